What follows belongs to an exercise in optimizing a design on an open flow for small area and a short achievable clock period; a production flow would make more cautious choices.
In this exercise RTL edits were held to simulation tests only and were not proved equivalent to the original.
Order is by start time. A run may have started before the one above it ended, and the first run may already hold edits.
The series may have gaps, and a smaller design here may also do less where the tests do not look.
No activity file was given, so power comes from the tool's default toggle rates.

--- flow/design.v ---
module riscv_top(
    input           clk,
    input           rst,
    input   [31:0]  Instruction,
    input   [31:0]  mem_data_in,
    output  [31:0]  mem_data_out,
    output  [31:0]  mem_address_out,
    output  [31:0]  PC,
    output          mem_we,
    output  [1:0]   mem_Write_Strobe_out
    );
reg  [31:0] pc_q;
reg         id_v;            
reg  [31:0] id_ir;
reg  [31:0] id_pc;
reg  [31:0] ex_a, ex_b, ex_c;
reg         ex_arith, ex_sub, ex_xor, ex_or, ex_and, ex_sll, ex_srl, ex_slt;
reg  [4:0]  ex_rd;
reg         ex_regw, ex_memw, ex_load;
reg  [4:0]  ex_rs2;
reg  [1:0]  ex_ws;
reg         ex_uns, ex_link;
reg  [31:0] mem_fu;
reg  [31:0] mem_c;
reg  [4:0]  mem_rd;
reg         mem_regw, mem_memw, mem_load;
reg  [4:0]  mem_rs2;
reg  [1:0]  mem_ws;
reg         mem_uns, mem_link;
reg  [31:0] wb_din;
reg  [4:0]  wb_rd;
reg         wb_regw;
reg  [31:0] rf [1:31];
reg  [31:1] rf_v;
wire [31:0] ir = id_v ? id_ir : 32'd0;
wire [6:0]  opc = ir[6:0];
wire [2:0]  f3  = ir[14:12];
wire isR     = opc == 7'b0110011;
wire isI     = opc == 7'b0010011;
wire isS     = opc == 7'b0100011;
wire isL     = opc == 7'b0000011;
wire isB     = opc == 7'b1100011;
wire isJALR  = opc == 7'b1100111;
wire isJAL   = opc == 7'b1101111;
wire isAUIPC = opc == 7'b0010111;
wire isLUI   = opc == 7'b0110111;
wire [4:0] rs1 = isLUI ? 5'd0 : ir[19:15];
wire [4:0] rs2 = ir[24:20];
wire [4:0] rd  = ir[11:7];
wire jump   = isJAL | isJALR;
wire bj     = isB | jump;
wire regw   = ~(isS | isB);
wire mux_b  = isI | isS | isL | isJAL | isLUI;
reg [31:0] imm;
always @(*) begin
    if (isS)
        imm = {{21{ir[31]}}, ir[30:25], ir[11:7]};
    else if (isB)
        imm = {{20{ir[31]}}, ir[7], ir[30:25], ir[11:8], 1'b0};
    else if (isAUIPC | isLUI)
        imm = {ir[31:12], 12'd0};
    else if (isJAL)
        imm = {11'd0, ir[31], ir[19:12], ir[20], ir[30:21], 1'b0};
    else
        imm = {{21{ir[31]}}, ir[30:20]};
end
wire alu_op  = isR | isI;
wire op_slt  = alu_op & (f3 == 3'b010 | f3 == 3'b011);
wire op_xor  = alu_op & (f3 == 3'b100);
wire op_or   = alu_op & (f3 == 3'b110);
wire op_and  = alu_op & (f3 == 3'b111);
wire op_sll  = alu_op & (f3 == 3'b001);
wire op_srl  = alu_op & (f3 == 3'b101);
wire op_sub  = (isR & f3 == 3'b000 & ir[30]) | isB;
wire op_arith = ~(op_slt | op_xor | op_or | op_and | op_sll | op_srl);
reg [1:0] ws;
always @(*) begin
    if (isS)
        ws = (f3 == 3'b000) ? 2'b00 : (f3 == 3'b001) ? 2'b01 : 2'b10;
    else
        ws = (f3[1:0] == 2'b00) ? 2'b00 : (f3 == 3'b010) ? 2'b10 : 2'b01;
end
wire        wb_we  = wb_regw & (wb_rd != 5'd0);
function [31:0] rf_read;
    input [4:0] a;
    integer k;
    begin
        rf_read = 32'd0;
        for (k = 1; k < 32; k = k + 1)
            if (a == k && rf_v[k]) rf_read = rf_read | rf[k];
    end
endfunction
wire [31:0] r1 = (wb_we && wb_rd == rs1) ? wb_din : rf_read(rs1);
wire [31:0] r2 = (wb_we && wb_rd == rs2) ? wb_din : rf_read(rs2);
integer j;
always @(posedge clk) begin
    if (wb_we) rf[wb_rd] <= wb_din;
end
always @(posedge clk or negedge rst) begin
    if (!rst)
        rf_v <= 31'd0;
    else
        for (j = 1; j < 32; j = j + 1)
            if (wb_we && wb_rd == j) rf_v[j] <= 1'b1;
end
wire [7:0] lb = (mem_fu[1:0] == 2'd0) ? mem_data_in[7:0]  :
                (mem_fu[1:0] == 2'd1) ? mem_data_in[15:8] :
                (mem_fu[1:0] == 2'd2) ? mem_data_in[23:16] : mem_data_in[31:24];
wire [15:0] lh = (mem_fu[1:0] == 2'd0) ? mem_data_in[15:0]  :
                 (mem_fu[1:0] == 2'd1) ? mem_data_in[23:8]  : mem_data_in[31:16];
reg [31:0] ld;
always @(*) begin
    case (mem_ws)
        2'b00: ld = {{24{~mem_uns & lb[7]}}, lb};
        2'b01: ld = (mem_fu[1:0] == 2'd3) ? 32'd0 : {{16{~mem_uns & lh[15]}}, lh};
        2'b10: ld = (mem_fu[1:0] == 2'd0) ? mem_data_in : 32'd0;
        default: ld = 32'd0;
    endcase
end
wire [31:0] mem_busd = mem_load ? ld : mem_fu;
wire stall_ld = ex_load & (ex_rd == rs1 | ex_rd == rs2);
wire stall_br = ex_regw & bj & (ex_rd != 5'd0) & (ex_rd == rs1 | ex_rd == rs2);
wire stall    = stall_ld | stall_br;
wire mem_fw   = mem_regw & (mem_rd != 5'd0);
wire fc1 = bj & mem_fw & (mem_rd == rs1);
wire fc2 = bj & mem_fw & (mem_rd == rs2);
wire [31:0] c1 = fc1 ? mem_busd : r1;
wire [31:0] c2 = fc2 ? mem_busd : r2;
reg cond;
always @(*) begin
    case (f3)
        3'b000: cond = (c1 == c2);
        3'b001: cond = (c1 != c2);
        3'b100, 3'b010: cond = $signed(c1) < $signed(c2);
        3'b101: cond = $signed(c1) >= $signed(c2);
        3'b110, 3'b011: cond = c1 < c2;
        default: cond = c1 >= c2;
    endcase
end
wire        taken  = (isB & cond) | jump;
wire [31:0] target = (isJALR ? c1 : id_pc) + imm;
wire [31:0] ex_res;
wire ex_fw = ex_regw & (ex_rd != 5'd0);
wire [31:0] fa = (ex_fw & ex_rd == rs1) ? ex_res : (mem_fw & mem_rd == rs1) ? mem_busd : r1;
wire [31:0] fb = (ex_fw & ex_rd == rs2) ? ex_res : (mem_fw & mem_rd == rs2) ? mem_busd : r2;
wire [31:0] bx  = ex_b ^ {32{ex_sub}};
wire [31:0] sum = ex_a + bx + {31'd0, ex_sub};
function [31:0] rev32;
    input [31:0] x;
    integer k;
    begin
        for (k = 0; k < 32; k = k + 1) rev32[k] = x[31-k];
    end
endfunction
wire [31:0] sh_in  = ex_srl ? rev32(ex_a) : ex_a;
wire [31:0] sh_out = sh_in << ex_b[4:0];
wire [31:0] shl    = ex_srl ? rev32(sh_out) : sh_out;
assign ex_res = ({32{ex_arith}} & sum)
              | ({32{ex_xor}}   & (ex_a ^ ex_b))
              | ({32{ex_or}}    & (ex_a | ex_b))
              | ({32{ex_and}}   & (ex_a & ex_b))
              | ({32{ex_sll | ex_srl}} & shl)
              | {31'd0, ex_slt};
assign PC                   = pc_q;
assign mem_address_out      = mem_fu;
assign mem_we               = mem_memw;
assign mem_Write_Strobe_out = mem_ws;
assign mem_data_out         = (wb_rd != 5'd0 && mem_rs2 == wb_rd) ? wb_din : mem_c;
always @(posedge clk or negedge rst) begin
    if (!rst) begin
        pc_q     <= 32'd0;
        id_v     <= 1'b0;
        ex_arith <= 1'b0; ex_sub <= 1'b0; ex_xor <= 1'b0; ex_or <= 1'b0;
        ex_and   <= 1'b0; ex_sll <= 1'b0; ex_srl <= 1'b0; ex_slt <= 1'b0;
        ex_rd    <= 5'd0; ex_regw <= 1'b0; ex_memw <= 1'b0; ex_load <= 1'b0;
        mem_fu   <= 32'd0;
        mem_rd   <= 5'd0; mem_regw <= 1'b0; mem_memw <= 1'b0;
        wb_rd    <= 5'd0; wb_regw <= 1'b0;
    end else begin
        if (!stall) begin
            pc_q <= taken ? target : pc_q + 32'd4;
            id_v <= ~taken;
        end
        if (stall) begin
            ex_arith <= 1'b0; ex_sub <= 1'b0; ex_xor <= 1'b0; ex_or <= 1'b0;
            ex_and   <= 1'b0; ex_sll <= 1'b0; ex_srl <= 1'b0; ex_slt <= 1'b0;
            ex_rd    <= 5'd0; ex_regw <= 1'b0; ex_memw <= 1'b0; ex_load <= 1'b0;
        end else begin
            ex_arith <= op_arith; ex_sub <= op_sub; ex_xor <= op_xor; ex_or <= op_or;
            ex_and   <= op_and;   ex_sll <= op_sll; ex_srl <= op_srl; ex_slt <= op_slt & cond;
            ex_rd    <= rd; ex_regw <= regw; ex_memw <= isS; ex_load <= isL;
        end
        mem_fu   <= ex_res;
        mem_rd   <= ex_rd; mem_regw <= ex_regw; mem_memw <= ex_memw;
        wb_rd    <= mem_rd; wb_regw <= mem_regw;
    end
end
always @(posedge clk) begin
    if (!stall) begin
        id_ir <= Instruction;
        id_pc <= pc_q;
    end
    ex_a    <= (isAUIPC | isJAL) ? id_pc : fa;
    ex_b    <= mux_b ? imm : fb;
    ex_c    <= isS ? fb : isAUIPC ? target : pc_q;
    ex_rs2  <= rs2;
    ex_ws   <= ws;
    ex_uns  <= f3[2];
    ex_link <= isAUIPC | jump;
    mem_c    <= ex_c;
    mem_load <= ex_load;
    mem_rs2  <= ex_rs2;
    mem_ws   <= ex_ws;
    mem_uns  <= ex_uns;
    mem_link <= ex_link;
    wb_din   <= mem_link ? mem_c : mem_busd;
end
endmodule
--- flow/run.sh ---
#!/bin/bash
# synth_recipe.tcl (not shown) runs the flow's synth.tcl, then flattens the netlist and writes it again
# the make line also repeats each setting of config.mk as NAME=value (left out here)
make -C /OpenROAD-flow-scripts/flow DESIGN_CONFIG=/design/flow/config.mk WORK_HOME=/design/flow/orfs CLKGATE_MAP_FILE= SYNTH_SCRIPT=/design/flow/synth_recipe.tcl finish
--- flow/config.mk ---
export PLATFORM = sky130hd
export DESIGN_NAME = riscv_top
export DESIGN_NICKNAME = riscv_top
export VERILOG_FILES = /design/flow/design.v
export SDC_FILE = /design/flow/constraint.sdc
export NUM_CORES = 4
export LEC_CHECK = 0
export CAP_MARGIN = 20
export CORE_MARGIN = 2
export CORE_UTILIZATION = 30
export PLACE_DENSITY = 0.5
export SLEW_MARGIN = 20
--- flow/constraint.sdc ---
create_clock -name core_clock -period 14.0 [get_ports {clk}]
set_input_delay 2.8000 -clock core_clock [delete_from_list [all_inputs] [get_ports {clk}]]
set_output_delay 2.8000 -clock core_clock [all_outputs]
set_load 0.01 [all_outputs]
==> results.cfg, run 1 <==
[synth]
synth_area_leader_cell = sky130_fd_sc_hd__edfxtp_1
post_synth.cell_area_avg_um2 = 11.83
synth_top_area_share_pct = 46.70
synth.cell_area_um2 = 67900
ys_top_cells_by_count = 1056 x sky130_fd_sc_hd__edfxtp_1, 440 x sky130_fd_sc_hd__nand2_1, 430 x sky130_fd_sc_hd__a22oi_1
asyncSetResetFlopFracSynth_pct = 9.191
syn_inst = 5738
synth-edff-count = 1056
synthMostInstantiatedCell = sky130_fd_sc_hd__edfxtp_1
mappedNetlistNets = 5964
yosys_warnings = 1
yosys-top-cells-area = sky130_fd_sc_hd__edfxtp_1 47%, sky130_fd_sc_hd__dfxtp_1 5.3%, sky130_fd_sc_hd__a22oi_1 4.8%, sky130_fd_sc_hd__dfrtp_1 4.6%, sky130_fd_sc_hd__ha_1 2.9%
netlist-cell-type-count = 103
seq_area_frac_synth_pct = 56.59
dominantRegCellSynth = sky130_fd_sc_hd__edfxtp_1
synth-seq-cells = 1360

[critical_path]
worstPathRequired_ps = 14720
worst_setup_path_startpoint = id_v
critical_path.endpoint_type = register
worst_ep_arrival_time_ps = 10010
timing_worst_setup_path_type = reg2reg
reg2reg_from = id_v
worstSetupEndpoint = pc_q[19]
worst-r2r-setup-slack_ps = 4700
regToRegEndpoint = pc_q[19]
worstRegToRegCells = 22
critPathMaxFanout = 61
critPathLaunchType = register

[sta]
period_share_pct = 66.40
timing.final.hold_violations = 0
max_slew_vio_count = 0
maxClockFrequency_mhz = 107.6
period_minus_slack_ps = 9296
rsz0062_at_grt = false
slack_of_the_critical_path_ps = 4704
worst-slew-pin-transition_ps = 1273
fin_skew_ps = 74.16
setup_violations = 0
setup_tns_ps = 0
slew-limit-headroom_pct = 13.99

[routing]
viasPerCell = 6.845
drc = 0
postRouteAntennaNets = 0
initialDrtViolationCount = 14570
drt_pass1_iterations = 13
routed_wirelength_mm = 385.3
route.vias.total = 61730
wl_per_cell_um = 42.72

[global_routing]
grt.total_usage_pct = 32.25
antenna_found_initial = 37
globalRouteOverflowTotal = 0
grt_pass1_vias = 56990
grt_start_max_net_pins = 62
grt_first_pass_wirelength_mm = 509.0

[layout]
final.fill_count = 21930
multiInputGateArea_um2 = 27720
area_growth_pct = 16.82
seqCellArea_um2 = 38440
final_layout_size_suffix_gt1_share_pct = 14.50
finalNetCount = 6112

[cts]
tritoncts = yes
ctsHtreeMaxLevel = 4
cts_setup_buffers = 0
worst_skew_pair_latency_ps = 870
clkSlewWorstSetupHoldPaths_ps = 60
clock-sinks = 1360
clk_root_buffer_cell = sky130_fd_sc_hd__clkbuf_16
clock_path_buffers = 3
cts_hold_repair.buffers = 0
cts.repair.resized = 0
cts_made_buffers = 152

[placed_design]
gpl.final_weighted_congestion = 1.032
port_buffers = 164
detailedPlacementHpwl_mm = 249.8
dpl_worst_slack_ps = 5159

[outcome]
outcome = no timing/DRC/antenna violations

[pwr]
max-vdd-ir-drop_v = 0.0001051
pwrdens_nw_per_um2 = 185.2
cellLeakagePower_nw = 27.98

[hold_path]
hold_wc_path_type = reg2reg
whs_path_depth = 0

[floorplanning]
dieArea_um2 = 230100
coreArea_um2 = 224900
num_io_pins = 165
initial_core_util_pct = 30.19
die_y_um = 479.7
die_x_um = 479.7
number_of_placement_rows = 174

[job]
cap_viol_max_count = 0
==> worst max-delay path: stages (launching register included) <==
cell	delay [ps]
sky130_fd_sc_hd__dfrtp_4	430
sky130_fd_sc_hd__buf_4	480
sky130_fd_sc_hd__buf_4	520
sky130_fd_sc_hd__and3b_1	790
sky130_fd_sc_hd__and3_2	920
sky130_fd_sc_hd__buf_4	540
sky130_fd_sc_hd__a22oi_1	160
sky130_fd_sc_hd__nand4_1	190
sky130_fd_sc_hd__nor4_1	70
sky130_fd_sc_hd__a31oi_1	800
sky130_fd_sc_hd__mux2i_1	190
sky130_fd_sc_hd__ha_1	350
sky130_fd_sc_hd__nand4_1	290
sky130_fd_sc_hd__nor4_1	1050
sky130_fd_sc_hd__and4_1	320
sky130_fd_sc_hd__a311oi_1	50
sky130_fd_sc_hd__and3_1	170
sky130_fd_sc_hd__or3_1	380
sky130_fd_sc_hd__a31oi_4	190
sky130_fd_sc_hd__buf_4	510
sky130_fd_sc_hd__nand3_1	180
sky130_fd_sc_hd__o22a_1	220
sky130_fd_sc_hd__o22a_1	190
==> layout make-up <==
class,count,area share [%]
timing repair buffer,418,4.542
clock buffer,197,5.307
tap,2992,4.720
antenna,18,0.05679
clock inverter,79,1.301
multi-input combinational,3815,34.95
inverter,139,0.6610
sequential,1360,48.46
==> report_power, final <==
| group | switching [mW] | internal, mW | leakage, nW |
|---|---|---|---|
| registers | 0.635 | 5.26 | 12.6 |
| logic | 3.09 | 1.46 | 12.9 |
| clock network | 1.83 | 2.41 | 2.53 |
| total | 5.55 | 9.14 | 28.0 |
==> sequential cells by signal, summed over array words and instances (netlist names), 2 cells and up <==
signal	cells
ex_rs2	5
ex_a	32
rf_v	31
pc_q	32
wb_din	32
wb_rd	5
mem_ws	2
id_ir	32
rf	992
mem_c	32
id_pc	32
mem_fu	32
ex_ws	2
ex_rd	5
ex_c	32
mem_rd	5
mem_rs2	5
ex_b	32
==> routing by layer <==
metal / track usage [%] / routed length (µm) / up-vias
li1: - / - / 23310
met1: 42.58 / 146200 / 30490
met2: 44.01 / 151500 / 6308
met3: 12.99 / 58890 / 1601
met4: 18.92 / 28600 / 18
met5: 0 / 129 / -
==> placed cells by master, fill, tap and decap left out, types with 125 or more instances in the layout <==
master / count
sky130_fd_sc_hd__a21oi_1: 302
sky130_fd_sc_hd__a221oi_1: 125
sky130_fd_sc_hd__a222oi_1: 132
sky130_fd_sc_hd__a22o_1: 134
sky130_fd_sc_hd__a22oi_1: 430
sky130_fd_sc_hd__buf_4: 250
sky130_fd_sc_hd__clkbuf_16: 157
sky130_fd_sc_hd__clkdlybuf4s50_1: 163
sky130_fd_sc_hd__dfxtp_1: 173
sky130_fd_sc_hd__edfxtp_1: 1056
sky130_fd_sc_hd__ha_1: 158
sky130_fd_sc_hd__inv_1: 136
sky130_fd_sc_hd__mux2_2: 149
sky130_fd_sc_hd__nand2_1: 440
sky130_fd_sc_hd__nand3_1: 139
sky130_fd_sc_hd__nand4_1: 125
sky130_fd_sc_hd__nor2_1: 225
sky130_fd_sc_hd__o21ai_0: 201
==> worst min-delay path by stage <==
stage | startpoint | end | slack (ps)
after floorplan | ex_c[0] | mem_c[0] | 310
after global placement | ex_rs2[1] | mem_rs2[1] | 310
after detailed placement | ex_c[0] | mem_c[0] | 310
after CTS | ex_rs2[3] | mem_rs2[3] | 330
after global routing | ex_rs2[0] | mem_rs2[0] | 330
final | ex_rs2[3] | mem_rs2[3] | 320
==> cells by family (layout without fill, tap and decap cells) <==
family	count (synthesis)	count (layout)	share of synthesized area (%)
compound gates	1866	1866	20.29
xor+xnor	108	108	1.393
fa+ha+maj	160	160	2.971
buf+inv	563	833	3.317
flops	1360	1360	56.59
mux	282	282	5.060
other cells	0	18	0
simple gates	1399	1399	10.38
==> stage by stage <==
| step | cell area (µm²) | total power [mW] | hold slack (ps) | utilization, % | instances |
|---|---|---|---|---|---|
| final | 79310 | 14.69 | 324.7 | 35.27 | 9018 |
| after global routing | 79270 | 15.01 | 329.8 | 35.25 | 9001 |
| after CTS | 79210 | 14.48 | 325.2 | 35.22 | 8998 |
| after detailed placement | 73970 | 10.29 | 312.1 | 32.89 | 8722 |
| after global placement | 73930 | 10.30 | 310.2 | 32.87 | 8720 |
| after floorplan | 67900 | 7.849 | 309.6 | - | 5738 |
==> run 2, diff against run 1 <==
==> flow/design.v (replaced) <==
module riscv_top(
    input           clk,
    input           rst,
    input   [31:0]  Instruction,
    input   [31:0]  mem_data_in,
    output  [31:0]  mem_data_out,
    output  [31:0]  mem_address_out,
    output  [31:0]  PC,
    output          mem_we,
    output  [1:0]   mem_Write_Strobe_out
    );
reg  [31:0] pc_q;
reg         id_v;            
reg  [31:0] id_ir;
reg  [31:0] id_pc;
reg  [31:0] id_r1, id_r2;    
reg         id_isS, id_isL, id_isB, id_isJALR, id_isJAL, id_isAUIPC, id_isLUI;
reg         id_regw, id_muxb, id_immS, id_immU;
reg         id_arith, id_sub, id_xor, id_or, id_and, id_sll, id_srl, id_slt;
reg  [1:0]  id_ws;
reg         pm_ex1, pm_ex2, pm_mem1, pm_mem2, pm_wb1, pm_wb2;
reg         st_v, st_b;
reg  [31:0] ex_a, ex_b, ex_c;
reg         ex_arith, ex_sub, ex_xor, ex_or, ex_and, ex_sll, ex_srl, ex_slt;
reg  [4:0]  ex_rd;
reg         ex_regw, ex_memw, ex_load;
reg  [4:0]  ex_rs2;
reg  [1:0]  ex_ws;
reg         ex_uns, ex_link;
reg  [31:0] mem_fu;
reg  [31:0] mem_c;
reg  [4:0]  mem_rd;
reg         mem_regw, mem_memw, mem_load;
reg  [4:0]  mem_rs2;
reg  [1:0]  mem_ws;
reg         mem_uns, mem_link;
reg         ms_fu;           
reg  [3:0]  ms_b0;           
reg  [3:1]  ms_b1;           
reg  [3:0]  ms_s1;           
reg         ms_w;            
reg  [3:0]  ms_s2;           
reg  [31:0] wb_din;
reg  [4:0]  wb_rd;
reg         wb_regw;
reg  [31:0] rf [1:31];
reg  [31:1] rf_v;
wire [31:0] fi   = Instruction;
wire [6:0]  f_op = fi[6:0];
wire [2:0]  f_f3 = fi[14:12];
wire f_isR     = f_op == 7'b0110011;
wire f_isI     = f_op == 7'b0010011;
wire f_isS     = f_op == 7'b0100011;
wire f_isL     = f_op == 7'b0000011;
wire f_isB     = f_op == 7'b1100011;
wire f_isJALR  = f_op == 7'b1100111;
wire f_isJAL   = f_op == 7'b1101111;
wire f_isAUIPC = f_op == 7'b0010111;
wire f_isLUI   = f_op == 7'b0110111;
wire f_alu     = f_isR | f_isI;
wire f_slt     = f_alu & (f_f3 == 3'b010 | f_f3 == 3'b011);
wire f_xor     = f_alu & (f_f3 == 3'b100);
wire f_or      = f_alu & (f_f3 == 3'b110);
wire f_and     = f_alu & (f_f3 == 3'b111);
wire f_sll     = f_alu & (f_f3 == 3'b001);
wire f_srl     = f_alu & (f_f3 == 3'b101);
wire f_sub     = (f_isR & f_f3 == 3'b000 & fi[30]) | f_isB;
wire f_arith   = ~(f_slt | f_xor | f_or | f_and | f_sll | f_srl);
reg [1:0] f_ws;
always @(*) begin
    if (f_isS)
        f_ws = (f_f3 == 3'b000) ? 2'b00 : (f_f3 == 3'b001) ? 2'b01 : 2'b10;
    else
        f_ws = (f_f3[1:0] == 2'b00) ? 2'b00 : (f_f3 == 3'b010) ? 2'b10 : 2'b01;
end
wire [31:0] ir = id_ir;
wire [2:0]  f3 = ir[14:12];
wire isB     = id_v & id_isB;
wire jump    = id_v & (id_isJAL | id_isJALR);
wire bj      = isB | jump;
wire [4:0] rs1u = id_isLUI ? 5'd0 : ir[19:15];
wire [4:0] rs2u = ir[24:20];
wire [4:0] rd   = ir[11:7];
reg [31:0] imm;
always @(*) begin
    if (id_immS)
        imm = {{21{ir[31]}}, ir[30:25], ir[11:7]};
    else if (id_isB)
        imm = {{20{ir[31]}}, ir[7], ir[30:25], ir[11:8], 1'b0};
    else if (id_immU)
        imm = {ir[31:12], 12'd0};
    else if (id_isJAL)
        imm = {11'd0, ir[31], ir[19:12], ir[20], ir[30:21], 1'b0};
    else
        imm = {{21{ir[31]}}, ir[30:20]};
end
wire        wb_we  = wb_regw & (wb_rd != 5'd0);
function [31:0] rf_read;
    input [4:0] a;
    integer k;
    begin
        rf_read = 32'd0;
        for (k = 1; k < 32; k = k + 1)
            if (a == k && rf_v[k]) rf_read = rf_read | rf[k];
    end
endfunction
wire [4:0]  f_rs1 = f_isLUI ? 5'd0 : fi[19:15];
wire [4:0]  f_rs2 = fi[24:20];
wire [31:0] if_r1 = (wb_we && wb_rd == f_rs1) ? wb_din : rf_read(f_rs1);
wire [31:0] if_r2 = (wb_we && wb_rd == f_rs2) ? wb_din : rf_read(f_rs2);
wire [31:0] hd_r1 = (wb_we && wb_rd == rs1u) ? wb_din : id_r1;
wire [31:0] hd_r2 = (wb_we && wb_rd == rs2u) ? wb_din : id_r2;
wire [31:0] r1 = pm_wb1 ? wb_din : id_r1;
wire [31:0] r2 = pm_wb2 ? wb_din : id_r2;
integer j;
always @(posedge clk) begin
    if (wb_we) rf[wb_rd] <= wb_din;
end
always @(posedge clk or negedge rst) begin
    if (!rst)
        rf_v <= 31'd0;
    else
        for (j = 1; j < 32; j = j + 1)
            if (wb_we && wb_rd == j) rf_v[j] <= 1'b1;
end
wire [7:0] lane0 = mem_data_in[7:0];
wire [7:0] lane1 = mem_data_in[15:8];
wire [7:0] lane2 = mem_data_in[23:16];
wire [7:0] lane3 = mem_data_in[31:24];
wire [3:0] sgn   = {mem_data_in[31], mem_data_in[23], mem_data_in[15], mem_data_in[7]};
wire [7:0] bd0 = ({8{ms_b0[0]}} & lane0) | ({8{ms_b0[1]}} & lane1)
               | ({8{ms_b0[2]}} & lane2) | ({8{ms_b0[3]}} & lane3);
wire [7:0] bd1 = ({8{ms_b1[1]}} & lane1) | ({8{ms_b1[2]}} & lane2) | ({8{ms_b1[3]}} & lane3)
               | {8{|(ms_s1 & sgn)}};
wire [15:0] bd2 = ({16{ms_w}} & {lane3, lane2}) | {16{|(ms_s2 & sgn)}};
wire [31:0] mem_busd = ({32{ms_fu}} & mem_fu) | {bd2, bd1, bd0};
wire stall    = id_v ? st_v : st_b;
wire ex_fw    = ex_regw & (ex_rd != 5'd0);
wire mem_fw   = mem_regw & (mem_rd != 5'd0);
wire fc1 = bj & pm_mem1;
wire fc2 = bj & pm_mem2;
wire [31:0] c_o   = fc1 ? r2 : r1;
wire e_eq  = r1 == r2;
wire e_lt  = $signed(r1) < $signed(r2);
wire e_ltu = r1 < r2;
wire l_eq  = mem_busd == c_o;
wire l_lt  = $signed(mem_busd) < $signed(c_o);
wire l_ltu = mem_busd < c_o;
reg c_eq, c_lt, c_ltu;       
always @(*) begin
    case ({fc1, fc2})
        2'b11:   begin c_eq = 1'b1; c_lt = 1'b0;            c_ltu = 1'b0;             end
        2'b10:   begin c_eq = l_eq; c_lt = l_lt;            c_ltu = l_ltu;            end
        2'b01:   begin c_eq = l_eq; c_lt = ~(l_lt | l_eq);  c_ltu = ~(l_ltu | l_eq);  end
        default: begin c_eq = e_eq; c_lt = e_lt;            c_ltu = e_ltu;            end
    endcase
end
reg cond;
always @(*) begin
    case (f3)
        3'b000: cond = c_eq;
        3'b001: cond = ~c_eq;
        3'b100, 3'b010: cond = c_lt;
        3'b101: cond = ~c_lt;
        3'b110, 3'b011: cond = c_ltu;
        default: cond = ~c_ltu;
    endcase
end
wire        taken  = (isB & cond) | jump;
wire [31:0] target_r = (id_isJALR ? r1 : id_pc) + imm;
wire [31:0] target_m = mem_busd + imm;
wire [31:0] target   = (id_isJALR & fc1) ? target_m : target_r;
wire [31:0] ex_res;
wire [31:0] fa = pm_ex1 ? ex_res : pm_mem1 ? mem_busd : r1;
wire [31:0] fb = pm_ex2 ? ex_res : pm_mem2 ? mem_busd : r2;
wire       bub     = stall | ~id_v;
wire [4:0] n_rs1   = stall ? rs1u : f_rs1;
wire [4:0] n_rs2   = stall ? rs2u : f_rs2;
wire       n_bj    = stall ? (id_isB | id_isJAL | id_isJALR) : (f_isB | f_isJAL | f_isJALR);
wire       n_ex_fw = ~bub & id_regw & (rd != 5'd0);
wire       n_ex_ld = ~bub & id_isL;
wire       n_ex1   = n_ex_fw & (rd == n_rs1);
wire       n_ex2   = n_ex_fw & (rd == n_rs2);
wire [31:0] bx  = ex_b ^ {32{ex_sub}};
wire [31:0] sum = ex_a + bx + {31'd0, ex_sub};
function [31:0] rev32;
    input [31:0] x;
    integer k;
    begin
        for (k = 0; k < 32; k = k + 1) rev32[k] = x[31-k];
    end
endfunction
wire [31:0] sh_in  = ex_srl ? rev32(ex_a) : ex_a;
wire [31:0] sh_out = sh_in << ex_b[4:0];
wire [31:0] shl    = ex_srl ? rev32(sh_out) : sh_out;
assign ex_res = ({32{ex_arith}} & sum)
              | ({32{ex_xor}}   & (ex_a ^ ex_b))
              | ({32{ex_or}}    & (ex_a | ex_b))
              | ({32{ex_and}}   & (ex_a & ex_b))
              | ({32{ex_sll | ex_srl}} & shl)
              | {31'd0, ex_slt};
wire [1:0] ea = ex_res[1:0];
wire e_b  = ex_load & (ex_ws == 2'b00);
wire e_h  = ex_load & (ex_ws == 2'b01);
wire e_w  = ex_load & (ex_ws == 2'b10) & (ea == 2'd0);
wire e_sg = ~ex_uns;
wire [3:0] e_lane = {ea == 2'd3, ea == 2'd2, ea == 2'd1, ea == 2'd0};
wire [3:0] n_b0 = ({4{e_b}} & e_lane) | ({4{e_h}} & {1'b0, e_lane[2:0]}) | {3'b000, e_w};
wire [3:1] n_b1 = ({3{e_h}} & e_lane[2:0]) | {2'b00, e_w};
wire [3:0] n_s1 = {4{e_b & e_sg}} & e_lane;
wire [3:0] n_s2 = ({4{e_b & e_sg}} & e_lane) | ({4{e_h & e_sg}} & {e_lane[2:0], 1'b0});
assign PC                   = pc_q;
assign mem_address_out      = mem_fu;
assign mem_we               = mem_memw;
assign mem_Write_Strobe_out = mem_ws;
assign mem_data_out         = (wb_rd != 5'd0 && mem_rs2 == wb_rd) ? wb_din : mem_c;
always @(posedge clk or negedge rst) begin
    if (!rst) begin
        pc_q     <= 32'd0;
        id_v     <= 1'b0;
        pm_ex1   <= 1'b0; pm_ex2 <= 1'b0; pm_mem1 <= 1'b0; pm_mem2 <= 1'b0;
        pm_wb1   <= 1'b0; pm_wb2 <= 1'b0; st_v <= 1'b0; st_b <= 1'b0;
        ex_arith <= 1'b0; ex_sub <= 1'b0; ex_xor <= 1'b0; ex_or <= 1'b0;
        ex_and   <= 1'b0; ex_sll <= 1'b0; ex_srl <= 1'b0; ex_slt <= 1'b0;
        ex_rd    <= 5'd0; ex_regw <= 1'b0; ex_memw <= 1'b0; ex_load <= 1'b0;
        mem_fu   <= 32'd0;
        mem_rd   <= 5'd0; mem_regw <= 1'b0; mem_memw <= 1'b0;
        wb_rd    <= 5'd0; wb_regw <= 1'b0;
    end else begin
        if (!stall) begin
            pc_q <= taken ? target : pc_q + 32'd4;
            id_v <= ~taken;
        end
        if (stall || !id_v) begin
            ex_arith <= 1'b0; ex_sub <= 1'b0; ex_xor <= 1'b0; ex_or <= 1'b0;
            ex_and   <= 1'b0; ex_sll <= 1'b0; ex_srl <= 1'b0; ex_slt <= 1'b0;
            ex_rd    <= 5'd0; ex_regw <= 1'b0; ex_memw <= 1'b0; ex_load <= 1'b0;
        end else begin
            ex_arith <= id_arith; ex_sub <= id_sub; ex_xor <= id_xor; ex_or <= id_or;
            ex_and   <= id_and;   ex_sll <= id_sll; ex_srl <= id_srl; ex_slt <= id_slt & cond;
            ex_rd    <= rd; ex_regw <= id_regw; ex_memw <= id_isS; ex_load <= id_isL;
        end
        pm_ex1   <= n_ex1;
        pm_ex2   <= n_ex2;
        pm_mem1  <= ex_fw & (ex_rd == n_rs1);
        pm_mem2  <= ex_fw & (ex_rd == n_rs2);
        pm_wb1   <= mem_fw & (mem_rd == n_rs1);
        pm_wb2   <= mem_fw & (mem_rd == n_rs2);
        st_v     <= (n_ex_ld & (rd == n_rs1 | rd == n_rs2)) | (n_bj & (n_ex1 | n_ex2));
        st_b     <= n_ex_ld & (rd == 5'd0);
        mem_fu   <= ex_res;
        mem_rd   <= ex_rd; mem_regw <= ex_regw; mem_memw <= ex_memw;
        wb_rd    <= mem_rd; wb_regw <= mem_regw;
    end
end
always @(posedge clk) begin
    if (!stall) begin
        id_ir      <= fi;
        id_pc      <= pc_q;
        id_r1      <= if_r1;
        id_r2      <= if_r2;
        id_isS     <= f_isS;
        id_isL     <= f_isL;
        id_isB     <= f_isB;
        id_isJALR  <= f_isJALR;
        id_isJAL   <= f_isJAL;
        id_isAUIPC <= f_isAUIPC;
        id_isLUI   <= f_isLUI;
        id_regw    <= ~(f_isS | f_isB);
        id_muxb    <= f_isI | f_isS | f_isL | f_isJAL | f_isLUI;
        id_immS    <= f_isS;
        id_immU    <= f_isAUIPC | f_isLUI;
        id_arith   <= f_arith;
        id_sub     <= f_sub;
        id_xor     <= f_xor;
        id_or      <= f_or;
        id_and     <= f_and;
        id_sll     <= f_sll;
        id_srl     <= f_srl;
        id_slt     <= f_slt;
        id_ws      <= f_ws;
    end else begin
        id_r1      <= hd_r1;
        id_r2      <= hd_r2;
    end
    ex_a    <= (id_isAUIPC | id_isJAL) ? id_pc : fa;
    ex_b    <= id_muxb ? imm : fb;
    ex_c    <= id_isS ? fb : id_isAUIPC ? target_r : pc_q;
    ex_rs2  <= rs2u;
    ex_ws   <= id_ws;
    ex_uns  <= f3[2];
    ex_link <= id_isAUIPC | id_isJAL | id_isJALR;
    mem_c    <= ex_c;
    ms_fu    <= ~ex_load;
    ms_b0    <= n_b0;
    ms_b1    <= n_b1;
    ms_s1    <= n_s1;
    ms_w     <= e_w;
    ms_s2    <= n_s2;
    mem_load <= ex_load;
    mem_rs2  <= ex_rs2;
    mem_ws   <= ex_ws;
    mem_uns  <= ex_uns;
    mem_link <= ex_link;
    wb_din   <= mem_link ? mem_c : mem_busd;
end
endmodule
==> flow/flow/run.sh (new file) <==
#!/bin/bash
# The standard layout, with the resizer asked to overfix setup: repair_timing
# keeps working on paths until their slack is SETUP_SLACK_MARGIN.
export SETUP_SLACK_MARGIN=9
bash standard.sh > standard.log 2>&1
==> flow/standard.sh (new file) <==
#!/bin/bash
# synth_recipe.tcl (not shown) runs the flow's synth.tcl, then flattens the netlist and writes it again
# the make line also repeats each setting of config.mk as NAME=value (left out here)
make -C /OpenROAD-flow-scripts/flow DESIGN_CONFIG=/design/flow/config.mk WORK_HOME=/design/flow/orfs CLKGATE_MAP_FILE= SYNTH_SCRIPT=/design/flow/synth_recipe.tcl "${@:-finish}"
removed: flow/run.sh
==> run 2 against run 1 <==
Still clean. Flip-flop and latch count grew 99. Setup slack gained 2800 ps. Hold slack lost 34 ps. Cell count grew 8.2%. Clock power grew 6.8%. Combinational power grew 29%. First-iteration DRC count shrank 12%. Routed wire length grew 4.3%. Non-clock buffer count grew 213. Largest cell class unchanged.
==> results.cfg, run 2 <==
[routing]
wl_per_cell_um = 41.17
route.vias.total = 64510
met2RoutedLength_mm = 168.6
wl_met1_mm = 142.9
viasPerCell = 6.612
detailroute.wirelength.met3_mm = 55.77
top_layer_used = met5
routed_wirelength_mm = 401.7
postRouteAntennaNets = 0
drt_pass1_iterations = 10
drc = 0
initialDrtViolationCount = 12800

[sta]
timing.final.hold_violations = 0
slew-limit-headroom_pct = 14.39
period_share_pct = 46.21
holdWs_ps = 291.0
maxClockFrequency_mhz = 154.6
setup_tns_ps = 0
period_minus_slack_ps = 6469
rsz0062_at_grt = true
worst-slew-pin-transition_ps = 1284
max_slew_vio_count = 0
fin_skew_ps = 112.3
setup_violations = 0

[global_routing]
grt_first_pass_wirelength_mm = 526.9
globalRouteOverflowTotal = 0
grt.total_usage_pct = 31.28
grt_pass1_vias = 60090
antenna_found_initial = 51
grt_start_max_net_pins = 73

[synth]
yosys-top-cells-area = sky130_fd_sc_hd__edfxtp_1 47%, sky130_fd_sc_hd__dfxtp_1 5.3%, sky130_fd_sc_hd__a22oi_1 4.8%, sky130_fd_sc_hd__dfrtp_1 4.6%, sky130_fd_sc_hd__ha_1 3.9%
mappedNetlistNets = 6364
synth_area_leader_cell = sky130_fd_sc_hd__edfxtp_1
ys_top_cells_by_count = 1133 x sky130_fd_sc_hd__edfxtp_1, 459 x sky130_fd_sc_hd__a22oi_1, 383 x sky130_fd_sc_hd__clkbuf_1
syn_inst = 6070
synth.cell_area_um2 = 72490
dominantRegCellSynth = sky130_fd_sc_hd__edfxtp_1
netlist-cell-type-count = 88
yosys_warnings = 1
synthMostInstantiatedCell = sky130_fd_sc_hd__edfxtp_1
synth-seq-cells = 1459
asyncSetResetFlopFracSynth_pct = 9.116
synth_top_area_share_pct = 46.94
seq_area_frac_synth_pct = 56.86
synth-edff-count = 1133
post_synth.cell_area_avg_um2 = 11.94

[pwr]
combinationalPowerShare_pct = 34.8
cellLeakagePower_nw = 32.30
sw_frac_of_total_pct = 38.66
p_sw_mw = 6.509
cell_internal_pwr_mw = 10.33
max-vdd-ir-drop_v = 0.0001511
power.sequential.fraction_pct = 38.2
clock_power_share_pct = 26.9
pwrdens_nw_per_um2 = 186.7

[job]
cap_viol_max_count = 0

[critical_path]
worstRegToRegCells = 16
critical_path.endpoint_type = register
timing_worst_setup_path_type = in2reg
worstPathRequired_ps = 14720
critPathLaunchType = input port
worst_ep_arrival_time_ps = 7190
critPathMaxFanout = 7

[layout]
commonest_non_fill_non_tap_cell_in_the_layout = sky130_fd_sc_hd__edfxtp_1
finalNetCount = 6714
area_growth_pct = 24.37
largest_register_ffs = 992
final_layout_size_suffix_gt1_share_pct = 22.05
most-common-layout-cells = 1133 x sky130_fd_sc_hd__edfxtp_1, 441 x sky130_fd_sc_hd__a22oi_1, 354 x sky130_fd_sc_hd__nand2_1
final.fill_count = 22950
largest-register = rf

[cts]
cts_made_buffers = 162
clkSlewWorstSetupHoldPaths_ps = 60
tritoncts = yes
worst_skew_pair_latency_ps = 890
clock_path_buffers = 3
clock-sinks = 1459
clk_root_buffer_cell = sky130_fd_sc_hd__clkbuf_16
ctsHtreeMaxLevel = 4

[placed_design]
port_buffers = 164
gpl.final_weighted_congestion = 1.002
detailedPlacementHpwl_mm = 244.7

[outcome]
outcome = no timing/DRC/antenna violations

[floorplanning]
num_io_pins = 165
number_of_placement_rows = 180
die_y_um = 495.6
dieArea_um2 = 245600
die_x_um = 495.6
initial_core_util_pct = 30.16
coreArea_um2 = 240300

[hold_path]
whs_path_depth = 0
hold_wc_path_type = reg2reg
==> run 2: path summary, 6_finish.rpt <==
path	from	end	slack (ps)
max	mem_data_in[31]	pc_q[26]	7530
min	ex_c[28]	mem_c[28]	290
max reg2reg	pm_wb2	pc_q[29]	8050
min reg2reg	ex_c[28]	mem_c[28]	290
max in group asynchronous	rst	pm_ex1	10460
min in group asynchronous	rst	ex_xor	2010
==> run 2: cell families (layout without fill, tap and decap cells) <==
kind of cell	after synthesis	after routing	synth area share (%)
DFF	1459	1459	56.86
AOI/OAI and AO/OA	1958	1958	19.85
and+or+nand+nor	1349	1350	9.204
adders and majority gates	228	228	3.967
xor gates and xnor gates	158	158	1.909
other	0	19	0
buffers and inverters	616	1098	3.245
muxes	302	302	4.966
==> run 2: layout make-up <==
cell class / count / area, µm² / share of cell area [%]
diodes: 19 / 47.55 / 0.05274
clock buffers: 194 / 4299 / 4.769
clock inverters: 103 / 1320 / 1.464
inverters: 170 / 650.6 / 0.7217
multi-input cells: 3996 / 31720 / 35.18
flip-flops and latches: 1459 / 41250 / 45.76
well taps: 3185 / 3985 / 4.420
repair buffers: 631 / 6880 / 7.632
==> run 2: power groups by stage <==
| stage | logic, mW | clock network (mW) | registers [mW] |
|---|---|---|---|
| final | 5.86 | 4.53 | 6.43 |
| after global routing | 6.10 | 4.71 | 6.46 |
| after CTS | 5.48 | 4.55 | 6.41 |
| after detailed placement | 5.17 | 0 | 6.48 |
| after global placement | 5.16 | 0 | 6.48 |
| after floorplan | 2.65 | 0 | 6.27 |
==> run 2: repair_timing <==
| action | 4_1_cts | 5_1_grt |
|---|---|---|
| setup buffers | 150 | 101 |
| gates resized for setup | 720 | 262 |
| hold buffers | 0 | 0 |
| pin swaps | 112 | 156 |
| gates cloned | 15 | 8 |
| endpoints found under the setup margin | 163 | 142 |
==> run 2: worst max-delay path, stage by stage <==
cell	delay, ps
sky130_fd_sc_hd__buf_12	100
sky130_fd_sc_hd__buf_4	130
sky130_fd_sc_hd__a22oi_2	150
sky130_fd_sc_hd__and3_4	260
sky130_fd_sc_hd__buf_4	130
sky130_fd_sc_hd__and3_4	240
sky130_fd_sc_hd__inv_2	80
sky130_fd_sc_hd__ha_1	300
sky130_fd_sc_hd__nand3_2	100
sky130_fd_sc_hd__nor2_1	60
sky130_fd_sc_hd__a221o_1	330
sky130_fd_sc_hd__and3_4	220
sky130_fd_sc_hd__o31a_1	270
sky130_fd_sc_hd__or3_4	380
sky130_fd_sc_hd__o2111a_1	130
sky130_fd_sc_hd__a311o_2	380
sky130_fd_sc_hd__a311oi_4	280
sky130_fd_sc_hd__buf_4	170
sky130_fd_sc_hd__buf_12	130
sky130_fd_sc_hd__nor2_4	90
sky130_fd_sc_hd__buf_6	190
sky130_fd_sc_hd__a211o_1	240
==> run 2: routing by layer <==
metal | track usage, % | up-vias
met2 | 46.35 | 6170
met5 | 0.1931 | -
met3 | 10.62 | 1719
li1 | - | 24900
met4 | 20.88 | 36
met1 | 38.52 | 31690
==> run 2: stage by stage <==
stage	cells	area (µm²)	utilization, %	power [mW]	worst slack [ps]
floorplan	6070	72950	-	8.918	7449
global placement	9166	78430	32.64	11.64	5125
detailed placement	9166	78450	32.65	11.64	5005
CTS	9628	87850	36.56	16.43	7560
global route	9741	90110	37.50	17.28	7419
finish	9757	90150	37.52	16.83	7531
==> run 3, diff against run 2 <==
==> flow/run.sh (new file) <==
#!/bin/bash
# synth_recipe.tcl (not shown) runs the flow's synth.tcl, then flattens the netlist and writes it again
# the make line also repeats each setting of config.mk as NAME=value (left out here)
make -C /OpenROAD-flow-scripts/flow DESIGN_CONFIG=/design/flow/config.mk WORK_HOME=/design/flow/orfs CLKGATE_MAP_FILE= SYNTH_SCRIPT=/design/flow/synth_recipe.tcl finish
--- a/flow/config.mk
+++ b/flow/config.mk
@@ -9,4 +9,5 @@
 export CORE_MARGIN = 2
-export CORE_UTILIZATION = 30
-export PLACE_DENSITY = 0.5
+export CORE_UTILIZATION = 55
+export PLACE_DENSITY = 0.65
+export SETUP_SLACK_MARGIN = 5
 export SLEW_MARGIN = 20
removed: flow/flow/run.sh
removed: flow/standard.sh
==> run 3 against run 2 <==
Global-route usage rose by 18 points. Count of clock-buffer cells in the layout fell by 2. Synthesized cell count did not move. Critical path type unchanged. Critical endpoint is now pc_q[4]. Largest cell class unchanged. Largest power group unchanged.
==> results.cfg, run 3 <==
[synth]
post_synth.cell_area_avg_um2 = 11.94
synth.cell_area_um2 = 72490
mappedNetlistNets = 6364
dominantRegCellSynth = sky130_fd_sc_hd__edfxtp_1
syn_inst = 6070
synth_area_leader_cell = sky130_fd_sc_hd__edfxtp_1
synthMostInstantiatedCell = sky130_fd_sc_hd__edfxtp_1
asyncSetResetFlopFracSynth_pct = 9.116
ys_top_cells_by_count = 1133 x sky130_fd_sc_hd__edfxtp_1, 459 x sky130_fd_sc_hd__a22oi_1, 383 x sky130_fd_sc_hd__clkbuf_1
synth-edff-count = 1133
synth_top_area_share_pct = 46.94
yosys_warnings = 1
seq_area_frac_synth_pct = 56.86
synth-seq-cells = 1459
yosys-top-cells-area = sky130_fd_sc_hd__edfxtp_1 47%, sky130_fd_sc_hd__dfxtp_1 5.3%, sky130_fd_sc_hd__a22oi_1 4.8%, sky130_fd_sc_hd__dfrtp_1 4.6%, sky130_fd_sc_hd__ha_1 3.9%
netlist-cell-type-count = 88

[cts]
cts.repair.resized = 0
tritoncts = yes
cts_setup_buffers = 0
clock-sinks = 1459
clock_path_buffers = 3
ctsHtreeMaxLevel = 4
cts_made_buffers = 153
worst_skew_pair_latency_ps = 810
clk_root_buffer_cell = sky130_fd_sc_hd__clkbuf_16
clkSlewWorstSetupHoldPaths_ps = 60
cts_hold_repair.buffers = 0

[floorplanning]
initial_core_util_pct = 55.28
num_io_pins = 165
number_of_placement_rows = 133
die_y_um = 367.0
dieArea_um2 = 134700
die_x_um = 367.0
coreArea_um2 = 131100

[layout]
largest_register_ffs = 992
largest-register = rf
most-common-layout-cells = 1133 x sky130_fd_sc_hd__edfxtp_1, 459 x sky130_fd_sc_hd__a22oi_1, 364 x sky130_fd_sc_hd__nand2_1
commonest_non_fill_non_tap_cell_in_the_layout = sky130_fd_sc_hd__edfxtp_1
utilization_pct = 62.36
final_layout_size_suffix_gt1_share_pct = 12.50
area_growth_pct = 12.81
finalNetCount = 6429

[placed_design]
gpl.final_weighted_congestion = 1.062
detailedPlacementHpwl_mm = 209.8
port_buffers = 164

[sta]
maxClockFrequency_mhz = 115.8
setup_violations = 0
rsz0062_at_grt = false
worst-slew-pin-transition_ps = 1205
fin_skew_ps = 57.73
timing.final.hold_violations = 0
setup_tns_ps = 0
holdWs_ps = 294.7
max_slew_vio_count = 0
slew-limit-headroom_pct = 18.84
period_minus_slack_ps = 8635
period_share_pct = 61.68

[hold_path]
whs_path_depth = 0
endpoint_of_the_worst_hold_path = mem_c[28]
hold_wc_path_type = reg2reg
min_from = ex_c[28]

[global_routing]
grt_pass1_vias = 58750
antenna_found_initial = 25
grt_start_max_net_pins = 89
grt.total_usage_pct = 49.39
grt_first_pass_wirelength_mm = 463.5
globalRouteOverflowTotal = 0

[critical_path]
critPathLaunchType = input port
crit_chain = clkdlybuf4s50_1 > a22oi_1 > nand3_1 > a221oi_1 > inv_1 > ha_1 > nand4_1 > nor4_1 > and3_1 > nor4_1 > or3_1 > a41o_1 > a211oi_1 > a311o_1 > o21ai_0 > a211o_1
worst_ep_arrival_time_ps = 9330
worstRegToRegCells = 16
worstPathRequired_ps = 14690
slowest_delay_ps = 940
slowest_stage = sky130_fd_sc_hd__a221oi_1
critPathMaxFanout = 17
crit_family = compound AO/OA/AOI/OAI gates
critical_path.most_common_cell = sky130_fd_sc_hd__nor4_1
worst-r2r-setup-slack_ps = 7250
critPathBufInv = 2
critical_path.endpoint_type = register
timing_worst_setup_path_type = in2reg
regToRegEndpoint = pc_q[4]
reg2reg_from = pm_mem1

[pwr]
max-vdd-ir-drop_v = 0.0001309
cellLeakagePower_nw = 29.46
pwrdens_nw_per_um2 = 194.1

[outcome]
outcome = no timing/DRC/antenna violations

[routing]
initialDrtViolationCount = 14840
drc = 0
route.vias.total = 63570
postRouteAntennaNets = 0
wl_per_cell_um = 42.61
drt_pass1_iterations = 13
viasPerCell = 7.909
routed_wirelength_mm = 342.5

[job]
cap_viol_max_count = 0
==> run 3: cell counts after synthesis <==
No cell type changed its count.
==> run 3: cell families (layout without fill, tap and decap cells) <==
family / count (synthesis) / after routing / share of synthesized area [%]
flops: 1459 / 1459 / 56.86
fa+ha+maj: 228 / 228 / 3.967
other cells: 0 / 19 / 0
mux: 302 / 302 / 4.966
simple gates: 1349 / 1349 / 9.204
compound gates: 1958 / 1958 / 19.85
buf+inv: 616 / 809 / 3.245
xor+xnor: 158 / 158 / 1.909
==> run 3: per-layer routing <==
layer | wire, µm | up-vias | track usage [%]
met3 | 63790 | 1619 | 24.16
met4 | 24840 | 24 | 27.58
met2 | 132600 | 7019 | 65.47
met5 | 251 | - | 0.4630
li1 | - | 24250 | -
met1 | 121000 | 30660 | 65.47
==> run 3: stage by stage <==
stage               cells  cell area (µm²)  power (mW)  setup WS [ps]
finish               8037            81770       15.87           5365
global route         8018            81720       16.24           5069
CTS                  8018            81700       15.53           5598
detailed placement   7735            76410       11.27           4766
global placement     7734            76400       11.24           4817
floorplan            6070            72490       8.895           7127
==> run 3: report_power, final <==
group | switching (mW) | internal [mW] | total (mW)
Combinational | 3.44 | 1.77 | 5.21
Sequential | 0.652 | 5.66 | 6.31
Clock | 1.84 | 2.51 | 4.35
==> run 3: worst max-delay path by stage <==
stage	cells after the start	start	slack (ps)	end
final	16	mem_data_in[31]	5370	pc_q[4]
after detailed placement	16	mem_data_in[31]	4770	pc_q[4]
after global placement	16	mem_data_in[31]	4820	pc_q[4]
after global routing	16	mem_data_in[31]	5070	pc_q[4]
after CTS	16	mem_data_in[31]	5600	pc_q[4]
after floorplan	18	mem_data_in[23]	7130	pc_q[22]
==> run 3: layout make-up <==
type | instances | area [µm²]
flip-flops and latches | 1459 | 41230
multi-input cells | 3995 | 29290
well taps | 1755 | 2196
clock buffers | 192 | 4060
inverters | 170 | 640.6
fillers | 10420 | 49360
repair buffers | 356 | 3082
clock inverters | 91 | 1227
diodes | 19 | 47.55
==> run 4, diff against run 3 <==
--- a/flow/design.v
+++ b/flow/design.v
@@ -11,3 +11,5 @@
     );
-reg  [31:0] pc_q;
+reg  [31:0] pc_s, pc_t, pc_m;
+reg         sel_t, sel_m;
+wire [31:0] pc_q = sel_m ? pc_m : sel_t ? pc_t : pc_s;
 reg         id_v;            
@@ -171,3 +173,2 @@
 wire [31:0] target_m = mem_busd + imm;
-wire [31:0] target   = (id_isJALR & fc1) ? target_m : target_r;
 wire [31:0] ex_res;
@@ -218,3 +219,5 @@
     if (!rst) begin
-        pc_q     <= 32'd0;
+        pc_s     <= 32'd0;
+        sel_t    <= 1'b0;
+        sel_m    <= 1'b0;
         id_v     <= 1'b0;
@@ -229,6 +232,7 @@
     end else begin
-        if (!stall) begin
-            pc_q <= taken ? target : pc_q + 32'd4;
+        pc_s  <= stall ? pc_q : pc_q + 32'd4;
+        sel_t <= ~stall & taken & ~(id_isJALR & fc1);
+        sel_m <= ~stall & jump & id_isJALR & fc1;
+        if (!stall)
             id_v <= ~taken;
-        end
         if (stall || !id_v) begin
@@ -293,2 +297,4 @@
     mem_c    <= ex_c;
+    pc_t     <= target_r;
+    pc_m     <= target_m;
     ms_fu    <= ~ex_load;
==> flow/flow/run.sh (new file) <==
#!/bin/bash
# The standard layout, with the resizer asked to overfix setup: repair_timing
# keeps working on paths until their slack is SETUP_SLACK_MARGIN.
export SETUP_SLACK_MARGIN=9
bash standard.sh > standard.log 2>&1
==> flow/standard.sh (new file) <==
#!/bin/bash
# synth_recipe.tcl (not shown) runs the flow's synth.tcl, then flattens the netlist and writes it again
# the make line also repeats each setting of config.mk as NAME=value (left out here)
make -C /OpenROAD-flow-scripts/flow DESIGN_CONFIG=/design/flow/config.mk WORK_HOME=/design/flow/orfs CLKGATE_MAP_FILE= SYNTH_SCRIPT=/design/flow/synth_recipe.tcl "${@:-finish}"
--- a/flow/config.mk
+++ b/flow/config.mk
@@ -9,5 +9,4 @@
 export CORE_MARGIN = 2
-export CORE_UTILIZATION = 55
-export PLACE_DENSITY = 0.65
-export SETUP_SLACK_MARGIN = 5
+export CORE_UTILIZATION = 30
+export PLACE_DENSITY = 0.5
 export SLEW_MARGIN = 20
removed: flow/run.sh
==> run 4 against run 3 <==
Global-route usage is 18 points lower. Maximum frequency is 52% higher. Register-to-register slack improved by 1800 ps. Die area increased by 85%. Flip-flop and latch count is 66 higher. Hold slack got worse by 10 ps. Critical path depth fell by 6. Sequential share of layout area shrank 3.5 points. Core utilization decreased by 25 points. Largest cell class unchanged. Highest routed layer unchanged.
==> results.cfg, run 4 <==
[routing]
drt_pass1_iterations = 11
viasPerCell = 6.651
drc = 0
initialDrtViolationCount = 12970
postRouteAntennaNets = 0
wl_met1_mm = 143.7
top_layer_used = met5
detailroute.wirelength.met3_mm = 55.90
met2RoutedLength_mm = 176.1
route.vias.total = 65120
routed_wirelength_mm = 414.2
wl_per_cell_um = 42.31

[cts]
clock-sinks = 1525
cts_made_buffers = 162
cts_hold_repair.buffers = 0
tritoncts = yes
clkSlewWorstSetupHoldPaths_ps = 60
clk_root_buffer_cell = sky130_fd_sc_hd__clkbuf_16
ctsHtreeMaxLevel = 4
worst_skew_pair_latency_ps = 850
clock_path_buffers = 3

[critical_path]
timing_worst_setup_path_type = reg2out
critPathLaunchType = register
regToRegEndpoint = ex_c[31]
critical_path.endpoint_type = primary output
worstRegToRegCells = 15
worstPathRequired_ps = 11200
worst-r2r-setup-slack_ps = 9000
critPathMaxFanout = 7
worst_ep_arrival_time_ps = 2900
reg2reg_from = id_immS

[job]
cap_viol_max_count = 0

[synth]
synth_top_area_share_pct = 46.20
synth_xor_area_share_pct = 2.224
syn_inst = 6077
synth_area_leader_cell = sky130_fd_sc_hd__edfxtp_1
yosys-top-cells-area = sky130_fd_sc_hd__edfxtp_1 46%, sky130_fd_sc_hd__dfxtp_1 7.0%, sky130_fd_sc_hd__a22oi_1 4.9%, sky130_fd_sc_hd__dfrtp_1 4.6%, sky130_fd_sc_hd__ha_1 3.8%
synth_compound_area_share_pct = 18.91
yosys.area_share.adder_pct = 3.905
netlist-cell-type-count = 95
mappedNetlistNets = 6371
ys_top_cells_by_count = 1133 x sky130_fd_sc_hd__edfxtp_1, 484 x sky130_fd_sc_hd__a22oi_1, 356 x sky130_fd_sc_hd__nand2_1
yosys_warnings = 1
post_synth.cell_area_avg_um2 = 12.12
synth.cell_area_um2 = 73640
post_synth_and_or_nand_nor_area_fraction_pct = 8.813
synth.mux.area_fraction_pct = 5.232
synth_top_family_by_area = compound AO/OA/AOI/OAI gates
synth-edff-count = 1133
seq_area_frac_synth_pct = 57.78
asyncSetResetFlopFracSynth_pct = 8.852
synthMostInstantiatedCell = sky130_fd_sc_hd__edfxtp_1
dominantRegCellSynth = sky130_fd_sc_hd__edfxtp_1
synth-seq-cells = 1525

[pwr]
cell_internal_pwr_mw = 10.63
pwrdens_nw_per_um2 = 189.2
power.sequential.fraction_pct = 38.7
sw_frac_of_total_pct = 38.03
clock_power_share_pct = 26.4
cellLeakagePower_nw = 32.35
p_sw_mw = 6.527
max-vdd-ir-drop_v = 0.0001238
combinationalPowerShare_pct = 34.9

[floorplanning]
number_of_placement_rows = 181
num_io_pins = 165
die_x_um = 499.4
coreArea_um2 = 243700
die_y_um = 499.4
initial_core_util_pct = 30.22
dieArea_um2 = 249400

[sta]
worst-slew-pin-transition_ps = 1246
timing.final.hold_violations = 0
slew-limit-headroom_pct = 16.95
period_share_pct = 40.70
rsz0062_at_grt = true
period_minus_slack_ps = 5698
maxClockFrequency_mhz = 175.5
fin_skew_ps = 74.65
max_slew_vio_count = 0
setup_violations = 0
setup_tns_ps = 0

[placed_design]
port_buffers = 164
post_dp_cell_area_um2 = 80290
gpl.final_weighted_congestion = 1.015
detailedPlacementHpwl_mm = 241.1

[layout]
finalNetCount = 6734
commonest_non_fill_non_tap_cell_in_the_layout = sky130_fd_sc_hd__edfxtp_1
multiInputGateArea_um2 = 31680
largest_register_ffs = 992
fin_area_um2 = 90720
area_growth_pct = 23.21
largest-register = rf
most-common-layout-cells = 1133 x sky130_fd_sc_hd__edfxtp_1, 437 x sky130_fd_sc_hd__a22oi_1, 341 x sky130_fd_sc_hd__nand2_1
final_layout_size_suffix_gt1_share_pct = 22.92
seqCellArea_um2 = 42580
final.fill_count = 23400

[global_routing]
grt_start_max_net_pins = 65
antenna_found_initial = 30
grt_pass1_vias = 60910
grt_first_pass_wirelength_mm = 543.8
grt.total_usage_pct = 31.83
globalRouteOverflowTotal = 0

[hold_path]
hold_wc_path_type = reg2reg
endpoint_of_the_worst_hold_path = mem_c[23]
min_from = ex_c[23]
whs_path_depth = 0

[outcome]
outcome = no timing/DRC/antenna violations
[run 4: cell count changes after synthesis, sizes merged, moves of 25 or more]
cell,before,now
buf,62,90
a22oi,459,484
clkbuf,384,336
dfxtp,193,257
a31oi,25,50
xnor2,75,103
[run 4: worst max-delay path, cell delays in order, from the launching register on]
cell and delay (ps):
sky130_fd_sc_hd__dfrtp_1 390, sky130_fd_sc_hd__buf_8 130, sky130_fd_sc_hd__or2_4 240, sky130_fd_sc_hd__nor2_4 120, sky130_fd_sc_hd__nand2_2 80, sky130_fd_sc_hd__nand4_1 120
sky130_fd_sc_hd__buf_12 190, sky130_fd_sc_hd__buf_16 170, sky130_fd_sc_hd__buf_8 130, sky130_fd_sc_hd__mux2_4 340, sky130_fd_sc_hd__buf_6 130
[run 4: worst max path at each step]
stage | from | endpoint | slack (ps) | cells after the start
6_report | wb_rd[1] | mem_data_out[23] | 8300 | 10
5_1_grt | wb_rd[1] | mem_data_out[21] | 8260 | 10
3_3_place_gp | mem_data_in[31] | id_v | 5950 | 16
2_1_floorplan | mem_data_in[23] | id_v | 8180 | 16
3_5_place_dp | mem_data_in[31] | id_v | 5960 | 16
4_1_cts | wb_rd[1] | mem_data_out[23] | 8330 | 10
[run 4: timing repair]
item | CTS | global route
gates cloned | 19 | 4
setup endpoints to repair | 182 | 131
setup buffers | 184 | 53
pin swaps | 128 | 58
gates resized for setup | 886 | 117
[run 4: per-stage QoR]
| stage | setup slack (ps) | util (%) | std cells | power (mW) | hold WS [ps] |
|---|---|---|---|---|---|
| floorplan | 8177 | - | 6077 | 9.191 | 309.6 |
| global placement | 5952 | 32.95 | 9217 | 11.85 | 311.8 |
| detailed placement | 5963 | 32.95 | 9217 | 11.85 | 312.1 |
| CTS | 8330 | 36.84 | 9720 | 16.83 | 278.0 |
| global route | 8259 | 37.22 | 9779 | 17.57 | 288.3 |
| finish | 8302 | 37.23 | 9791 | 17.16 | 284.4 |
[run 4: layer usage]
layer | track usage [%] | vias to the layer above
met3 | 11.53 | 1781
met4 | 23.24 | 32
met2 | 47.47 | 6149
met5 | 0.09647 | -
li1 | - | 24830
met1 | 37.68 | 32320
[run 4: final cells by class]
class                   instances  area share [%]
repair buffers                616           6.991
diodes                         13         0.03586
clock buffers                 208           4.842
inverters                     171          0.7475
flip-flops and latches       1525           46.93
clock inverters                92           1.123
well taps                    3202           4.416
multi-input cells            3964           34.91
[run 4: logic make-up after synthesis]
| logic type | Yosys count |
|---|---|
| and+or+nand+nor | 1324 |
| muxes | 320 |
| AOI/OAI and AO/OA | 1896 |
| DFF | 1525 |
| adders and majority gates | 228 |
| xor gates and xnor gates | 187 |
| buffers and inverters | 597 |
[run 4: power by group through the flow]
| stage | combinational [mW] | clock [mW] | sequential, mW |
|---|---|---|---|
| after detailed placement | 5.19 | 0 | 6.66 |
| after floorplan | 2.68 | 0 | 6.51 |
| after global placement | 5.18 | 0 | 6.66 |
| after global routing | 6.21 | 4.70 | 6.66 |
| after CTS | 5.71 | 4.52 | 6.60 |
| final | 5.99 | 4.53 | 6.65 |
==> run 5, diff against run 4 <==
--- a/flow/design.v
+++ b/flow/design.v
@@ -11,9 +11,7 @@
     );
-reg  [31:0] pc_s, pc_t, pc_m;
-reg         sel_t, sel_m;
-wire [31:0] pc_q = sel_m ? pc_m : sel_t ? pc_t : pc_s;
+reg  [31:0] pc_s, pc_t;
+reg         sel_t;
+wire [31:0] pc_q = sel_t ? pc_t : pc_s;
 reg         id_v;            
 reg  [31:0] id_ir;
-reg  [31:0] id_pc;
-reg  [31:0] id_r1, id_r2;    
 reg         id_isS, id_isL, id_isB, id_isJALR, id_isJAL, id_isAUIPC, id_isLUI;
@@ -35,3 +33,2 @@
 reg         mem_regw, mem_memw, mem_load;
-reg  [4:0]  mem_rs2;
 reg  [1:0]  mem_ws;
@@ -110,8 +107,4 @@
 wire [4:0]  f_rs2 = fi[24:20];
-wire [31:0] if_r1 = (wb_we && wb_rd == f_rs1) ? wb_din : rf_read(f_rs1);
-wire [31:0] if_r2 = (wb_we && wb_rd == f_rs2) ? wb_din : rf_read(f_rs2);
-wire [31:0] hd_r1 = (wb_we && wb_rd == rs1u) ? wb_din : id_r1;
-wire [31:0] hd_r2 = (wb_we && wb_rd == rs2u) ? wb_din : id_r2;
-wire [31:0] r1 = pm_wb1 ? wb_din : id_r1;
-wire [31:0] r2 = pm_wb2 ? wb_din : id_r2;
+wire [31:0] r1 = pm_wb1 ? wb_din : rf_read(rs1u);
+wire [31:0] r2 = pm_wb2 ? wb_din : rf_read(rs2u);
 integer j;
@@ -159,15 +152,20 @@
 end
-reg cond;
-always @(*) begin
-    case (f3)
-        3'b000: cond = c_eq;
-        3'b001: cond = ~c_eq;
-        3'b100, 3'b010: cond = c_lt;
-        3'b101: cond = ~c_lt;
-        3'b110, 3'b011: cond = c_ltu;
-        default: cond = ~c_ltu;
+function cond_of;
+    input [2:0] f;
+    input eq, lt, ltu;
+    case (f)
+        3'b000: cond_of = eq;
+        3'b001: cond_of = ~eq;
+        3'b100, 3'b010: cond_of = lt;
+        3'b101: cond_of = ~lt;
+        3'b110, 3'b011: cond_of = ltu;
+        default: cond_of = ~ltu;
     endcase
-end
+endfunction
+wire cond   = cond_of(f3, c_eq, c_lt, c_ltu);
+wire cond_e = cond_of(f3, e_eq, e_lt, e_ltu);
 wire        taken  = (isB & cond) | jump;
-wire [31:0] target_r = (id_isJALR ? r1 : id_pc) + imm;
+wire [31:0] id_pc    = pc_q - 32'd4;
+wire [31:0] target_p = id_pc + imm;
+wire [31:0] target_j = r1 + imm;
 wire [31:0] target_m = mem_busd + imm;
@@ -212,2 +210,3 @@
 wire [3:0] n_s2 = ({4{e_b & e_sg}} & e_lane) | ({4{e_h & e_sg}} & {e_lane[2:0], 1'b0});
+wire [31:0] n_wb_din = mem_link ? mem_c : mem_busd;
 assign PC                   = pc_q;
@@ -216,3 +215,3 @@
 assign mem_Write_Strobe_out = mem_ws;
-assign mem_data_out         = (wb_rd != 5'd0 && mem_rs2 == wb_rd) ? wb_din : mem_c;
+assign mem_data_out         = mem_c;
 always @(posedge clk or negedge rst) begin
@@ -221,3 +220,2 @@
         sel_t    <= 1'b0;
-        sel_m    <= 1'b0;
         id_v     <= 1'b0;
@@ -233,4 +231,3 @@
         pc_s  <= stall ? pc_q : pc_q + 32'd4;
-        sel_t <= ~stall & taken & ~(id_isJALR & fc1);
-        sel_m <= ~stall & jump & id_isJALR & fc1;
+        sel_t <= ~stall & taken;
         if (!stall)
@@ -243,3 +240,3 @@
             ex_arith <= id_arith; ex_sub <= id_sub; ex_xor <= id_xor; ex_or <= id_or;
-            ex_and   <= id_and;   ex_sll <= id_sll; ex_srl <= id_srl; ex_slt <= id_slt & cond;
+            ex_and   <= id_and;   ex_sll <= id_sll; ex_srl <= id_srl; ex_slt <= id_slt & cond_e;
             ex_rd    <= rd; ex_regw <= id_regw; ex_memw <= id_isS; ex_load <= id_isL;
@@ -262,5 +259,2 @@
         id_ir      <= fi;
-        id_pc      <= pc_q;
-        id_r1      <= if_r1;
-        id_r2      <= if_r2;
         id_isS     <= f_isS;
@@ -285,5 +279,2 @@
         id_ws      <= f_ws;
-    end else begin
-        id_r1      <= hd_r1;
-        id_r2      <= hd_r2;
     end
@@ -291,3 +282,3 @@
     ex_b    <= id_muxb ? imm : fb;
-    ex_c    <= id_isS ? fb : id_isAUIPC ? target_r : pc_q;
+    ex_c    <= id_isS ? fb : id_isAUIPC ? target_p : pc_q;
     ex_rs2  <= rs2u;
@@ -296,5 +287,4 @@
     ex_link <= id_isAUIPC | id_isJAL | id_isJALR;
-    mem_c    <= ex_c;
-    pc_t     <= target_r;
-    pc_m     <= target_m;
+    mem_c    <= (ex_memw && mem_rd != 5'd0 && ex_rs2 == mem_rd) ? n_wb_din : ex_c;
+    pc_t     <= ~id_isJALR ? target_p : fc1 ? target_m : target_j;
     ms_fu    <= ~ex_load;
@@ -306,3 +296,2 @@
     mem_load <= ex_load;
-    mem_rs2  <= ex_rs2;
     mem_ws   <= ex_ws;
@@ -310,3 +299,3 @@
     mem_link <= ex_link;
-    wb_din   <= mem_link ? mem_c : mem_busd;
+    wb_din   <= n_wb_din;
 end
==> flow/flow/run.sh (replaced) <==
#!/bin/bash
# The standard layout, with the resizer asked to overfix setup: repair_timing
# keeps working on paths until their slack is SETUP_SLACK_MARGIN.
export SETUP_SLACK_MARGIN=8.6
bash standard.sh > standard.log 2>&1
--- a/flow/config.mk
+++ b/flow/config.mk
@@ -9,4 +9,4 @@
 export CORE_MARGIN = 2
-export CORE_UTILIZATION = 30
-export PLACE_DENSITY = 0.5
+export CORE_UTILIZATION = 45
+export PLACE_DENSITY = 0.6
 export SLEW_MARGIN = 20
==> run 5 against run 4 <==
Synthesized cell count fell by 2.0%. Design area fell by 7.0%. Total power fell by 9.1%. Combinational power fell by about 10%. Routed wire length fell by 9.7%.
==> results.cfg, run 5 <==
[layout]
finalNetCount = 6549
utilization_pct = 54.19
area_growth_pct = 20.05
final-instance-count-excl-fill = 8469
largest-register = rf
most-common-layout-cells = 1037 x sky130_fd_sc_hd__edfxtp_1, 433 x sky130_fd_sc_hd__nand2_1, 375 x sky130_fd_sc_hd__a22oi_1
final_layout_size_suffix_gt1_share_pct = 19.17
final.fill_count = 13180
largest_register_ffs = 992
commonest_non_fill_non_tap_cell_in_the_layout = sky130_fd_sc_hd__edfxtp_1

[critical_path]
worst_ep_arrival_time_ps = 6570
worstRegToRegCells = 25
critical_path.most_common_cell = sky130_fd_sc_hd__buf_4
worst-r2r-setup-slack_ps = 8160
worstPathRequired_ps = 14730
slowest_stage = sky130_fd_sc_hd__edfxtp_1
regToRegEndpoint = id_v
timing_worst_setup_path_type = reg2reg
critPathLaunchType = register
critical_path.endpoint_type = register
slowest_delay_ps = 450
critPathMaxFanout = 12
reg2reg_from = id_isLUI

[sta]
fin_skew_ps = 62.63
period_minus_slack_ps = 5837
maxClockFrequency_mhz = 171.3
max_slew_vio_count = 0
period_share_pct = 41.69
setup_tns_ps = 0
rsz0062_at_grt = true
timing.final.hold_violations = 0
worst-slew-pin-transition_ps = 1325
slew-limit-headroom_pct = 11.13
slack_of_the_critical_path_ps = 8163
setup_violations = 0

[synth]
synth_top_area_share_pct = 44.32
netlist-cell-type-count = 107
yosys_warnings = 1
synth-edff-count = 1037
mappedNetlistNets = 6252
yosys-top-cells-area = sky130_fd_sc_hd__edfxtp_1 44%, sky130_fd_sc_hd__dfxtp_1 6.3%, sky130_fd_sc_hd__dfrtp_1 4.8%, sky130_fd_sc_hd__a22oi_1 4.2%, sky130_fd_sc_hd__ha_1 4.0%
syn_inst = 5957
seq_area_frac_synth_pct = 55.36
ys_top_cells_by_count = 1037 x sky130_fd_sc_hd__edfxtp_1, 449 x sky130_fd_sc_hd__nand2_1, 391 x sky130_fd_sc_hd__a22oi_1
post_synth.cell_area_avg_um2 = 11.80
dominantRegCellSynth = sky130_fd_sc_hd__edfxtp_1
synth_area_leader_cell = sky130_fd_sc_hd__edfxtp_1
synthMostInstantiatedCell = sky130_fd_sc_hd__edfxtp_1
asyncSetResetFlopFracSynth_pct = 9.633
synth-seq-cells = 1391
synth.cell_area_um2 = 70270

[routing]
routed_wirelength_mm = 374.2
route.vias.total = 64900
postRouteAntennaNets = 0
drc = 0
viasPerCell = 7.663
wl_per_cell_um = 44.18
drt_pass1_iterations = 14
initialDrtViolationCount = 15290

[global_routing]
grt.total_usage_pct = 45.10
grt_start_max_net_pins = 67
grt_pass1_vias = 59120
globalRoute.busiestLayer = met1
globalRouteMet3Util_pct = 21.80
grt_first_pass_wirelength_mm = 491.4
use_met2_pct = 59.05
globalRouteOverflowTotal = 0
grt.met1_usage_pct = 59.07
antenna_found_initial = 42

[cts]
clock_path_buffers = 3
ctsHtreeMaxLevel = 4
cts_made_buffers = 150
clk_root_buffer_cell = sky130_fd_sc_hd__clkbuf_16
tritoncts = yes
clkSlewWorstSetupHoldPaths_ps = 70
worst_skew_pair_latency_ps = 860
cts_hold_repair.buffers = 0
clock-sinks = 1391

[placed_design]
port_buffers = 164
dp.cells = 7946
gpl.final_weighted_congestion = 1.042
dpl_worst_slack_ps = 6384
detailedPlacementHpwl_mm = 221.4

[floorplanning]
initial_core_util_pct = 45.14
die_x_um = 399.2
num_io_pins = 165
die_y_um = 399.2
number_of_placement_rows = 145
dieArea_um2 = 159300
coreArea_um2 = 155700

[pwr]
pwrdens_nw_per_um2 = 184.9
cellLeakagePower_nw = 30.46
max-vdd-ir-drop_v = 0.0001001

[job]
cap_viol_max_count = 0

[hold_path]
min_from = ex_link
endpoint_of_the_worst_hold_path = mem_link
hold_wc_path_type = reg2reg
whs_path_depth = 0

[outcome]
outcome = no timing/DRC/antenna violations
==> run 5: cell count changes in the layout (fill, tap and decap cells not counted), sizes merged, moves of 38 or more <==
cell / previous run / this run
a22oi: 484 / 391
o32a: 1 / 42
edfxtp: 1133 / 1037
a221oi: 247 / 320
clkdlybuf4s50: 53 / 119
a222oi: 68 / 25
a22o: 221 / 267
mux2: 149 / 110
buf: 508 / 389
nor2: 291 / 216
nand2: 356 / 450
inv: 176 / 214
==> run 5: area by class of cell <==
| cell class | count | area, µm² | area share, % |
|---|---|---|---|
| diodes | 30 | 75.07 | 0.08899 |
| clock buffers | 207 | 4168 | 4.941 |
| clock inverters | 72 | 762.0 | 0.9033 |
| inverters | 213 | 812.0 | 0.9626 |
| multi-input cells | 3940 | 31330 | 37.14 |
| flip-flops and latches | 1391 | 38910 | 46.13 |
| well taps | 2058 | 2575 | 3.052 |
| repair buffers | 558 | 5718 | 6.778 |
==> run 5: cells by family (layout without fill, tap and decap cells) <==
kind of cell,count (synthesis),count (layout),synth area share (%)
AO/OA/AOI/OAI,1906,1906,20.42
XOR/XNOR,204,204,2.553
adder cells (fa/ha/maj),229,229,4.110
buffers and inverters,629,1050,3.568
flip-flops,1391,1391,55.36
multiplexers,247,247,4.377
other,0,30,0
AND/OR/NAND/NOR,1351,1354,9.615
==> run 5: what timing repair did <==
| item | 4_1_cts | 5_1_grt |
|---|---|---|
| setup buffers | 132 | 64 |
| pin swaps | 82 | 53 |
| resized for setup | 432 | 174 |
| endpoints found under the setup margin | 77 | 41 |
| cloned | 7 | 10 |
==> run 5: worst max-delay path by stage <==
stage / from / endpoint / slack (ps) / cells past startpoint
floorplan: mem_data_in[15] / id_v / 8040 / 15
global placement: mem_data_in[31] / id_v / 6310 / 15
detailed placement: mem_data_in[31] / id_v / 6380 / 15
CTS: mem_data_in[15] / id_v / 8290 / 15
global route: id_isLUI / id_v / 8090 / 26
finish: id_isLUI / id_v / 8160 / 25
==> run 5: metal layers <==
| metal | vias up | part of all wire, % |
|---|---|---|
| li1 | 24230 | - |
| met1 | 31500 | 35 |
| met2 | 7223 | 38 |
| met3 | 1904 | 18 |
| met4 | 43 | 8.4 |
| met5 | - | 0.15 |
==> run 5: through the flow <==
| stage | hold slack [ps] | cell area, µm² | power (mW) |
|---|---|---|---|
| global route | 355.0 | 84300 | 15.93 |
| detailed placement | 327.5 | 74830 | 10.84 |
| finish | 337.1 | 84360 | 15.60 |
| floorplan | 309.6 | 70600 | 8.492 |
| global placement | 315.0 | 74830 | 10.81 |
| CTS | 341.2 | 82660 | 15.10 |
==> run 5: where the power goes <==
group          internal, mW  total [mW]  switching, mW
combinational          1.99        5.38           3.40
sequential             5.36        6.17          0.813
clock                  2.23        4.05           1.82
==> run 5: worst max-delay path, delay by kind of cell (launching register included) <==
kind | cells | cell delay, ps
buffers and inverters | 5 | 1290
AND/OR/NAND/NOR | 7 | 1400
AO/OA/AOI/OAI | 11 | 1880
flip-flops | 1 | 450
multiplexers | 1 | 340
adder cells (fa/ha/maj) | 1 | 340
==> run 6, diff against run 5 <==
--- a/flow/design.v
+++ b/flow/design.v
@@ -11,7 +11,9 @@
     );
-reg  [31:0] pc_s, pc_t;
-reg         sel_t;
-wire [31:0] pc_q = sel_t ? pc_t : pc_s;
+reg  [31:0] pc_s, pc_t, pc_m;
+reg         sel_t, sel_m;
+wire [31:0] pc_q = sel_m ? pc_m : sel_t ? pc_t : pc_s;
 reg         id_v;            
 reg  [31:0] id_ir;
+reg  [31:0] id_pc;
+reg  [31:0] id_r1, id_r2;    
 reg         id_isS, id_isL, id_isB, id_isJALR, id_isJAL, id_isAUIPC, id_isLUI;
@@ -107,4 +109,8 @@
 wire [4:0]  f_rs2 = fi[24:20];
-wire [31:0] r1 = pm_wb1 ? wb_din : rf_read(rs1u);
-wire [31:0] r2 = pm_wb2 ? wb_din : rf_read(rs2u);
+wire [31:0] if_r1 = (wb_we && wb_rd == f_rs1) ? wb_din : rf_read(f_rs1);
+wire [31:0] if_r2 = (wb_we && wb_rd == f_rs2) ? wb_din : rf_read(f_rs2);
+wire [31:0] hd_r1 = (wb_we && wb_rd == rs1u) ? wb_din : id_r1;
+wire [31:0] hd_r2 = (wb_we && wb_rd == rs2u) ? wb_din : id_r2;
+wire [31:0] r1 = pm_wb1 ? wb_din : id_r1;
+wire [31:0] r2 = pm_wb2 ? wb_din : id_r2;
 integer j;
@@ -167,5 +173,3 @@
 wire        taken  = (isB & cond) | jump;
-wire [31:0] id_pc    = pc_q - 32'd4;
-wire [31:0] target_p = id_pc + imm;
-wire [31:0] target_j = r1 + imm;
+wire [31:0] target_r = (id_isJALR ? r1 : id_pc) + imm;
 wire [31:0] target_m = mem_busd + imm;
@@ -220,2 +224,3 @@
         sel_t    <= 1'b0;
+        sel_m    <= 1'b0;
         id_v     <= 1'b0;
@@ -231,3 +236,4 @@
         pc_s  <= stall ? pc_q : pc_q + 32'd4;
-        sel_t <= ~stall & taken;
+        sel_t <= ~stall & taken & ~(id_isJALR & fc1);
+        sel_m <= ~stall & jump & id_isJALR & fc1;
         if (!stall)
@@ -259,2 +265,5 @@
         id_ir      <= fi;
+        id_pc      <= pc_q;
+        id_r1      <= if_r1;
+        id_r2      <= if_r2;
         id_isS     <= f_isS;
@@ -279,2 +288,5 @@
         id_ws      <= f_ws;
+    end else begin
+        id_r1      <= hd_r1;
+        id_r2      <= hd_r2;
     end
@@ -282,3 +294,3 @@
     ex_b    <= id_muxb ? imm : fb;
-    ex_c    <= id_isS ? fb : id_isAUIPC ? target_p : pc_q;
+    ex_c    <= id_isS ? fb : id_isAUIPC ? target_r : pc_q;
     ex_rs2  <= rs2u;
@@ -288,3 +300,4 @@
     mem_c    <= (ex_memw && mem_rd != 5'd0 && ex_rs2 == mem_rd) ? n_wb_din : ex_c;
-    pc_t     <= ~id_isJALR ? target_p : fc1 ? target_m : target_j;
+    pc_t     <= target_r;
+    pc_m     <= target_m;
     ms_fu    <= ~ex_load;
==> flow/flow/run.sh (replaced) <==
#!/bin/bash
# The standard layout, with the resizer asked to overfix setup: repair_timing
# keeps working on paths until their slack is SETUP_SLACK_MARGIN.
export SETUP_SLACK_MARGIN=9
bash standard.sh > standard.log 2>&1
==> run 6 against run 5 <==
Synthesized area is 5.1% higher. Setup slack improved by 78 ps. Clock skew grew 7.5 ps. Die area up 5.1%. Sequential power increased by about 10%. Routed wire length is 2.0% higher.
==> results.cfg, run 6 <==
[routing]
drt_pass1_iterations = 14
postRouteAntennaNets = 0
route.vias.total = 65340
initialDrtViolationCount = 13940
routed_wirelength_mm = 381.6
drc = 0
wl_per_cell_um = 43.51
viasPerCell = 7.450

[critical_path]
timing_worst_setup_path_type = in2reg
slowest_delay_ps = 460
critPathLaunchType = input port
critical_path.endpoint_type = register
critical_path.most_common_cell = sky130_fd_sc_hd__buf_4
critical_path_stages = 17
critPathMaxFanout = 5
worst_ep_arrival_time_ps = 6470
worstPathRequired_ps = 14720
worstRegToRegCells = 9
crit_chain = buf_8 > a22oi_2 > buf_4 > nand3_4 > buf_4 > a221o_1 > ha_1 > nand3_1 > nor2_1 > nand2_1 > a41oi_4 > or4_4 > a211o_1 > buf_6 > a41oi_2 > a311o_1 > a32oi_1
slowest_stage = sky130_fd_sc_hd__a221o_1
critPathBufInv = 4
crit_family = compound AO/OA/AOI/OAI gates

[synth]
post_synth.cell_area_avg_um2 = 12.03
synth.cell_area_um2 = 73870
ys_top_cells_by_count = 1133 x sky130_fd_sc_hd__edfxtp_1, 483 x sky130_fd_sc_hd__a22oi_1, 376 x sky130_fd_sc_hd__nand2_1
synth-edff-count = 1133
synth_area_leader_cell = sky130_fd_sc_hd__edfxtp_1
yosys_warnings = 1
dominantRegCellSynth = sky130_fd_sc_hd__edfxtp_1
asyncSetResetFlopFracSynth_pct = 8.882
synth_top_area_share_pct = 46.06
syn_inst = 6140
seq_area_frac_synth_pct = 57.46
mappedNetlistNets = 6434
synth-seq-cells = 1520
synthMostInstantiatedCell = sky130_fd_sc_hd__edfxtp_1
netlist-cell-type-count = 87
yosys-top-cells-area = sky130_fd_sc_hd__edfxtp_1 46%, sky130_fd_sc_hd__dfxtp_1 6.8%, sky130_fd_sc_hd__a22oi_1 4.9%, sky130_fd_sc_hd__dfrtp_1 4.6%, sky130_fd_sc_hd__ha_1 3.8%

[job]
cap_viol_max_count = 0

[global_routing]
grt.total_usage_pct = 43.92
grt_pass1_vias = 60540
globalRouteOverflowTotal = 0
grt_start_max_net_pins = 67
antenna_found_initial = 24
grt_first_pass_wirelength_mm = 505.3

[cts]
cts_made_buffers = 162
clkSlewWorstSetupHoldPaths_ps = 60
clock-sinks = 1520
clk_root_buffer_cell = sky130_fd_sc_hd__clkbuf_16
tritoncts = yes
ctsHtreeMaxLevel = 4
clock_path_buffers = 3
worst_skew_pair_latency_ps = 840
cts_hold_repair.buffers = 0

[pwr]
max-vdd-ir-drop_v = 0.0001427
cellLeakagePower_nw = 32.04
pwrdens_nw_per_um2 = 193.7
sum_of_internal_switching_and_leakage_power_mw = 17.08

[layout]
commonest_non_fill_non_tap_cell_in_the_layout = sky130_fd_sc_hd__edfxtp_1
final_layout_size_suffix_gt1_share_pct = 20.02
largest-register = rf
final-instance-count-excl-fill = 8771
most-common-layout-cells = 1133 x sky130_fd_sc_hd__edfxtp_1, 467 x sky130_fd_sc_hd__a22oi_1, 363 x sky130_fd_sc_hd__nand2_1
fin_area_um2 = 88180
utilization_pct = 54.12
area_growth_pct = 19.37
finalNetCount = 6739
largest_register_ffs = 992

[floorplanning]
coreArea_um2 = 163000
initial_core_util_pct = 45.33
num_io_pins = 165
number_of_placement_rows = 148
die_x_um = 409.2
dieArea_um2 = 167400
die_y_um = 409.2

[sta]
worst-slew-pin-transition_ps = 1320
period_share_pct = 41.13
setup_tns_ps = 0
slew-limit-headroom_pct = 11.49
fin_skew_ps = 70.13
max_slew_vio_count = 0
setup_violations = 0
rsz0062_at_grt = true
maxClockFrequency_mhz = 173.6
period_minus_slack_ps = 5759
holdWs_ps = 328.3
slack_of_the_critical_path_ps = 8241
timing.final.hold_violations = 0

[placed_design]
gpl.final_weighted_congestion = 1.055
port_buffers = 164
post_dp_cell_area_um2 = 78560
detailedPlacementHpwl_mm = 226.2
dp.cells = 8244
dpl_worst_slack_ps = 6688

[outcome]
outcome = no timing/DRC/antenna violations

[hold_path]
hold_wc_path_type = reg2reg
whs_path_depth = 0
run 6: final timing paths:
path	from	end	slack, ps
setup / recovery	mem_data_in[23]	sel_t	8240
hold / removal	ex_link	mem_link	330
setup reg to reg	ex_srl	ex_b[1]	8870
hold reg to reg	ex_link	mem_link	330
max in group asynchronous	rst	pm_wb1	10240
min in group asynchronous	rst	mem_fu[22]	2000
run 6: metal layers:
layer / vias up / routed length, µm / GRT usage [%]
met3: 2136 / 55410 / 17.05
met2: 6664 / 158400 / 64.29
met4: 18 / 42190 / 35.79
met5: - / 272 / 0.7471
met1: 31540 / 125400 / 50.98
li1: 24990 / - / -
run 6: cell families (layout without fill, tap and decap cells):
family          count (synthesis)  after routing  synth area share, %
compound gates               1912           1912                19.07
flops                        1520           1520                57.46
simple gates                 1392           1396                9.163
buf+inv                       605           1039                3.161
mux                           298            298                5.059
fa+ha+maj                     228            228                3.892
xor+xnor                      185            185                2.193
other cells                     0             18                    0
run 6: timing repair:
| item | CTS | global route |
|---|---|---|
| pin swaps | 78 | 63 |
| cloned | 9 | 5 |
| buffers inserted | 121 | 76 |
| gates resized for setup | 526 | 217 |
| endpoints found under the setup margin | 136 | 107 |
run 6: report_power, final:
part / total [mW] / internal (mW) / switching (mW)
clock: 4.50 / 2.58 / 1.92
sequential: 6.80 / 5.94 / 0.854
combinational: 5.79 / 2.17 / 3.62
total: 17.1 / 10.7 / 6.39
run 6: worst reg2reg max path, delay by kind of cell (launching register included):
kind / cells / cell delay (ps)
flip-flops: 1 / 360
AND/OR/NAND/NOR: 4 / 2030
AO/OA/AOI/OAI: 3 / 1710
buffers and inverters: 2 / 870
run 6: area by class of cell:
type | instances | area (µm²)
repair buffers | 574 | 5523
clock inverters | 95 | 1172
multi-input cells | 4019 | 31250
inverters | 168 | 645.6
well taps | 2175 | 2721
flip-flops and latches | 1520 | 42480
diodes | 18 | 45.04
fillers | 13710 | 74770
clock buffers | 202 | 4350
==> run 7, diff against run 6 <==
--- a/flow/config.mk
+++ b/flow/config.mk
@@ -9,4 +9,4 @@
 export CORE_MARGIN = 2
-export CORE_UTILIZATION = 45
-export PLACE_DENSITY = 0.6
+export CORE_UTILIZATION = 30
+export PLACE_DENSITY = 0.5
 export SLEW_MARGIN = 20
==> run 7 against run 6 <==
Routed wire length increased by 6.4%. Largest cell class unchanged. Combinational power grew 3%. Highest routed layer unchanged. Clock skew decreased by 6.1 ps. First-iteration DRC count down 3.1%.
==> results.cfg, run 7 <==
[outcome]
outcome = no timing/DRC/antenna violations

[floorplanning]
die_x_um = 500.2
coreArea_um2 = 245500
num_io_pins = 165
die_y_um = 500.2
number_of_placement_rows = 182
initial_core_util_pct = 30.09
dieArea_um2 = 250200

[synth]
synth-edff-count = 1133
seq_area_frac_synth_pct = 57.46
asyncSetResetFlopFracSynth_pct = 8.882
synth.cell_area_um2 = 73870
synthMostInstantiatedCell = sky130_fd_sc_hd__edfxtp_1
post_synth.cell_area_avg_um2 = 12.03
netlist-cell-type-count = 87
yosys_warnings = 1
dominantRegCellSynth = sky130_fd_sc_hd__edfxtp_1
synth-seq-cells = 1520
syn_inst = 6140
yosys-top-cells-area = sky130_fd_sc_hd__edfxtp_1 46%, sky130_fd_sc_hd__dfxtp_1 6.8%, sky130_fd_sc_hd__a22oi_1 4.9%, sky130_fd_sc_hd__dfrtp_1 4.6%, sky130_fd_sc_hd__ha_1 3.8%
mappedNetlistNets = 6434
synth_area_leader_cell = sky130_fd_sc_hd__edfxtp_1
ys_top_cells_by_count = 1133 x sky130_fd_sc_hd__edfxtp_1, 483 x sky130_fd_sc_hd__a22oi_1, 376 x sky130_fd_sc_hd__nand2_1
synth_top_area_share_pct = 46.06

[critical_path]
critical_path.most_common_cell = sky130_fd_sc_hd__a221o_2
slowest_delay_ps = 440
crit_chain = buf_8 > a22oi_2 > nand3_4 > buf_12 > a221o_2 > ha_4 > and4_4 > a221o_1 > a221o_2 > or4_4 > a211o_1 > and2_1 > a311o_1 > a32oi_1
timing_worst_setup_path_type = in2reg
worstPathRequired_ps = 14740
critPathLaunchType = input port
critical_path.endpoint_type = register
worstRegToRegCells = 17
critPathMaxFanout = 8
reg2reg_from = id_isJALR
worst_setup_path_startpoint = mem_data_in[23]
slowest_stage = sky130_fd_sc_hd__or4_4
worst_ep_arrival_time_ps = 6480

[cts]
tritoncts = yes
clock_path_buffers = 3
clk_root_buffer_cell = sky130_fd_sc_hd__clkbuf_16
clkSlewWorstSetupHoldPaths_ps = 60
clock-sinks = 1520
ctsHtreeMaxLevel = 4
worst_skew_pair_latency_ps = 860
cts_made_buffers = 166
cts_hold_repair.buffers = 0

[layout]
largest_register_ffs = 992
final-instance-count-excl-fill = 9855
most-common-layout-cells = 1133 x sky130_fd_sc_hd__edfxtp_1, 467 x sky130_fd_sc_hd__a22oi_1, 364 x sky130_fd_sc_hd__nand2_1
area_growth_pct = 22.87
final_layout_size_suffix_gt1_share_pct = 21.06
commonest_non_fill_non_tap_cell_in_the_layout = sky130_fd_sc_hd__edfxtp_1
finalNetCount = 6770
fin_area_um2 = 90770
largest-register = rf

[sta]
worst-slew-pin-transition_ps = 1249
max_slew_vio_count = 0
period_share_pct = 40.99
setup_tns_ps = 0
timing.final.hold_violations = 0
period_minus_slack_ps = 5739
maxClockFrequency_mhz = 174.2
rsz0062_at_grt = true
fin_skew_ps = 64.05
slew-limit-headroom_pct = 16.12
setup_violations = 0

[job]
cap_viol_max_count = 0

[placed_design]
dp.cells = 9281
gpl.final_weighted_congestion = 0.9651
detailedPlacementHpwl_mm = 232.8
post_dp_cell_area_um2 = 79840
port_buffers = 164

[routing]
route.vias.total = 66100
postRouteAntennaNets = 0
drc = 0
routed_wirelength_mm = 406.1
drt_pass1_iterations = 13
initialDrtViolationCount = 13510
wl_per_cell_um = 41.21
viasPerCell = 6.707

[pwr]
cellLeakagePower_nw = 32.44
max-vdd-ir-drop_v = 0.0001372
pwrdens_nw_per_um2 = 190.0

[global_routing]
grt_first_pass_wirelength_mm = 528.0
grt.total_usage_pct = 30.65
grt_start_max_net_pins = 65
globalRouteOverflowTotal = 0
grt_pass1_vias = 60600
antenna_found_initial = 37

[hold_path]
whs_path_depth = 0
min_from = ex_link
hold_wc_path_type = reg2reg
run 7: cell counts after synthesis:
Identical to the previous run, type by type.
run 7: final timing paths:
| check | slack (ps) | end |
|---|---|---|
| min in group asynchronous | 1940 | mem_fu[15] |
| max in group asynchronous | 10100 | pm_mem1 |
| min reg2reg | 330 | mem_link |
| min | 330 | mem_link |
| max | 8260 | sel_t |
| max reg2reg | 8870 | sel_t |
run 7: power by group:
| part | leakage (nW) | switching (mW) | internal (mW) |
|---|---|---|---|
| logic | 15.4 | 3.72 | 2.23 |
| registers | 14.3 | 0.821 | 5.94 |
| clock network | 2.71 | 1.98 | 2.55 |
| total | 32.4 | 6.52 | 10.7 |
run 7: kinds of logic after synthesis:
| family | share of synthesized area [%] |
|---|---|
| flip-flops | 57.46 |
| AO/OA/AOI/OAI | 19.07 |
| AND/OR/NAND/NOR | 9.163 |
| XOR/XNOR | 2.193 |
| adder cells (fa/ha/maj) | 3.892 |
| buffers and inverters | 3.161 |
| multiplexers | 5.059 |
run 7: final cells by class:
class | instances | area [µm²]
Antenna cell | 21 | 52.55
Clock buffer | 219 | 4613
Clock inverter | 87 | 953.4
Fill cell | 23660 | 154700
Inverter | 168 | 665.6
Multi-Input combinational cell | 4020 | 31660
Sequential cell | 1520 | 42480
Tap cell | 3220 | 4029
Timing Repair Buffer | 600 | 6310
run 7: metrics by stage:
stage | utilization (%) | hold slack (ps) | setup WS (ps) | total power, mW
6_report | 36.97 | 328.9 | 8261 | 17.24
3_5_place_dp | 32.52 | 326.8 | 6243 | 11.80
5_1_grt | 36.95 | 341.1 | 8272 | 17.68
4_1_cts | 36.25 | 340.9 | 8230 | 16.81
2_1_floorplan | - | 309.6 | 7899 | 9.199
3_3_place_gp | 32.52 | 322.5 | 6131 | 11.77
run 7: repair_timing:
action                                  4_1_cts  5_1_grt
pin swaps                                   102      101
endpoints found under the setup margin      144      111
setup buffers                               159       66
cloned                                       14        8
gates resized for setup                     675      215
run 7: metal layers:
layer	track usage (%)	part of all wire (%)	vias up
li1	-	-	25080
met5	0.09647	0.046	-
met2	45.25	42	6392
met3	10.15	14	1743
met4	19.01	8.3	22
met1	38.59	36	32860
run 7: worst max-delay path, delay by kind of cell:
| kind | cells | cell delay [ps] |
|---|---|---|
| AOI/OAI and AO/OA | 7 | 2170 |
| adders and majority gates | 1 | 240 |
| and+or+nand+nor | 4 | 950 |
| buffers and inverters | 2 | 300 |

-- port drivers added, routing unchanged --
The results above use ideal ports. As a check the final layouts listed here were re-extracted and re-timed, cells and wires unchanged.
Step 1, drivers: a clkbuf_16 drives clk and a buf_2 each remaining input, both assumed.
Step 2 times the ports against the registers' clock, not the clock port: input delays grow and output delays shrink by t, the midpoint of the rising clock arrivals with the driver on.
Slacks: ideal ports / drivers / drivers and shift; pairs: ideal ports / drivers.
run	t (ns)	slack for setup (ns)	slew at the worst register clock pin (ns)	cell pins on the clock port's net
run 1	0.912	4.704 / 4.704 / 4.704	0.07 / 0.07	1
run 2	0.932	7.531 / 7.559 / 6.627	0.07 / 0.07	1
run 3	0.874	5.365 / 5.423 / 4.549	0.07 / 0.07	1
run 4	0.905	8.302 / 8.213 / 7.580	0.07 / 0.07	1
run 5	0.911	8.163 / 8.163 / 7.395	0.07 / 0.07	1
run 6	0.891	8.241 / 8.281 / 7.390	0.07 / 0.07	1
run 7	0.931	8.261 / 8.318 / 7.387	0.07 / 0.07	1
After both steps every run listed still meets setup and hold. The setup slack of run 2, which loses most, moves by +0.028 ns with the drivers and by -0.904 ns with both steps.
